What follows belongs to an exercise in optimizing a design on an open flow for small area; a production flow would make more cautious choices.
In this exercise RTL edits were held to simulation tests only and were not proved equivalent to the original.
The runs stand in the order in which they began. Some may have run side by side, so a run need not build on the results above it, and the first need not be the original design.
The series may have gaps, and a smaller design here may also do less where the tests do not look.
The clock port is modelled as an ideal driver, which makes a skipped or thinned clock tree look cheaper than it is; a real chip needs a root buffer or a tree.

==> design/flow/design.v <==
`timescale 1ns / 1ps
module ten_us_counter(    
    input logic clk,
    input logic rst,
    input logic counter_en,
    output logic timer_out
);
    localparam TRIG_CLOCK_CYCLES = 350;
    logic [15:0] counter; 
    always @(posedge clk) begin
        if (rst) begin
            counter <= 0;
        end
        else if (counter_en) begin
            if (counter != TRIG_CLOCK_CYCLES) begin
                counter <= counter + 1;
            end
        end
        else begin
            counter <= 0;
        end
    end
    assign timer_out = (counter == TRIG_CLOCK_CYCLES);
endmodule
`timescale 1ns / 1ps
module SensorController(
    input logic clk,
    input logic rst,
    input logic READ,
    output logic TRIGGER_OUT,
    input  logic ECHO_IN,
    output logic [31:0] DISTANCE,
    output logic        DISTANCE_VALID
);
localparam IDLE = 0,
           TRIGGER = 1,
           WAIT_ECHO = 2,
           MEASURE = 3,
           DONE = 4;
logic [4:0] state, state_next;
localparam SOUND_SPEED_DIV2 = 145;
localparam DONE_DELAY = 200;   
logic [9:0] done_counter;    
localparam int ECHO_TIMEOUT = 3000000;
logic [26:0] echo_wait_counter;  
always @(posedge clk) begin
    if (rst) begin
        state <= IDLE;
    end else begin
        state <= state_next;
    end
end
always_comb begin
    if (rst) begin
        state_next = IDLE;
    end else begin
        case (state)
            IDLE: begin
                if (READ) state_next = TRIGGER;
                else state_next = state;
            end
            TRIGGER: begin
                if (timer_out) state_next = WAIT_ECHO;
                else state_next = state;
            end
            WAIT_ECHO: begin
                if (ECHO_IN) begin
                    state_next = MEASURE;
                end else if (echo_wait_counter >= ECHO_TIMEOUT) begin
                    state_next = IDLE;  
                end else begin
                    state_next = state;
                end
            end
            MEASURE: begin
                if (~ECHO_IN) state_next = DONE;
                else state_next = state;
            end
            DONE: begin
                if (done_counter >= DONE_DELAY - 1 && READ) begin
                    state_next = TRIGGER;
                end else begin
                    state_next = state;
                end
            end
            default: state_next = IDLE;
        endcase
    end
end
always @(posedge clk) begin
    if (rst || state != DONE) begin
        done_counter <= 0;
    end else if (state == DONE) begin
        done_counter <= done_counter + 1;
    end
    if (rst || state != WAIT_ECHO) begin
        echo_wait_counter <= 0;  
    end else begin
        echo_wait_counter <= echo_wait_counter + 1;  
    end
end
    always_comb begin
        TRIGGER_OUT    = 0;
        counter_en     = 0;
        counter_rst    = 0;
        DISTANCE_VALID = 0;
        if (state == IDLE) begin
            counter_rst    = 1;
        end
        else if (state == TRIGGER) begin
            counter_en  = 1;
            TRIGGER_OUT = 1;
        end
        else if (state == WAIT_ECHO) begin
            counter_rst = 1;
        end
        else if (state == MEASURE) begin
            counter_rst    = 1;
        end
        else if (state == DONE) begin
            DISTANCE_VALID = 1;
        end
        else begin
            TRIGGER_OUT    = 0;
            counter_en     = 0;
            counter_rst    = 0;
            DISTANCE_VALID = 0;
        end
    end
    logic counter_en;
    logic counter_rst;
    logic timer_out;
    ten_us_counter trig_counter(
        .clk ( clk ),
        .rst ( counter_rst ),
        .counter_en ( counter_en ),
        .timer_out  ( timer_out )
    );
    logic [31:0] echo_count;
    always @(posedge clk) begin
        if (rst || TRIGGER_OUT) begin
            echo_count <= 0;
        end
        else if (ECHO_IN) begin
            echo_count <= echo_count + 1;
        end
    end
    assign DISTANCE = (((echo_count << 4) + (echo_count)) << 1) << 1;
endmodule
`timescale 1ns / 1ps
module PWMGenerator(
    input  logic clk,           
    input  logic rst,
    input  logic [31:0] duty_cycle,  
    output logic pwm_out         
);
    localparam PERIOD = 256;    
    logic [7:0] counter;         
    logic pwm;
    assign pwm_out = pwm;
    always @(posedge clk) begin
        if (rst) begin
            counter <= 8'd0;   
            pwm <= 1'b0;   
        end
        else begin
            if (counter < PERIOD - 1)
                counter <= counter + 1'b1;   
            else
                counter <= 8'd0;   
            if (counter < (duty_cycle << 8) / 100)  
                pwm <= 1'b1;   
            else
                pwm <= 1'b0;   
        end
    end
endmodule
`timescale 1ns / 1ps
module PWMController(
    input logic clk,
    input logic rst,
    input logic [31:0] DISTANCE,
    input logic        DISTANCE_VALID,
    output logic        PWM,
    output logic [31:0] DutyCycle
);
logic [31:0] dist_reg_out;
always @(posedge clk) begin
    if (rst) begin
        dist_reg_out <= 1999999;
    end
    else if (DISTANCE_VALID) begin
        dist_reg_out <= DISTANCE;
    end
end
localparam THRESH = 1999999;  
logic [31:0] error;
assign error = (dist_reg_out > THRESH) ? 0 : THRESH - dist_reg_out;
logic [31:0] error_pipeline_reg_out;
always @(posedge clk) begin
    error_pipeline_reg_out <= error;
end
localparam Kp = 1;
logic [31:0] control_sig;
assign control_sig = Kp * error_pipeline_reg_out;
localparam int INDEX_INCREMENT = 85714;   
always_comb begin
    if      (rst)                    DutyCycle = 0; 
    else if (control_sig <= 85713)   DutyCycle = 0;
    else if (control_sig <= 171427)  DutyCycle = 5;
    else if (control_sig <= 257141)  DutyCycle = 10;
    else if (control_sig <= 342855)  DutyCycle = 15;
    else if (control_sig <= 428569)  DutyCycle = 20;
    else if (control_sig <= 514283)  DutyCycle = 25;
    else if (control_sig <= 599997)  DutyCycle = 30;
    else if (control_sig <= 685711)  DutyCycle = 35;
    else if (control_sig <= 771425)  DutyCycle = 40;
    else if (control_sig <= 857139)  DutyCycle = 45;
    else if (control_sig <= 942853)  DutyCycle = 50;
    else if (control_sig <= 1028567) DutyCycle = 55;
    else if (control_sig <= 1114281) DutyCycle = 60;
    else if (control_sig <= 1199995) DutyCycle = 65;
    else if (control_sig <= 1285709) DutyCycle = 70;
    else if (control_sig <= 1371423) DutyCycle = 75;
    else if (control_sig <= 1457137) DutyCycle = 80;
    else if (control_sig <= 1542851) DutyCycle = 85;
    else if (control_sig <= 1628565) DutyCycle = 90;
    else if (control_sig <= 1714279) DutyCycle = 95;
    else                             DutyCycle = 100;   
end
PWMGenerator pwm_gen(
    .clk (clk),
    .rst (rst),
    .duty_cycle (DutyCycle),
    .pwm_out    (PWM)
);
endmodule
`timescale 1ns / 1ps
module Controller_top(
    input logic clk,
    input logic rst,  
    output logic TRIGGER,
    input  logic ECHO,
    output logic PWM_out
);
    logic [31:0] DISTANCE;
    logic        DISTANCE_VALID;
    logic TRIGGER_OUT;
    assign TRIGGER = (rst) ? 0 : TRIGGER_OUT;
    logic        ECHO_sync;    
    logic        ECHO_sync_2;  
    always_ff @(posedge clk) begin
        if (rst) begin
            ECHO_sync   <= 0;
            ECHO_sync_2 <= 0;
        end else begin
            ECHO_sync   <= ECHO;         
            ECHO_sync_2 <= ECHO_sync;    
        end
    end
    SensorController sensor_ctrl (
        .clk            ( clk ),
        .rst            ( rst ),
        .READ           ( 1 ),  
        .TRIGGER_OUT    ( TRIGGER_OUT ),
        .ECHO_IN        ( ECHO_sync_2 ),
        .DISTANCE       ( DISTANCE ),
        .DISTANCE_VALID ( DISTANCE_VALID )
    );
    logic [31:0] DutyCycle_out;  
    PWMController pwm_ctrl(
        .clk            ( clk ),
        .rst            ( rst ),
        .DISTANCE       ( DISTANCE ),
        .DISTANCE_VALID ( DISTANCE_VALID ),
        .PWM            ( PWM_out ),
        .DutyCycle      ( DutyCycle_out )
);
endmodule
==> design/flow/run.sh <==
#!/bin/bash
# synth_recipe.tcl (not shown) runs the flow's synth.tcl, then flattens the netlist and writes it again
# the make line also repeats each setting of config.mk as NAME=value (left out here)
make -C /OpenROAD-flow-scripts/flow DESIGN_CONFIG=/design/flow/config.mk WORK_HOME=/design/flow/orfs CLKGATE_MAP_FILE= SYNTH_SCRIPT=/design/flow/synth_recipe.tcl finish
==> design/flow/config.mk <==
export PLATFORM = sky130hd
export DESIGN_NAME = Controller_top
export DESIGN_NICKNAME = Controller_top
export VERILOG_FILES = /design/flow/design.v
export SDC_FILE = /design/flow/constraint.sdc
export NUM_CORES = 4
export LEC_CHECK = 0
export CAP_MARGIN = 20
export CORE_MARGIN = 2
export CORE_UTILIZATION = 40
export SLEW_MARGIN = 20
==> design/flow/constraint.sdc <==
create_clock -name core_clock -period 12.0 [get_ports {clk}]
set_input_delay 2.4000 -clock core_clock [delete_from_list [all_inputs] [get_ports {clk}]]
set_output_delay 2.4000 -clock core_clock [all_outputs]
set_load 0.01 [all_outputs]
==> results.toml, run 1 <==
[status]
status = "finished clean"

[layout]
drive_gt1_share_pct = 9.58
final_cells = 1818
antennaDiodeCount = 0
area_growth_pct = 10.1
fillers = 2799
layout.nets = 1481

[synthesis]
syn-instance-count = 1426
synth.ff_latch_count = 159
async_flop_share_pct = 0
avgSynthCellArea_sq_um = 7.81
yosys_warnings = 6
synth_ff_type = "dfxtp_1"
ys_seq_area_share_pct = 28.6
synth-edff-count = 0
netlist_area_sq_um = 11100
synth_cell_types = 110

[worst_setup_path]
arrival_ns = 11.79
required_ns = 12.36
crit_top_cell = "ha_1"
worstSetupStartpointType = "primary input"
critPathKind = "in -> reg"
critPathMaxStageDelay_ns = 0.61
worstPathMaxFanout = 12
cp-end-kind = "flip-flop"
crit_path_top_delay_cell = "or4b_1"

[floorplan]
fp.dieH_um = 171
rows = 61
core_sq_um = 27600
start_util_pct = 40.3
die_w_um = 171
dieArea_sq_um = 29200
pin_count = 5

[global_routing]
grtUsageTotal_pct = 19.2
gr-total-overflow = 0
grt_max_degree = 45
met1_usage_pct = 26.0
met2_usage_pct = 30.9
grt_pass1_vias = 9736
grt_pass1_wl_mm = 46.8
antenna_found_initial = 0
grtUsageMet3_pct = 2.73
top_usage_layer = "met2"

[route]
ant_nets = 0
num_vias = 10200
drc = 0
vias_per_cell = 5.62
wl_mm = 27.0
wire_per_inst_um = 14.9
drt_first_pass_iters = 5
drt_first_iter_violations = 849

[timing]
fmaxAchievable_mhz = 87.5
worst_pin_slew_ns = 0.831
maxSlewViolCount = 0
min_period_over_period_pct = 95.3
hold_violations = 0
fin_worst_skew_ns = 0.00763
fin_ws_ns = 0.569
relSlewSlack_pct = 44.5
finalSetupViolCount = 0
post-route-min-period_ns = 11.43

[clocking]
hold_buffers = 0
cts-root-buf = "clkbuf_16"
cts_tree = "built"
insertion_delay_ns = 0.43
cts_made_buffers = 17
clk_pin_slew_ns = 0.07
h-tree-depth = 4
cts.sinks = 159
clock_path_buffers = 2

[flow_run]
max-cap-violations = 0

[placed_design]
place_congestion = 0.998
portBuffers = 4
dp_hpwl_mm = 20.2
placedCellCount = 1778
preCtsSetupSlack_ns = -0.0768

[worst_hold_path]
hold_path_class = "reg -> reg"
==> final cells by class <==
cell class / instances / area (sq um) / share of cell area (%)
inverters: 59 / 241 / 1.97
multi-input cells: 1149 / 7450 / 60.7
flip-flops and latches: 159 / 3180 / 25.9
well taps: 378 / 473 / 3.85
clock inverters: 15 / 174 / 1.42
clock buffers: 17 / 425 / 3.47
repair buffers: 41 / 325 / 2.65
==> logic make-up after synthesis <==
kind of cell	share of synthesized area [%]
other	0.0337
and+or+nand+nor	29.6
AOI/OAI and AO/OA	20.8
muxes	1.66
xor gates and xnor gates	8.41
DFF	28.6
adders and majority gates	5.90
buffers and inverters	4.97
==> cells in the mapped netlist (17+ instances only) <==
cell	number	area share [%]
nor2_1	190	6.4
buf_2	18	0.81
clkbuf_1	33	1.1
nor4_1	22	1.2
a21o_1	20	1.3
o21ai_0	61	2.7
xor2_1	58	4.6
inv_1	53	1.8
nand4_1	28	1.6
and3_1	35	2.0
or3_1	20	1.1
o211ai_1	22	1.5
ha_1	50	5.6
dfxtp_1	159	29
a21oi_1	82	3.7
nand3_1	62	2.8
nor3_1	33	1.5
nand2b_1	17	0.95
nand2_1	125	4.2
xnor2_1	49	3.9
==> per-stage QoR <==
stage	hold WS [ns]	TNS, ns	util, %	instance area [sq um]
final	0.408	0	44.4	12300
after global routing	0.427	-0.0448	44.4	12300
after CTS	0.413	0	44.1	12200
after detailed placement	0.409	-0.0768	41.9	11600
after global placement	0.403	0	41.9	11600
after floorplan	0.392	0	-	11200
==> worst max-delay path, delay by kind of cell <==
| kind | cells | cell delay [ns] |
|---|---|---|
| adder cells (fa/ha/maj) | 8 | 2.10 |
| buffers and inverters | 5 | 1.09 |
| multiplexers | 2 | 0.33 |
| AO/OA/AOI/OAI | 16 | 2.94 |
| AND/OR/NAND/NOR | 15 | 2.80 |
| XOR/XNOR | 1 | 0.12 |
==> placed cells by master (no fill, tap or decap), types with 9 or more instances in the layout <==
cell,synthesis,routed
a21o_1,20,20
xor2_1,58,58
clkbuf_16,0,17
o211ai_1,22,22
nor2b_1,13,13
and2_1,13,13
ha_1,50,50
nand3_1,62,62
or3_1,20,20
inv_1,53,53
dfxtp_1,159,159
xnor2_1,49,49
nor2_1,190,190
a211oi_1,13,13
buf_4,3,36
a31oi_1,10,9
nand2_1,125,125
a21oi_1,82,82
o21ai_0,61,61
nor3_1,33,32
and3_1,35,35
o31ai_1,12,11
nand4_1,28,28
nor4_1,22,22
nand2b_1,17,17
mux2i_1,9,9
==> path summary, 6_finish.rpt <==
check | start | to | slack, ns | cells past startpoint
hold reg to reg | pwm_ctrl.dist_reg_out[1] | pwm_ctrl.error_pipeline_reg_out[1] | 0.41 | 1
hold / removal | pwm_ctrl.dist_reg_out[1] | pwm_ctrl.error_pipeline_reg_out[1] | 0.41 | 1
setup reg to reg | pwm_ctrl.error_pipeline_reg_out[14] | pwm_ctrl.pwm_gen.pwm | 0.71 | 50
setup / recovery | rst | pwm_ctrl.pwm_gen.pwm | 0.57 | 47
==> sequential cells by signal (all words and copies together) (netlist names) <==
| register | cells |
|---|---|
| pwm_ctrl.pwm_gen.counter | 8 |
| ECHO_sync | 1 |
| pwm_ctrl.error_pipeline_reg_out | 31 |
| sensor_ctrl.echo_count | 30 |
| sensor_ctrl.echo_wait_counter | 27 |
| sensor_ctrl.done_counter | 10 |
| sensor_ctrl.trig_counter.counter | 16 |
| pwm_ctrl.dist_reg_out | 31 |
| sensor_ctrl.state | 3 |
| pwm_ctrl.pwm_gen.pwm | 1 |
| ECHO_sync_2 | 1 |
==> timing repair <==
item	CTS	global route
setup endpoints to repair	0	1
resized for setup	0	6
setup buffers	0	7
==> per-layer routing <==
layer	vias to the layer above	routed length (um)
met5	-	0
met4	0	726
met3	65	1420
met2	311	11900
met1	4656	13000
li1	5184	-
Power of run 1 is not shown: the default activity estimate is doubtful for this run.
==> run 2: changes to the inputs <==
==> design/flow/design.v (replaced) <==
`timescale 1ns / 1ps
`timescale 1ns / 1ps
`timescale 1ns / 1ps
`timescale 1ns / 1ps
`timescale 1ns / 1ps
module Controller_top(
    input  logic clk,
    input  logic rst,
    output logic TRIGGER,
    input  logic ECHO,
    output logic PWM_out
);
    logic s1, e;
    always_ff @(posedge clk) begin
        s1 <= ECHO;
        e  <= s1;
    end
    localparam logic [2:0] IDLE = 3'd0, TRIG = 3'd1, WAIT = 3'd2, MEAS = 3'd3, DONE = 3'd4;
    logic [2:0]  st;
    logic [23:0] R;
    wire zl = ~|R[10:0];
    wire zm = ~|R[15:11];
    wire zh = ~|R[21:16];
    wire zt = ~|R[23:22];
    wire [15:0] dec_lo = R[15:0] - 16'd1;
    wire        hi_cin = (st == WAIT) ? (zl & zm) : 1'b1;
    wire [7:0]  dec_hi = R[23:16] - {7'd0, hi_cin};
    wire [15:0] echo_nx = !zl ? dec_lo :
                          {zm ? 5'd0 : dec_lo[15:11], R[11] ? 11'd1259 : 11'd1260};
    always_ff @(posedge clk) begin
        if (rst) st <= IDLE;
        else case (st)
            IDLE: st <= TRIG;
            TRIG: if (zl) st <= WAIT;
            WAIT: if (e) st <= MEAS; else if (zl & zm & zh) st <= IDLE;
            MEAS: if (!e) st <= DONE;
            DONE: if (zh & zt) st <= TRIG;
            default: st <= IDLE;
        endcase
    end
    always_ff @(posedge clk) begin
        case (st)
            IDLE: R <= 24'd350;
            TRIG: R <= zl ? 24'd3000000 : {dec_hi, dec_lo};
            WAIT: R <= e ? {R[23:16], 5'd23, 11'd419} : {dec_hi, dec_lo};
            MEAS: R <= {8'd199, e ? echo_nx : R[15:0]};
            DONE: R <= (zh & zt) ? 24'd350 : {dec_hi, e ? echo_nx : R[15:0]};
            default: R <= 24'd350;
        endcase
    end
    logic [4:0] D;
    always_ff @(posedge clk) begin
        if (rst) D <= 5'd0;
        else if (st == DONE) D <= R[15:11];
    end
    logic [7:0] cnt;
    wire  [7:0] cnt_n = rst ? 8'd0 : cnt + 8'd1;
    logic [8:0] thr;
    always_comb begin
        case (D)
            5'd0:  thr = 9'd0;   5'd1:  thr = 9'd12;  5'd2:  thr = 9'd25;
            5'd3:  thr = 9'd38;  5'd4:  thr = 9'd51;  5'd5:  thr = 9'd64;
            5'd6:  thr = 9'd76;  5'd7:  thr = 9'd89;  5'd8:  thr = 9'd102;
            5'd9:  thr = 9'd115; 5'd10: thr = 9'd128; 5'd11: thr = 9'd140;
            5'd12: thr = 9'd153; 5'd13: thr = 9'd166; 5'd14: thr = 9'd179;
            5'd15: thr = 9'd192; 5'd16: thr = 9'd204; 5'd17: thr = 9'd217;
            5'd18: thr = 9'd230; 5'd19: thr = 9'd243;
            default: thr = 9'd256;
        endcase
    end
    logic x, pwm;
    always_ff @(posedge clk) begin
        cnt <= cnt_n;
        x   <= ({1'b0, cnt_n} < thr);
        pwm <= !rst & x;
    end
    assign PWM_out = pwm;
    assign TRIGGER = !rst & (st == TRIG);
endmodule
==> results.toml, run 2 <==
[timing]
finalSetupViolCount = 0
fin_worst_skew_ns = 0.00613
fmaxAchievable_mhz = 164
hold_violations = 0
holdWs_ns = 0.339
relSlewSlack_pct = 47.0
post-route-min-period_ns = 6.09
setup_tns_ns = 0
rsz0062_at_grt = "false"
min_period_over_period_pct = 50.7
worst_pin_slew_ns = 0.786
maxSlewViolCount = 0

[synthesis]
synth_common_cells = "dfxtp_1, nor2_1, nand2_1, o21ai_0, a21oi_1"
synth-edff-count = 8
ys_seq_area_share_pct = 36.7
synth_ff_type = "dfxtp_1"
async_flop_share_pct = 0
yosysMostFrequentCell = "dfxtp_1"
avgSynthCellArea_sq_um = 8.27
yosysTopAreaCell = "dfxtp_1"
synth.ff_latch_count = 51
netlist_area_sq_um = 3000
synth_cell_types = 53
yosys_warnings = 1
syn-instance-count = 363
synth_top_area_share_pct = 28.7
synthTopCellsByArea = "dfxtp_1, edfxtp_1, ha_1, nor2_1, o21ai_0"

[clocking]
hold_buffers = 0
clock_path_buffers = 2
cts_made_buffers = 5
clk_pin_slew_ns = 0.09
cts-root-buf = "clkbuf_8"
insertion_delay_ns = 0.30
h-tree-depth = 2
post_cts_buffers = 0
cts_tree = "built"
cts.sinks = 51
post_cts_resized = 0

[placed_design]
dp_hpwl_mm = 4.66
place_congestion = 0.794
portBuffers = 4

[route]
drt_first_iter_violations = 205
wl_mm = 6.49
wire_per_inst_um = 14.1
ant_nets = 0
drt_first_pass_iters = 5
drc = 0
num_vias = 2543
vias_per_cell = 5.52

[layout]
largest_reg_flops = 24
final_common_cell = "dfxtp_1"
mostFrequentLayoutCells = "dfxtp_1, nor2_1, nand2_1, o21ai_0, a21oi_1"
area_growth_pct = 7.84
regMostFlops = "R"
fillers = 753
layout.nets = 380
antennaDiodeCount = 0
final_util_pct = 44.6
drive_gt1_share_pct = 5.52
multi_input_area_sq_um = 1770
regArea_sq_um = 1100

[floorplan]
rows = 31
dieArea_sq_um = 8210
pin_count = 5
core_sq_um = 7250
die_w_um = 90.6
fp.dieH_um = 90.6
start_util_pct = 41.4

[global_routing]
grt_pass1_vias = 2427
grtUsageTotal_pct = 16.6
antenna_found_initial = 0
grt_max_degree = 29
grt_pass1_wl_mm = 11.5
gr-total-overflow = 0

[worst_setup_path]
required_ns = 9.60
worstPathMaxFanout = 21
arrival_ns = 3.69
cp-end-kind = "output port"
critPathKind = "in -> out"
worstSetupStartpointType = "primary input"

[status]
status = "finished clean"

[worst_hold_path]
hold_path_class = "reg -> reg"

[flow_run]
max-cap-violations = 0
[run 2: worst paths after layout]
check            end  from  cells after the start  slack (ns)
max          TRIGGER   rst                      4        5.91
min                e    s1                      0        0.34
max reg2reg    R[23]  R[6]                      5        9.42
min reg2reg        e    s1                      0        0.34
[run 2: layout make-up]
cell class,instances,share of cell area [%]
inverter,17,1.97
sequential,51,34.0
clock buffer,6,2.24
timing repair buffer,8,2.17
clock inverter,2,1.12
multi-input combinational,278,54.6
tap,99,3.83
[run 2: cell families after synthesis]
group                    count (synthesis)  share of synthesized area (%)
AO/OA/AOI/OAI                           94                           19.9
AND/OR/NAND/NOR                        139                           23.4
XOR/XNOR                                19                           5.55
flip-flops                              51                           36.7
multiplexers                            10                           3.38
adder cells (fa/ha/maj)                 16                           6.67
buffers and inverters                   34                           4.38
[run 2: metrics by stage]
stage | setup slack, ns | cell area [sq um] | instances
2_1_floorplan | 6.54 | 3000 | 363
3_3_place_gp | 5.94 | 3130 | 453
3_5_place_dp | 5.90 | 3130 | 453
4_1_cts | 5.90 | 3240 | 461
5_1_grt | 5.86 | 3240 | 461
6_report | 5.91 | 3240 | 461
[run 2: critical path: stages]
cell and delay, ns:
clkdlybuf4s50_1 0.39, buf_4 0.20, nor2_1 0.13, clkdlybuf4s50_1 0.56
[run 2: per-layer routing]
layer	vias to the layer above	track usage [%]	part of all wire (%)
met4	0	3.59	0.69
met3	4	2.67	3.7
met5	-	0	0
met2	49	26.6	45
met1	1187	23.5	51
li1	1303	-	-
Power of run 2 is not shown: the default activity estimate is doubtful for this run.
==> run 3: changes to the inputs <==
==> design/flow/design.v (replaced) <==
`timescale 1ns / 1ps
`timescale 1ns / 1ps
`timescale 1ns / 1ps
`timescale 1ns / 1ps
`timescale 1ns / 1ps
module Controller_top(
    input  logic clk,
    input  logic rst,
    output logic TRIGGER,
    input  logic ECHO,
    output logic PWM_out
);
    logic s1, e;
    always_ff @(posedge clk) begin
        s1 <= ECHO;
        e  <= s1;
    end
    localparam logic [2:0] IDLE = 3'b000, TRIG = 3'b001, WAIT = 3'b011,
                           MEAS = 3'b010, DONE = 3'b110;
    logic [2:0]  st;
    logic [21:0] T;
    logic [10:0] r;
    logic [4:0]  q;
    logic [4:0]  D;
    logic [3:0]  p;
    logic [4:0]  g;
    wire t_done = ~T[1] & T[2] & ~T[9];    
    wire t_trig = ~T[3] & T[4] & ~T[8] & ~T[16];    
    wire t_wait = T[0] & ~T[1] & ~T[2] & ~T[3] & ~T[4] & ~T[5] & ~T[6] & T[7] & ~T[8] & ~T[9] & ~T[10] & ~T[11] & ~T[12] & ~T[13] & T[14] & ~T[15] & T[16] & T[17] & ~T[18] & ~T[21];    
    wire r_end = ~r[0] & ~r[1] & ~r[2] & r[5] & ~r[6] & r[7] & ~r[8] & r[9] & r[10];    
    wire p_end = ~p[0] & ~p[2] & p[3];    
    always_ff @(posedge clk) begin
        if (rst) st <= IDLE;
        else case (st)
            IDLE: st <= TRIG;
            TRIG: if (t_trig) st <= WAIT;
            WAIT: if (e) st <= MEAS; else if (t_wait) st <= IDLE;
            MEAS: if (!e) st <= DONE;
            DONE: if (t_done) st <= TRIG;
            default: st <= IDLE;
        endcase
    end
    wire [21:0] T_sh = {T[20:0], ~(T[21] ^ T[20])};
    always_ff @(posedge clk) begin
        if (st == IDLE) T <= 22'h3ffbfb;
        else if (st == MEAS) T <= 22'd0;
        else T <= T_sh;
    end
    wire counting = (st == MEAS) || (st == DONE);
    always_ff @(posedge clk) begin
        if (!counting) begin
            r <= 11'h376;
            q <= 5'd23;
        end else if (e) begin
            if (r_end) begin
                r <= {10'd0, q[0]};
                if (q != 5'd0) q <= q - 5'd1;
            end else begin
                r <= {r[9:0], ~(r[10] ^ r[8])};
            end
        end
    end
    always_ff @(posedge clk) begin
        if (rst) D <= 5'd0;
        else if (st == DONE) D <= q;
    end
    wire last5 = (g == 5'd4) || (g == 5'd9) || (g == 5'd14) || (g == 5'd19);
    logic [3:0] p_n;
    logic [4:0] g_n;
    always_comb begin
        if (rst) begin
            p_n = 4'd1; g_n = 5'd0;
        end else if (p_end) begin
            p_n = {3'd0, last5};
            g_n = (g == 5'd19) ? 5'd0 : g + 5'd1;
        end else begin
            p_n = {p[2:0], ~(p[3] ^ p[2])};
            g_n = g;
        end
    end
    logic x, pwm;
    always_ff @(posedge clk) begin
        p   <= p_n;
        g   <= g_n;
        x   <= (g_n < D);
        pwm <= !rst & x;
    end
    assign PWM_out = pwm;
    assign TRIGGER = !rst & (st == TRIG);
endmodule
==> results.toml, run 3 <==
[timing]
fin_worst_skew_ns = 0.00746
post-route-min-period_ns = 6.07
min_period_over_period_pct = 50.6
finalSetupViolCount = 0
rsz0062_at_grt = "false"
holdWs_ns = 0.329
relSlewSlack_pct = 46.0
maxSlewViolCount = 0
fmaxAchievable_mhz = 165
worst_pin_slew_ns = 0.809
setup_tns_ns = 0
hold_violations = 0

[layout]
largest_reg_flops = 22
mostFrequentLayoutCells = "dfxtp_1, nand2_1, o21ai_0, nor2_1, a21oi_1"
layout.nets = 287
antennaDiodeCount = 0
drive_gt1_share_pct = 7.14
fillers = 595
area_growth_pct = 12.1
final_common_cell = "dfxtp_1"
final_cells = 355
regMostFlops = "T"

[clocking]
cts-root-buf = "clkbuf_8"
cts.sinks = 59
clk_pin_slew_ns = 0.07
post_cts_buffers = 0
clock_path_buffers = 2
cts_tree = "built"
h-tree-depth = 3
insertion_delay_ns = 0.34
hold_buffers = 0
post_cts_resized = 0
cts_made_buffers = 9

[synthesis]
async_flop_share_pct = 0
syn-instance-count = 274
synth.ff_latch_count = 59
synth-edff-count = 0
netlist_area_sq_um = 2450
yosysMostFrequentCell = "dfxtp_1"
ys_seq_area_share_pct = 48.1
synth_common_cells = "dfxtp_1, nand2_1, o21ai_0, nor2_1, a21oi_1"
yosys_warnings = 1
avgSynthCellArea_sq_um = 8.95
yosysTopAreaCell = "dfxtp_1"
synthTopCellsByArea = "dfxtp_1, o21ai_0, nand2_1, ha_1, mux2i_1"
synth_ff_type = "dfxtp_1"
synth_top_area_share_pct = 48.1
synth_cell_types = 44

[global_routing]
grt_max_degree = 29
grt_pass1_vias = 1737
grt_pass1_wl_mm = 7.75
antenna_found_initial = 0
grtUsageTotal_pct = 15.1
gr-total-overflow = 0

[worst_setup_path]
worstSetupStartpointType = "primary input"
critPathKind = "in -> out"
worstPathMaxFanout = 21
cp-end-kind = "output port"
arrival_ns = 3.67
required_ns = 9.60

[flow_run]
max-cap-violations = 0

[route]
wl_met1_mm = 2.12
met2_length_mm = 1.99
wire_per_inst_um = 12.3
wl_mm = 4.36
drt_first_pass_iters = 4
wl_met3_um = 177
routed.top_layer = "met4"
ant_nets = 0
drt_first_iter_violations = 76
drc = 0
vias_per_cell = 5.10
num_vias = 1810

[floorplan]
die_w_um = 82.3
fp.dieH_um = 82.3
core_sq_um = 5920
start_util_pct = 41.4
dieArea_sq_um = 6780
rows = 28
pin_count = 5

[worst_hold_path]
hold_path_class = "reg -> reg"

[placed_design]
dp_hpwl_mm = 2.78
place_congestion = 0.808
portBuffers = 4
placedCellCount = 339

[status]
status = "finished clean"
==> run 3: path summary, 6_finish.rpt <==
check,startpoint,to,slack [ns],depth (start not counted)
max,rst,TRIGGER,5.93,4
min,s1,e,0.33,0
max reg2reg,p[3],x,9.65,8
min reg2reg,s1,e,0.33,0
==> run 3: cell type report <==
cell class	instances	area [sq um]	area share, %
Tap cell	75	93.8	3.41
Clock inverter	6	90.1	3.28
Sequential cell	59	1180	42.9
Inverter	11	41.3	1.50
Timing Repair Buffer	5	47.5	1.73
Multi-Input combinational cell	189	1170	42.5
Clock buffer	10	128	4.64
==> run 3: metrics by stage <==
stage	worst slack, ns	cell area (sq um)	util (%)
after floorplan	6.53	2450	-
after global placement	5.92	2530	42.7
after detailed placement	5.93	2530	42.7
after CTS	5.92	2750	46.4
after global routing	5.85	2750	46.4
final	5.93	2750	46.4
==> run 3: cell families (layout without fill, tap and decap cells) <==
group           after synthesis  in the layout  share of synthesized area [%]
fa+ha+maj                     9              9                           4.59
mux                          10             10                           4.08
compound gates               57             57                           13.4
simple gates                108            108                           23.7
xor+xnor                      5              5                           1.79
buf+inv                      26             32                           4.33
flops                        59             59                           48.1
==> run 3: routing by layer <==
layer / global-route usage, % / up-vias
li1: - / 950
met1: 17.4 / 829
met2: 24.4 / 24
met3: 5.98 / 7
met4: 7.00 / 0
met5: 0 / -
==> run 3: critical path: stages <==
cell             delay [ns]
clkdlybuf4s50_1        0.40
buf_4                  0.21
nor2_1                 0.12
clkdlybuf4s50_1        0.54
Power of run 3 is not shown: the default activity estimate is doubtful for this run.
==> run 4: changes to the inputs <==
--- a/design/flow/design.v
+++ b/design/flow/design.v
@@ -20,13 +20,12 @@
     logic [2:0]  st;
     logic [21:0] T;
-    logic [10:0] r;
-    logic [4:0]  q;
+    logic [1:0]  X;
     logic [4:0]  D;
     logic [3:0]  p;
     logic [4:0]  g;
-    wire t_done = ~T[1] & T[2] & ~T[9];    
     wire t_trig = ~T[3] & T[4] & ~T[8] & ~T[16];    
     wire t_wait = T[0] & ~T[1] & ~T[2] & ~T[3] & ~T[4] & ~T[5] & ~T[6] & T[7] & ~T[8] & ~T[9] & ~T[10] & ~T[11] & ~T[12] & ~T[13] & T[14] & ~T[15] & T[16] & T[17] & ~T[18] & ~T[21];    
-    wire r_end = ~r[0] & ~r[1] & ~r[2] & r[5] & ~r[6] & r[7] & ~r[8] & r[9] & r[10];    
+    wire r_end = ~T[0] & ~T[1] & ~T[2] & T[5] & ~T[6] & T[7] & ~T[8] & T[9] & T[10];    
+    wire dt_end = T[16] & ~T[17] & T[18] & ~T[19] & ~T[21] & ~X[0] & ~X[1];    
     wire p_end = ~p[0] & ~p[2] & p[3];    
     always_ff @(posedge clk) begin
@@ -37,27 +36,32 @@
             WAIT: if (e) st <= MEAS; else if (t_wait) st <= IDLE;
             MEAS: if (!e) st <= DONE;
-            DONE: if (t_done) st <= TRIG;
+            DONE: if (dt_end) st <= TRIG;
             default: st <= IDLE;
         endcase
     end
-    wire [21:0] T_sh = {T[20:0], ~(T[21] ^ T[20])};
+    wire [21:0] T_sh  = {T[20:0], ~(T[21] ^ T[20])};
+    wire [4:0]  q     = T[15:11];
+    wire [15:0] echo_n = r_end ? {q - {4'd0, q != 5'd0}, 10'd0, q[0]}
+                               : {q, T[9:0], ~(T[10] ^ T[8])};
+    wire [7:0]  dt_sh = {X[0], T[21:16], ~(X[1] ^ T[21] ^ T[20] ^ T[19])};
     always_ff @(posedge clk) begin
-        if (st == IDLE) T <= 22'h3ffbfb;
-        else if (st == MEAS) T <= 22'd0;
-        else T <= T_sh;
-    end
-    wire counting = (st == MEAS) || (st == DONE);
-    always_ff @(posedge clk) begin
-        if (!counting) begin
-            r <= 11'h376;
-            q <= 5'd23;
-        end else if (e) begin
-            if (r_end) begin
-                r <= {10'd0, q[0]};
-                if (q != 5'd0) q <= q - 5'd1;
-            end else begin
-                r <= {r[9:0], ~(r[10] ^ r[8])};
+        case (st)
+            IDLE: T <= 22'h3ffbfb;
+            TRIG: T <= T_sh;
+            WAIT: T <= e ? {T_sh[21:16], 5'd23, 11'h376} : T_sh;
+            MEAS: begin
+                T[21:16] <= 6'd0;
+                X <= 2'd0;
+                if (e) T[15:0] <= echo_n;
             end
-        end
+            DONE: begin
+                if (dt_end) T <= 22'h3ffbfb;
+                else begin
+                    {X, T[21:16]} <= dt_sh;
+                    if (e) T[15:0] <= echo_n;
+                end
+            end
+            default: T <= 22'h3ffbfb;
+        endcase
     end
     always_ff @(posedge clk) begin
==> results.toml, run 4 <==
[status]
status = "finished clean"

[worst_setup_path]
cp-end-kind = "output port"
crit_top_cell = "clkdlybuf4s50_1"
worstPathCellList = "clkdlybuf4s50_1, buf_4, nor3_1, clkdlybuf4s50_1"
crit_path_top_delay_cell = "clkdlybuf4s50_1"
arrival_ns = 3.76
critPathMaxStageDelay_ns = 0.57
critPathKind = "in -> out"
worstPathMaxFanout = 16
required_ns = 9.60
r2r_slack_ns = 9.79
worstSetupStartpointType = "primary input"

[clocking]
post_cts_buffers = 0
cts_made_buffers = 5
cts.sinks = 45
cts-root-buf = "clkbuf_8"
post_cts_resized = 0
clk_pin_slew_ns = 0.08
clock_path_buffers = 2
hold_buffers = 0
cts_tree = "built"
insertion_delay_ns = 0.30
h-tree-depth = 2

[timing]
maxSlewViolCount = 0
post-route-min-period_ns = 6.16
hold_violations = 0
fmaxAchievable_mhz = 162
relSlewSlack_pct = 47.8
worst_pin_slew_ns = 0.779
fin_worst_skew_ns = 0.00731
rsz0062_at_grt = "false"
finalSetupViolCount = 0
setup_tns_ns = 0
min_period_over_period_pct = 51.3

[synthesis]
avgSynthCellArea_sq_um = 8.98
ys_seq_area_share_pct = 43.5
yosys_warnings = 1
yosysTopAreaCell = "dfxtp_1"
synth-edff-count = 2
yosysMostFrequentCell = "dfxtp_1"
synth_ff_type = "dfxtp_1"
syn-instance-count = 236
synth.ff_latch_count = 45
synthTopCellsByArea = "dfxtp_1, ha_1, nand2_1, a21oi_1, xnor2_1"
netlist_area_sq_um = 2120
synth_top_area_share_pct = 40.6
synth_cell_types = 44
async_flop_share_pct = 0
synth_common_cells = "dfxtp_1, nand2_1, a21oi_1, inv_1, nor2_1"

[global_routing]
antenna_found_initial = 0
grt_max_degree = 18
grtUsageTotal_pct = 16.3
gr-total-overflow = 0
grt_pass1_vias = 1648
grt_pass1_wl_mm = 7.69

[route]
ant_nets = 0
drc = 0
num_vias = 1695
wl_mm = 4.51
drt_first_iter_violations = 100
drt_first_pass_iters = 4
wire_per_inst_um = 14.5
vias_per_cell = 5.47

[flow_run]
max-cap-violations = 0

[layout]
mostFrequentLayoutCells = "dfxtp_1, nand2_1, a21oi_1, inv_1, nor2_1"
drive_gt1_share_pct = 5.83
layout.nets = 252
final_common_cell = "dfxtp_1"
area_growth_pct = 8.56
antennaDiodeCount = 0
largest_reg_flops = 22
regMostFlops = "T"

[floorplan]
dieArea_sq_um = 5890
start_util_pct = 41.5
fp.dieH_um = 76.8
core_sq_um = 5110
die_w_um = 76.8
pin_count = 5
rows = 26

[placed_design]
dp_hpwl_mm = 3.17
place_congestion = 0.791
portBuffers = 4

[worst_hold_path]
hold_path_class = "reg -> reg"
-- run 4: changes by cell type after synthesis, moves of 4 or more --
cell	previous run	this run
dfxtp_1	59	43
nor2_1	23	13
clkbuf_1	12	8
xnor2_1	3	7
nor2b_1	11	7
a21o_1	1	7
nand2b_1	6	2
a22oi_1	0	7
mux2i_1	10	0
o21ai_0	28	12
-- run 4: kinds of logic after synthesis --
logic type	synth area share (%)
xor+xnor	4.55
flops	43.5
simple gates	21.9
fa+ha+maj	5.91
compound gates	20.0
buf+inv	4.13
-- run 4: final timing paths --
path,start,end,cells past startpoint
max reg2reg,p[2],x,7
max,rst,TRIGGER,4
min,s1,e,0
min reg2reg,s1,e,0
-- run 4: per-layer routing --
metal	global-route usage [%]	vias up	part of all wire [%]
met5	0	-	0
met1	20.0	795	46
met2	26.9	34	48
li1	-	857	-
met4	8.36	0	2.1
met3	3.65	9	3.6
-- run 4: critical path, delay by kind of cell --
family,cells,cell delay [ns]
and+or+nand+nor,1,0.20
buffers and inverters,3,1.15
-- run 4: stage by stage --
stage | instances | worst slack (ns) | hold WS (ns) | utilization (%) | cell area (sq um)
final | 310 | 5.84 | 0.344 | 45.0 | 2300
after global routing | 310 | 5.78 | 0.366 | 45.0 | 2300
after CTS | 310 | 5.83 | 0.348 | 45.0 | 2300
after detailed placement | 302 | 5.83 | 0.312 | 43.4 | 2220
after global placement | 302 | 5.84 | 0.317 | 43.4 | 2220
after floorplan | 236 | 6.71 | 0.310 | - | 2120
-- run 4: cell type report --
type	count	area (sq um)
fill	522	2810
timing repair buffer	5	47.5
clock inverter	3	12.5
clock buffer	5	68.8
multi-input combinational	168	1110
sequential	45	921
inverter	14	52.6
tap	70	87.6
Power of run 4 is not shown: the default activity estimate is doubtful for this run.
==> run 5: changes to the inputs <==
--- a/design/flow/design.v
+++ b/design/flow/design.v
@@ -16,7 +16,6 @@
         e  <= s1;
     end
-    localparam logic [2:0] IDLE = 3'b000, TRIG = 3'b001, WAIT = 3'b011,
-                           MEAS = 3'b010, DONE = 3'b110;
-    logic [2:0]  st;
+    localparam logic [1:0] TRIG = 2'b00, WAIT = 2'b01, MEAS = 2'b11, DONE = 2'b10;
+    logic [1:0]  st;
     logic [21:0] T;
     logic [1:0]  X;
@@ -24,4 +23,5 @@
     logic [3:0]  p;
     logic [4:0]  g;
+    wire t_idle = T[0] & ~T[1] & T[2] & T[3] & T[5] & ~T[9] & T[21];    
     wire t_trig = ~T[3] & T[4] & ~T[8] & ~T[16];    
     wire t_wait = T[0] & ~T[1] & ~T[2] & ~T[3] & ~T[4] & ~T[5] & ~T[6] & T[7] & ~T[8] & ~T[9] & ~T[10] & ~T[11] & ~T[12] & ~T[13] & T[14] & ~T[15] & T[16] & T[17] & ~T[18] & ~T[21];    
@@ -30,12 +30,10 @@
     wire p_end = ~p[0] & ~p[2] & p[3];    
     always_ff @(posedge clk) begin
-        if (rst) st <= IDLE;
+        if (rst) st <= TRIG;
         else case (st)
-            IDLE: st <= TRIG;
             TRIG: if (t_trig) st <= WAIT;
-            WAIT: if (e) st <= MEAS; else if (t_wait) st <= IDLE;
+            WAIT: if (e) st <= MEAS; else if (t_wait) st <= TRIG;
             MEAS: if (!e) st <= DONE;
             DONE: if (dt_end) st <= TRIG;
-            default: st <= IDLE;
         endcase
     end
@@ -46,8 +44,9 @@
     wire [7:0]  dt_sh = {X[0], T[21:16], ~(X[1] ^ T[21] ^ T[20] ^ T[19])};
     always_ff @(posedge clk) begin
-        case (st)
-            IDLE: T <= 22'h3ffbfb;
+        X <= {X[0], T[21]};
+        if (rst) T <= 22'h3ffdfd;
+        else case (st)
             TRIG: T <= T_sh;
-            WAIT: T <= e ? {T_sh[21:16], 5'd23, 11'h376} : T_sh;
+            WAIT: T <= e ? {T_sh[21:16], 5'd23, 11'h376} : t_wait ? 22'h3ffdfd : T_sh;
             MEAS: begin
                 T[21:16] <= 6'd0;
@@ -62,5 +61,4 @@
                 end
             end
-            default: T <= 22'h3ffbfb;
         endcase
     end
@@ -91,4 +89,4 @@
     end
     assign PWM_out = pwm;
-    assign TRIGGER = !rst & (st == TRIG);
+    assign TRIGGER = !rst & (st == TRIG) & !t_idle;
 endmodule
==> design/flow/flow/run.sh (new file) <==
#!/bin/bash
# Layout flow: the standard flow (standard.sh) with these changes:
#  - synthesis maps the logic with an area-oriented ABC script
#    (flow/abc_area.script) and without Yosys's full/half-adder extraction;
#    the rest of the synthesis (registers, flattening, renaming) is the standard flow's own;
#  - clock tree synthesis with explicit buffer choice and no dummy load cells;
#  - port buffers are buf_1 cells.
# Each step's full output goes to its own log file here.
set -euo pipefail
rm -rf scripts_synth
cp -r "$FLOW_HOME/scripts" scripts_synth
cp flow/abc_area.script scripts_synth/abc_area.script
bash standard.sh SCRIPTS_DIR="$PWD/scripts_synth" ABC_AREA=1 ADDER_MAP_FILE= synth > synth.log 2>&1
bash standard.sh "CTS_ARGS=-sink_clustering_enable -repair_clock_nets -dont_use_dummy_load -buf_list sky130_fd_sc_hd__clkbuf_8 -root_buf sky130_fd_sc_hd__clkbuf_8 -sink_clustering_size 50 -sink_clustering_max_diameter 500" "BUFFER_PORTS_ARGS=-buffer_cell sky130_fd_sc_hd__buf_1"  > layout.log 2>&1
==> design/flow/flow/abc_area.script (new file) <==
strash
&get -n
&fraig -x
&put
scorr
dc2
strash
&get -n
&dch -f
&nf -R 1000 -a
&put
strash
&get -n
&synch2
&nf -R 1000 -a
&put
strash
&get -n
&synch2
&nf -R 1000 -a
&put
strash
&get -n
&dc2
&dch -f
&nf -R 1000 -a
&put
strash
&get -n
&synch2
&nf -R 1000 -a
&put
topo
==> design/flow/standard.sh (new file) <==
#!/bin/bash
# synth_recipe.tcl (not shown) runs the flow's synth.tcl, then flattens the netlist and writes it again
# the make line also repeats each setting of config.mk as NAME=value (left out here)
make -C /OpenROAD-flow-scripts/flow DESIGN_CONFIG=/design/flow/config.mk WORK_HOME=/design/flow/orfs CLKGATE_MAP_FILE= SYNTH_SCRIPT=/design/flow/synth_recipe.tcl "${@:-finish}"
removed: design/flow/run.sh
==> results.toml, run 5 <==
[layout]
regArea_sq_um = 881
multi_input_area_sq_um = 917
mostFrequentLayoutCells = "dfxtp_1, nor2_1, nand2_1, a21oi_1, o21ai_0"
fillers = 461
antennaDiodeCount = 0
regMostFlops = "T"
area_growth_pct = 8.54
largest_reg_flops = 22
drive_gt1_share_pct = 2.64
final_common_cell = "dfxtp_1"
layout.nets = 232

[worst_setup_path]
r2r_slack_ns = 9.55
crit_path_top_delay_cell = "nor4_1"
worstRegToRegCells = 4
critPathCapture = "TRIGGER"
cp-end-kind = "output port"
required_ns = 9.60
worstSetupStartpointType = "primary input"
critPathBufInv = 3
r2r_start = "st[1]"
crit_top_cell = "buf_1"
startpoint = "rst"
worstPathCellList = "buf_1, buf_4, nor4_1, buf_1"
cp.depth = 4
critPathMaxStageDelay_ns = 0.24
arrival_ns = 3.10
crit_family = "buffers and inverters"
worstPathMaxFanout = 26
r2r_end = "T[3]"
critPathKind = "in -> out"

[floorplan]
die_w_um = 71.7
dieArea_sq_um = 5140
core_sq_um = 4380
rows = 24
start_util_pct = 41.8
fp.dieH_um = 71.7
pin_count = 5

[global_routing]
grt_pass1_wl_mm = 6.72
grt_pass1_vias = 1462
grt_max_degree = 27
antenna_found_initial = 0
gr-total-overflow = 0
grtUsageTotal_pct = 16.7

[route]
drt_first_pass_iters = 4
drt_first_iter_violations = 59
ant_nets = 0
drc = 0
vias_per_cell = 5.52
wire_per_inst_um = 14.1
wl_mm = 3.94
num_vias = 1539

[synthesis]
synth_cell_types = 38
netlist_area_sq_um = 1830
synth_ff_type = "dfxtp_1"
ys_seq_area_share_pct = 48.1
async_flop_share_pct = 0
syn-instance-count = 217
synth.ff_latch_count = 44
synth_top_area_share_pct = 48.1
synth-edff-count = 0
yosysMostFrequentCell = "dfxtp_1"
yosysTopAreaCell = "dfxtp_1"
synthTopCellsByArea = "dfxtp_1, nor2_1, nand2_1, a21oi_1, a221o_1"
yosys_warnings = 1
avgSynthCellArea_sq_um = 8.44
synth_common_cells = "dfxtp_1, nor2_1, nand2_1, a21oi_1, o21ai_0"

[timing]
worst_pin_slew_ns = 0.730
hold_violations = 0
fmaxAchievable_mhz = 182
maxSlewViolCount = 0
finalSetupViolCount = 0
min_period_over_period_pct = 45.8
relSlewSlack_pct = 51.2
holdWs_ns = 0.331
setup_tns_ns = 0
rsz0062_at_grt = "false"
fin_worst_skew_ns = 0.0167
post-route-min-period_ns = 5.50

[worst_hold_path]
hold_path_class = "reg -> reg"

[clocking]
cts_tree = "built"
cts_made_buffers = 5
insertion_delay_ns = 0.29
cts.sinks = 44
clock_path_buffers = 2
post_cts_resized = 0
h-tree-depth = 2
hold_buffers = 0
cts-root-buf = "clkbuf_8"
post_cts_buffers = 0
clk_pin_slew_ns = 0.08

[placed_design]
place_congestion = 0.873
dp_hpwl_mm = 2.74
portBuffers = 4

[flow_run]
max-cap-violations = 0

[status]
status = "finished clean"
-- run 5: worst register-to-register path, stage by stage, from the launching register on --
cell and delay [ns]:
dfxtp_1 0.72, clkinv_1 0.48, nor2_1 0.69, nor2_1 0.12, a221o_1 0.32
-- run 5: how the worst min path moves through the flow --
stage	startpoint	endpoint	depth (start not counted)
2_1_floorplan	s1	e	0
3_3_place_gp	s1	e	0
3_5_place_dp	s1	e	0
4_1_cts	s1	e	0
5_1_grt	s1	e	0
6_report	s1	e	0
-- run 5: logic make-up (layout without fill, tap and decap cells) --
logic type	Yosys count	count (layout)	share of synthesized area [%]
compound gates	46	46	16.0
xor+xnor	7	7	3.35
fa+ha+maj	2	2	1.09
buf+inv	9	19	1.84
flops	44	44	48.1
mux	2	2	1.09
simple gates	107	107	28.6
-- run 5: stage by stage --
stage          setup WS (ns)  std cells  utilization (%)  instance area [sq um]
2_1_floorplan           6.79        217                -                   1830
3_3_place_gp            6.51        274             43.8                   1920
3_5_place_dp            6.49        274             43.8                   1920
4_1_cts                 6.49        279             45.3                   1990
5_1_grt                 6.39        279             45.3                   1990
6_report                6.50        279             45.3                   1990
-- run 5: area by class of cell --
cell class,instances,share of cell area (%)
Clock buffer,5,3.46
Inverter,9,1.70
Multi-Input combinational cell,164,46.1
Sequential cell,44,44.3
Tap cell,52,3.27
Timing Repair Buffer,5,1.13
-- run 5: routing by layer --
metal / wire length, um / part of all wire, % / track usage [%] / vias up
met5: 0 / 0 / 0 / -
met4: 67 / 1.7 / 7.34 / 0
met3: 157 / 4.0 / 4.22 / 6
met2: 1820 / 46 / 27.2 / 27
met1: 1900 / 48 / 21.1 / 718
li1: - / - / - / 788
Power of run 5 is not shown: the default activity estimate is doubtful for this run.
==> run 6: changes to the inputs <==
--- a/design/flow/flow/run.sh
+++ b/design/flow/flow/run.sh
@@ -12,3 +12,3 @@
 cp flow/abc_area.script scripts_synth/abc_area.script
 bash standard.sh SCRIPTS_DIR="$PWD/scripts_synth" ABC_AREA=1 ADDER_MAP_FILE= synth > synth.log 2>&1
-bash standard.sh "CTS_ARGS=-sink_clustering_enable -repair_clock_nets -dont_use_dummy_load -buf_list sky130_fd_sc_hd__clkbuf_8 -root_buf sky130_fd_sc_hd__clkbuf_8 -sink_clustering_size 50 -sink_clustering_max_diameter 500" "BUFFER_PORTS_ARGS=-buffer_cell sky130_fd_sc_hd__buf_1"  > layout.log 2>&1
+bash standard.sh "CTS_ARGS=-sink_clustering_enable -repair_clock_nets -dont_use_dummy_load -buf_list sky130_fd_sc_hd__clkbuf_8 -root_buf sky130_fd_sc_hd__clkbuf_8" "BUFFER_PORTS_ARGS=-buffer_cell sky130_fd_sc_hd__buf_1"  > layout.log 2>&1
--- a/design/flow/flow/abc_area.script
+++ b/design/flow/flow/abc_area.script
@@ -17,4 +17,10 @@
 strash
 &get -n
+&dc2
+&dch -f
+&nf -R 1000 -a
+&put
+strash
+&get -n
 &synch2
 &nf -R 1000 -a
@@ -31,3 +37,20 @@
 &nf -R 1000 -a
 &put
+strash
+&get -n
+&dc2
+&dch -f
+&nf -R 1000 -a
+&put
+strash
+&get -n
+&synch2
+&nf -R 1000 -a
+&put
+strash
+&get -n
+&dc2
+&dch -f
+&nf -R 1000 -a
+&put
 topo
==> results.toml, run 6 <==
[status]
status = "finished clean"

[route]
drc = 0
drt_first_iter_violations = 126
wl_met3_um = 126
num_vias = 1515
wl_mm = 3.88
ant_nets = 0
routed.top_layer = "met4"
vias_per_cell = 5.45
wire_per_inst_um = 14.0
drt_first_pass_iters = 4
met2_length_mm = 1.73
wl_met1_mm = 1.98

[synthesis]
synth_top_area_share_pct = 48.4
synth.ff_latch_count = 44
yosysMostFrequentCell = "dfxtp_1"
synth-edff-count = 0
synth_ff_type = "dfxtp_1"
ys_seq_area_share_pct = 48.4
synthTopCellsByArea = "dfxtp_1, nand2_1, nor2b_1, o21ai_0, a21oi_1"
avgSynthCellArea_sq_um = 8.43
syn-instance-count = 216
yosysTopAreaCell = "dfxtp_1"
async_flop_share_pct = 0
synth_common_cells = "dfxtp_1, nand2_1, nor2_1, o21ai_0, a21oi_1"
netlist_area_sq_um = 1820
yosys_warnings = 1
synth_cell_types = 35

[layout]
fillers = 450
mostFrequentLayoutCells = "dfxtp_1, nand2_1, nor2_1, o21ai_0, a21oi_1"
final_common_cell = "dfxtp_1"
layout.nets = 231
multi_input_area_sq_um = 903
antennaDiodeCount = 0
regMostFlops = "T"
final_util_pct = 45.1
regArea_sq_um = 881
drive_gt1_share_pct = 2.65
final_cells = 278
area_growth_pct = 8.59
largest_reg_flops = 22

[floorplan]
die_w_um = 71.5
core_sq_um = 4380
dieArea_sq_um = 5110
start_util_pct = 41.6
rows = 24
fp.dieH_um = 71.5
pin_count = 5

[worst_setup_path]
r2r_start = "T[2]"
worstPathMaxFanout = 25
critPathBufInv = 3
critPathMaxStageDelay_ns = 0.28
crit_path_top_delay_cell = "a2111oi_0"
worstSetupStartpointType = "primary input"
worstPathCellList = "buf_1, buf_4, a2111oi_0, buf_1"
required_ns = 9.60
crit_family = "buffers and inverters"
cp-end-kind = "output port"
arrival_ns = 3.17
critPathKind = "in -> out"
startpoint = "rst"
crit_top_cell = "buf_1"

[clocking]
clk_pin_slew_ns = 0.08
post_cts_resized = 0
hold_buffers = 0
cts.sinks = 44
post_cts_buffers = 0
cts_made_buffers = 5
cts_tree = "built"
cts-root-buf = "clkbuf_8"
h-tree-depth = 2
clock_path_buffers = 2
insertion_delay_ns = 0.30

[global_routing]
grt_pass1_vias = 1371
grt_pass1_wl_mm = 6.64
antenna_found_initial = 0
grtUsageTotal_pct = 16.8
grt_max_degree = 26
gr-total-overflow = 0

[timing]
post-route-min-period_ns = 5.57
hold_violations = 0
min_period_over_period_pct = 46.4
fin_worst_skew_ns = 0.0180
finalSetupViolCount = 0
rsz0062_at_grt = "false"
worst_pin_slew_ns = 0.694
relSlewSlack_pct = 53.7
fin_ws_ns = 6.43
setup_tns_ns = 0
maxSlewViolCount = 0
fmaxAchievable_mhz = 180

[flow_run]
max-cap-violations = 0

[placed_design]
place_congestion = 0.893
portBuffers = 4
placedCellCount = 273
preCtsSetupSlack_ns = 6.44
dp_hpwl_mm = 2.74

[worst_hold_path]
hold_start = "s1"
hold_path_class = "reg -> reg"
## run 6: changes by cell type after synthesis, moves of 5 or more
cell | before | now
a221o_1 | 6 | 1
a22oi_1 | 1 | 7
nand2_1 | 26 | 35
nor2_1 | 33 | 19
nor2b_1 | 8 | 14
o21ai_0 | 11 | 16
## run 6: worst register-to-register path: stages (launching register included)
cell	delay, ns
dfxtp_1	0.34
nor2_1	0.11
nand2_1	0.08
nor4_1	0.57
nand2_1	0.23
or4_1	0.47
a21oi_1	0.17
a21oi_1	0.05
or2_0	0.21
## run 6: cell families after synthesis
kind of cell              count (synthesis)  synth area share, %
DFF                                      44                 48.4
buffers and inverters                    10                 2.06
and+or+nand+nor                          99                 27.3
AOI/OAI and AO/OA                        56                 18.8
xor gates and xnor gates                  6                 2.89
muxes                                     1                0.618
## run 6: final timing paths
check | slack [ns] | end | depth (start not counted)
min | 0.33 | e | 0
max reg2reg | 9.68 | T[15] | 8
min reg2reg | 0.33 | e | 0
max | 6.43 | TRIGGER | 4
## run 6: stage by stage
step / instance area, sq um / hold WS, ns
after detailed placement: 1910 / 0.312
final: 1980 / 0.330
after floorplan: 1820 / 0.310
after CTS: 1980 / 0.331
after global routing: 1980 / 0.355
after global placement: 1910 / 0.312
## run 6: layer usage
metal	GRT usage, %	vias up
met4	5.66	0
met2	25.4	22
met1	23.0	695
met5	0	-
met3	5.06	4
li1	-	794
## run 6: cell type report
type | instances | share of cell area (%)
timing repair buffer | 5 | 1.14
clock buffer | 5 | 3.48
multi-input combinational | 162 | 45.7
inverter | 10 | 1.90
sequential | 44 | 44.5
tap | 52 | 3.29
Power of run 6 is not shown: the default activity estimate is doubtful for this run.
==> run 7: changes to the inputs <==
--- a/design/flow/design.v
+++ b/design/flow/design.v
@@ -23,7 +23,7 @@
     logic [3:0]  p;
     logic [4:0]  g;
-    wire t_idle = T[0] & ~T[1] & T[2] & T[3] & T[5] & ~T[9] & T[21];    
-    wire t_trig = ~T[3] & T[4] & ~T[8] & ~T[16];    
-    wire t_wait = T[0] & ~T[1] & ~T[2] & ~T[3] & ~T[4] & ~T[5] & ~T[6] & T[7] & ~T[8] & ~T[9] & ~T[10] & ~T[11] & ~T[12] & ~T[13] & T[14] & ~T[15] & T[16] & T[17] & ~T[18] & ~T[21];    
+    wire t_idle = ~T[4] & ~T[6] & ~T[8] & ~T[16] & ~T[19] & ~T[20];    
+    wire t_trig = T[0] & ~T[1] & ~T[4] & T[5] & T[7] & T[10] & ~T[21];    
+    wire t_wait = T[0] & T[1] & ~T[2] & T[4] & ~T[6] & ~T[8] & T[9] & ~T[10] & ~T[11] & T[13] & ~T[14] & T[15] & T[16] & T[17] & T[18] & T[19] & T[20] & X[0] & ~X[1];    
     wire r_end = ~T[0] & ~T[1] & ~T[2] & T[5] & ~T[6] & T[7] & ~T[8] & T[9] & T[10];    
     wire dt_end = T[16] & ~T[17] & T[18] & ~T[19] & ~T[21] & ~X[0] & ~X[1];    
@@ -38,28 +38,21 @@
         endcase
     end
-    wire [21:0] T_sh  = {T[20:0], ~(T[21] ^ T[20])};
-    wire [4:0]  q     = T[15:11];
-    wire [15:0] echo_n = r_end ? {q - {4'd0, q != 5'd0}, 10'd0, q[0]}
-                               : {q, T[9:0], ~(T[10] ^ T[8])};
-    wire [7:0]  dt_sh = {X[0], T[21:16], ~(X[1] ^ T[21] ^ T[20] ^ T[19])};
+    wire        counting = st[1];
+    wire [4:0]  q        = T[15:11];
+    wire        adv      = e | !counting;
+    wire        q_stop   = counting & (q == 5'd0);
+    wire [15:0] rq_n     = r_end ? {q_stop ? q : q - 5'd1, 10'd0, q[0]}
+                                 : {q, T[9:0], ~(T[10] ^ T[8])};
+    wire [7:0]  u_n      = {X[0], T[21:16], ~(X[1] ^ T[21] ^ T[20] ^ T[19])};
     always_ff @(posedge clk) begin
-        X <= {X[0], T[21]};
-        if (rst) T <= 22'h3ffdfd;
-        else case (st)
-            TRIG: T <= T_sh;
-            WAIT: T <= e ? {T_sh[21:16], 5'd23, 11'h376} : t_wait ? 22'h3ffdfd : T_sh;
-            MEAS: begin
-                T[21:16] <= 6'd0;
-                X <= 2'd0;
-                if (e) T[15:0] <= echo_n;
-            end
-            DONE: begin
-                if (dt_end) T <= 22'h3ffbfb;
-                else begin
-                    {X, T[21:16]} <= dt_sh;
-                    if (e) T[15:0] <= echo_n;
-                end
-            end
-        endcase
+        if (rst || (st == WAIT && !e && t_wait))
+            {X, T} <= 24'h000000;
+        else if (st == DONE && dt_end)
+            {X, T} <= 24'h010001;
+        else begin
+            {X, T[21:16]} <= (st == MEAS) ? 8'd0 : u_n;
+            if (st == WAIT && e) T[15:0] <= {5'd23, 11'h376};
+            else if (adv)        T[15:0] <= rq_n;
+        end
     end
     always_ff @(posedge clk) begin
==> design/flow/flow/run.sh (replaced) <==
#!/bin/bash
# Layout flow: the standard flow (standard.sh) with these changes:
#  - synthesis maps the logic with an area-oriented ABC script
#    (flow/abc_area.script) and without Yosys's full/half-adder extraction;
#    the rest of the synthesis (registers, flattening, renaming) is the standard flow's own;
#  - clock tree: after TritonCTS (no dummy loads), flow/post_cts.tcl rebuilds it
#    as 2 sky130_fd_sc_hd__clkbuf_16 buffers driven by the clock port, one per register cluster;
#  - port buffers are buf_1 cells.
# Each step's full output goes to its own log file here.
set -euo pipefail
rm -rf scripts_synth
cp -r "$FLOW_HOME/scripts" scripts_synth
cp flow/abc_area.script scripts_synth/abc_area.script
bash standard.sh SCRIPTS_DIR="$PWD/scripts_synth" ABC_AREA=1 ADDER_MAP_FILE= synth > synth.log 2>&1
export CLK_TREE_K=2 CLK_TREE_CELL=sky130_fd_sc_hd__clkbuf_16
bash standard.sh "CTS_ARGS=-sink_clustering_enable -repair_clock_nets -dont_use_dummy_load -buf_list sky130_fd_sc_hd__clkbuf_8 -root_buf sky130_fd_sc_hd__clkbuf_8" \
  "POST_CTS_TCL=$PWD/flow/post_cts.tcl" "BUFFER_PORTS_ARGS=-buffer_cell sky130_fd_sc_hd__buf_1"  > layout.log 2>&1
==> design/flow/flow/post_cts.tcl (new file) <==
# Clock tree rebuilt after TritonCTS: the clock port drives CLK_TREE_K buffers
# (CLK_TREE_CELL) directly, each feeding one cluster of registers (k-means on
# register positions), so every register sees the clock through exactly one
# buffer of the same type. TritonCTS's own buffers are removed first.
set ct_k    $::env(CLK_TREE_K)
set ct_cell $::env(CLK_TREE_CELL)
set block [ord::get_db_block]
set clk_net [[$block findBTerm clk] getNet]

# 1. remove TritonCTS's buffers: move their loads back onto their input net
set again 1
while {$again} {
  set again 0
  foreach inst [$block getInsts] {
    set mname [[$inst getMaster] getName]
    if {[string match "sky130_fd_sc_hd__clkbuf_*" $mname] && [string match "clkbuf_*" [$inst getName]]} {
      set out [[$inst findITerm X] getNet]
      set in  [[$inst findITerm A] getNet]
      set iname [$inst getName]
      foreach it [$out getITerms] {
        if {[[$it getInst] getName] ne $iname} {
          $it disconnect
          $it connect $in
        }
      }
      odb::dbInst_destroy $inst
      odb::dbNet_destroy $out
      set again 1
      break
    }
  }
}

# 2. cluster the register clock pins
set pts {}
foreach it [$clk_net getITerms] {
  set inst [$it getInst]
  set bb [$inst getBBox]
  set x [expr {([$bb xMin] + [$bb xMax]) / 2.0}]
  set y [expr {([$bb yMin] + [$bb yMax]) / 2.0}]
  lappend pts [list "[$inst getName]/[[$it getMTerm] getName]" $x $y]
}
puts "post_cts: [llength $pts] clock sinks, $ct_k clusters of $ct_cell"
set pts [lsort -real -index 1 $pts]
set n [llength $pts]
set cent {}
for {set k 0} {$k < $ct_k} {incr k} {
  set p [lindex $pts [expr {int(($k + 0.5) * $n / $ct_k)}]]
  lappend cent [list [lindex $p 1] [lindex $p 2]]
}
for {set iter 0} {$iter < 50} {incr iter} {
  set groups {}
  for {set k 0} {$k < $ct_k} {incr k} { lappend groups {} }
  foreach p $pts {
    set best 0; set bd 1e30
    for {set k 0} {$k < $ct_k} {incr k} {
      set c [lindex $cent $k]
      set d [expr {abs([lindex $p 1] - [lindex $c 0]) + abs([lindex $p 2] - [lindex $c 1])}]
      if {$d < $bd} { set bd $d; set best $k }
    }
    lset groups $best [concat [lindex $groups $best] [list $p]]
  }
  set cent {}
  foreach g $groups {
    set sx 0; set sy 0
    foreach p $g { set sx [expr {$sx + [lindex $p 1]}]; set sy [expr {$sy + [lindex $p 2]}] }
    set m [llength $g]
    if {$m == 0} { lappend cent {0 0} } else { lappend cent [list [expr {$sx / $m}] [expr {$sy / $m}]] }
  }
}

# 3. one buffer per cluster, at its centroid
set dbu [$block getDbUnitsPerMicron]
for {set k 0} {$k < $ct_k} {incr k} {
  set g [lindex $groups $k]
  if {[llength $g] == 0} { continue }
  set pins {}
  foreach p $g { lappend pins [get_pins [lindex $p 0]] }
  set c [lindex $cent $k]
  puts "post_cts: cluster $k: [llength $g] sinks at [expr {[lindex $c 0] / $dbu}] [expr {[lindex $c 1] / $dbu}]"
  insert_buffer -buffer_cell $ct_cell -net [get_nets [$clk_net getName]] -load_pins $pins \
    -location [list [expr {[lindex $c 0] / $dbu}] [expr {[lindex $c 1] / $dbu}]] \
    -buffer_name clkbuf_leaf_$k -net_name clknet_leaf_$k
}
foreach net [$block getNets] {
  if {[string match "clknet_leaf_*" [$net getName]]} { $net setSigType CLOCK }
}
detailed_placement
check_placement -verbose
estimate_parasitics -placement
report_clock_skew
==> results.toml, run 7 <==
[status]
status = "finished clean"

[placed_design]
portBuffers = 4
preCtsSetupSlack_ns = 6.26
place_congestion = 0.808
post_dp_cell_area_sq_um = 1820
dp_hpwl_mm = 2.51

[timing]
finalSetupViolCount = 0
rsz0062_at_grt = "false"
fin_ws_ns = 6.29
relSlewSlack_pct = 50.3
maxSlewViolCount = 0
fin_worst_skew_ns = 0.0257
hold_violations = 0
worst_pin_slew_ns = 0.746
fmaxAchievable_mhz = 175
setup_tns_ns = 0
min_period_over_period_pct = 47.6
post-route-min-period_ns = 5.71

[layout]
area_growth_pct = 7.34
final_common_cell = "dfxtp_1"
layout.nets = 206
fillers = 421
drive_gt1_share_pct = 0.995
regArea_sq_um = 881
largest_reg_flops = 22
mostFrequentLayoutCells = "dfxtp_1, nor2_1, nand2_1, a21oi_1, and2_0"
regMostFlops = "T"
multi_input_area_sq_um = 835
antennaDiodeCount = 0
design_area_sq_um = 1870

[worst_setup_path]
critPathMaxStageDelay_ns = 0.40
crit_family = "buffers and inverters"
arrival_ns = 3.31
cp-end-kind = "output port"
worstPathMaxFanout = 18
crit_path_top_delay_cell = "a2111oi_0"
critPathBufInv = 2
crit_top_cell = "buf_1"
required_ns = 9.60
critPathKind = "in -> out"
worstPathCellList = "buf_1, a2111oi_0, buf_1"
worstSetupStartpointType = "primary input"

[floorplan]
pin_count = 5
core_sq_um = 4090
dieArea_sq_um = 4890
rows = 23
die_w_um = 69.9
fp.dieH_um = 69.9
start_util_pct = 42.5

[global_routing]
antenna_found_initial = 0
grt_pass1_wl_mm = 5.97
gr-total-overflow = 0
grt_max_degree = 28
grt_pass1_vias = 1336
grtUsageTotal_pct = 17.3

[worst_hold_path]
hold_path_class = "reg -> reg"

[clocking]
insertion_delay_ns = 0.16
clk_pin_slew_ns = 0.10
cts.sinks = 44

[synthesis]
synth.ff_latch_count = 44
synth_common_cells = "dfxtp_1, nor2_1, nand2_1, a21oi_1, and2_0"
yosysMostFrequentCell = "dfxtp_1"
syn-instance-count = 195
synth-edff-count = 0
netlist_area_sq_um = 1740
synth_top_area_share_pct = 50.7
ys_seq_area_share_pct = 50.7
avgSynthCellArea_sq_um = 8.91
synth_cell_types = 34
synth_ff_type = "dfxtp_1"
yosys_warnings = 1
async_flop_share_pct = 0
yosysTopAreaCell = "dfxtp_1"
synthTopCellsByArea = "dfxtp_1, nor2_1, a21oi_1, nand2_1, and2_0"

[route]
wire_per_inst_um = 13.8
num_vias = 1439
drt_first_iter_violations = 155
wl_mm = 3.47
drt_first_pass_iters = 7
drc = 0
ant_nets = 0
vias_per_cell = 5.73

[flow_run]
max-cap-violations = 0
## run 7: final cells by class, without the clock buffers
class                   count  share of cell area (%)
repair buffers              4                   0.805
inverters                   6                    1.21
flip-flops and latches     44                    47.2
multi-input cells         145                    44.7
well taps                  50                    3.35
## run 7: kinds of logic after synthesis
logic type      Yosys count  synth area share [%]
simple gates             94                  27.1
flops                    44                  50.7
compound gates           38                  13.9
xor+xnor                  6                  3.02
buf+inv                   6                  1.30
mux                       4                  2.30
fa+ha+maj                 3                  1.73
## run 7: final timing paths
kind	from	endpoint	slack [ns]	depth (start not counted)
max	rst	TRIGGER	6.29	3
min	s1	e	0.35	0
max reg2reg	p[3]	x	9.36	7
min reg2reg	s1	e	0.35	0
## run 7: through the flow
step / utilization, % / std cells / hold WS, ns
final: 45.7 / 251 / 0.350
after global routing: 45.7 / 251 / 0.356
after detailed placement: 44.4 / 249 / 0.315
after global placement: 44.4 / 249 / 0.314
after floorplan: - / 195 / 0.310
## run 7: per-layer routing
metal | GRT usage, % | wire, um
met4 | 4.70 | 48
met2 | 28.0 | 1640
met3 | 2.02 | 274
met5 | 0 | 0
met1 | 24.4 | 1510
Power of run 7 is not shown: the default activity estimate is doubtful for this run.
==> run 8: changes to the inputs <==
--- a/design/flow/design.v
+++ b/design/flow/design.v
@@ -23,9 +23,9 @@
     logic [3:0]  p;
     logic [4:0]  g;
-    wire t_idle = ~T[4] & ~T[6] & ~T[8] & ~T[16] & ~T[19] & ~T[20];    
-    wire t_trig = T[0] & ~T[1] & ~T[4] & T[5] & T[7] & T[10] & ~T[21];    
-    wire t_wait = T[0] & T[1] & ~T[2] & T[4] & ~T[6] & ~T[8] & T[9] & ~T[10] & ~T[11] & T[13] & ~T[14] & T[15] & T[16] & T[17] & T[18] & T[19] & T[20] & X[0] & ~X[1];    
+    wire t_idle = ~T[0] & ~T[1] & ~T[5] & ~T[7] & ~T[9] & ~T[16] & ~T[21];    
+    wire t_trig = ~T[3] & ~T[4] & T[7] & T[10] & T[21] & X[1];    
+    wire t_wait = T[0] & T[1] & ~T[2] & T[4] & ~T[6] & T[7] & ~T[8] & T[9] & ~T[10] & ~T[11] & ~T[12] & ~T[14] & T[15] & ~T[17] & ~T[18] & ~T[19] & T[20] & T[21] & X[0] & X[1];    
     wire r_end = ~T[0] & ~T[1] & ~T[2] & T[5] & ~T[6] & T[7] & ~T[8] & T[9] & T[10];    
-    wire dt_end = T[16] & ~T[17] & T[18] & ~T[19] & ~T[21] & ~X[0] & ~X[1];    
+    wire dt_end = T[16] & T[17] & ~T[18] & ~T[19] & T[20] & ~T[21] & X[0] & X[1];    
     wire p_end = ~p[0] & ~p[2] & p[3];    
     always_ff @(posedge clk) begin
@@ -44,5 +44,5 @@
     wire [15:0] rq_n     = r_end ? {q_stop ? q : q - 5'd1, 10'd0, q[0]}
                                  : {q, T[9:0], ~(T[10] ^ T[8])};
-    wire [7:0]  u_n      = {X[0], T[21:16], ~(X[1] ^ T[21] ^ T[20] ^ T[19])};
+    wire [7:0]  u_n      = {X[0], T[21:16], ~(X[1] ^ T[20])};
     always_ff @(posedge clk) begin
         if (rst || (st == WAIT && !e && t_wait))
@@ -61,22 +61,16 @@
     end
     wire last5 = (g == 5'd4) || (g == 5'd9) || (g == 5'd14) || (g == 5'd19);
-    logic [3:0] p_n;
-    logic [4:0] g_n;
-    always_comb begin
-        if (rst) begin
-            p_n = 4'd1; g_n = 5'd0;
-        end else if (p_end) begin
-            p_n = {3'd0, last5};
-            g_n = (g == 5'd19) ? 5'd0 : g + 5'd1;
-        end else begin
-            p_n = {p[2:0], ~(p[3] ^ p[2])};
-            g_n = g;
-        end
-    end
     logic x, pwm;
     always_ff @(posedge clk) begin
-        p   <= p_n;
-        g   <= g_n;
-        x   <= (g_n < D);
+        if (rst) begin
+            p <= 4'h3;    
+            g <= 5'd0;
+        end else if (p_end) begin
+            p <= {3'd0, last5};
+            g <= (g == 5'd19) ? 5'd0 : g + 5'd1;
+        end else begin
+            p <= {p[2:0], ~(p[3] ^ p[2])};
+        end
+        x   <= rst ? (D != 5'd0) : (g < D);
         pwm <= !rst & x;
     end
==> design/flow/flow/run.sh (replaced) <==
#!/bin/bash
# Layout flow: the standard flow (standard.sh) with these changes:
#  - synthesis: the standard flow's own synthesis script, but the logic is mapped with
#    area-oriented ABC scripts (flow/abc_*.script, each tried in turn; the
#    smallest netlist is kept) and without Yosys's full/half-adder extraction.
#    Registers, flattening and renaming are untouched;
#  - clock tree: after TritonCTS (no dummy loads), flow/post_cts.tcl rebuilds it
#    as 2 sky130_fd_sc_hd__clkbuf_16 buffers driven by the clock port, one per register cluster;
#  - port buffers are buf_1 cells.
# Each step's full output goes to its own log file here.
set -euo pipefail
rm -rf scripts_synth
cp -r "$FLOW_HOME/scripts" scripts_synth
best=""; best_area=""
for s in flow/abc_*.script; do
  name=$(basename "$s" .script)
  cp "$s" scripts_synth/abc_area.script
  rm -rf orfs
  if bash standard.sh SCRIPTS_DIR="$PWD/scripts_synth" ABC_AREA=1 ADDER_MAP_FILE= synth > "synth_$name.log" 2>&1; then
    area=$(grep "Chip area" orfs/reports/*/Controller_top/base/synth_stat.txt | awk '{print $NF}')
    echo "$name $area" >> synth_areas.log
    if [ -z "$best" ] || awk "BEGIN {exit !($area < $best_area)}"; then
      rm -rf orfs_best; mv orfs orfs_best; best=$name; best_area=$area
    fi
  fi
done
echo "chosen $best $best_area" >> synth_areas.log
rm -rf orfs; mv orfs_best orfs
export CLK_TREE_K=2 CLK_TREE_CELL=sky130_fd_sc_hd__clkbuf_16
bash standard.sh "CTS_ARGS=-sink_clustering_enable -repair_clock_nets -dont_use_dummy_load -buf_list sky130_fd_sc_hd__clkbuf_8 -root_buf sky130_fd_sc_hd__clkbuf_8" \
  "POST_CTS_TCL=$PWD/flow/post_cts.tcl" "BUFFER_PORTS_ARGS=-buffer_cell sky130_fd_sc_hd__buf_1"  > layout.log 2>&1
==> design/flow/flow/abc_g_a4.script (new file) <==
strash
&get -n
&fraig -x
&put
scorr
dc2
strash
&get -n
&dch -f
&nf -R 1000 -a
&put
strash
&get -n
&synch2
&nf -R 1000 -a
&put
strash
&get -n
&synch2
&nf -R 1000 -a
&put
strash
&get -n
&synch2
&nf -R 1000 -a
&put
strash
&get -n
&synch2
&nf -R 1000 -a
&put
topo
==> design/flow/flow/abc_g_c2.script (new file) <==
strash
&get -n
&fraig -x
&put
scorr
dc2
strash
&get -n
&dch -f
&nf -R 1000 -a
&put
strash
&get -n
&synch2
&nf -R 1000 -a
&put
strash
&get -n
&dc2
&dch -f
&nf -R 1000 -a
&put
strash
&get -n
&synch2
&nf -R 1000 -a
&put
strash
&get -n
&dc2
&dch -f
&nf -R 1000 -a
&put
topo
==> design/flow/flow/abc_g_c4.script (new file) <==
strash
&get -n
&fraig -x
&put
scorr
dc2
strash
&get -n
&dch -f
&nf -R 1000 -a
&put
strash
&get -n
&synch2
&nf -R 1000 -a
&put
strash
&get -n
&dc2
&dch -f
&nf -R 1000 -a
&put
strash
&get -n
&synch2
&nf -R 1000 -a
&put
strash
&get -n
&dc2
&dch -f
&nf -R 1000 -a
&put
strash
&get -n
&synch2
&nf -R 1000 -a
&put
strash
&get -n
&dc2
&dch -f
&nf -R 1000 -a
&put
strash
&get -n
&synch2
&nf -R 1000 -a
&put
strash
&get -n
&dc2
&dch -f
&nf -R 1000 -a
&put
topo
==> design/flow/flow/abc_g_c6.script (new file) <==
strash
&get -n
&fraig -x
&put
scorr
dc2
strash
&get -n
&dch -f
&nf -R 1000 -a
&put
strash
&get -n
&synch2
&nf -R 1000 -a
&put
strash
&get -n
&dc2
&dch -f
&nf -R 1000 -a
&put
strash
&get -n
&synch2
&nf -R 1000 -a
&put
strash
&get -n
&dc2
&dch -f
&nf -R 1000 -a
&put
strash
&get -n
&synch2
&nf -R 1000 -a
&put
strash
&get -n
&dc2
&dch -f
&nf -R 1000 -a
&put
strash
&get -n
&synch2
&nf -R 1000 -a
&put
strash
&get -n
&dc2
&dch -f
&nf -R 1000 -a
&put
strash
&get -n
&synch2
&nf -R 1000 -a
&put
strash
&get -n
&dc2
&dch -f
&nf -R 1000 -a
&put
strash
&get -n
&synch2
&nf -R 1000 -a
&put
strash
&get -n
&dc2
&dch -f
&nf -R 1000 -a
&put
topo
==> design/flow/flow/abc_s10.script (new file) <==
strash
&get -n
&fraig -x
&put
scorr
dc2
strash
&get -n
&dch -f
&nf -R 1000 -a
&put
strash
&get -n
&synch2
&nf -R 1000 -a
&put
strash
&get -n
&synch2
&nf -R 1000 -a
&put
topo
==> design/flow/flow/abc_s13.script (new file) <==
strash
&get -n
&fraig -x
&put
scorr
dc2
strash
&get -n
&dch -f
&nf -R 1000 -a
&put
strash
&get -n
&synch2
&nf -R 1000 -a
&put
strash
&get -n
&synch2
&nf -R 1000 -a
&put
strash
&get -n
&dc2
&dch -f
&nf -R 1000 -a
&put
strash
&get -n
&synch2
&nf -R 1000 -a
&put
topo
removed: design/flow/flow/abc_area.script
==> results.toml, run 8 <==
[global_routing]
grtUsageTotal_pct = 17.5
antenna_found_initial = 0
grt_pass1_vias = 1386
grt_max_degree = 24
grt_pass1_wl_mm = 6.07
gr-total-overflow = 0

[synthesis]
synth-edff-count = 0
async_flop_share_pct = 0
avgSynthCellArea_sq_um = 8.82
synth_top_area_share_pct = 51.5
yosysMostFrequentCell = "dfxtp_1"
synth_ff_type = "dfxtp_1"
synth_cell_types = 33
netlist_area_sq_um = 1710
yosys_warnings = 1
synthTopCellsByArea = "dfxtp_1, nand2_1, a21oi_1, nor2_1, nand3_1"
ys_seq_area_share_pct = 51.5
synth.ff_latch_count = 44
synth_common_cells = "dfxtp_1, nand2_1, a21oi_1, nor2_1, nand3_1"
yosysTopAreaCell = "dfxtp_1"
syn-instance-count = 194

[worst_hold_path]
hold_start = "s1"
min_path_cells = 0
worstHoldEndpoint = "e"
hold_path_class = "reg -> reg"

[route]
ant_nets = 0
drt_first_pass_iters = 8
vias_per_cell = 5.82
drc = 0
drt_first_iter_violations = 104
num_vias = 1460
wl_mm = 3.52
wire_per_inst_um = 14.0

[floorplan]
pin_count = 5
rows = 23
dieArea_sq_um = 4810
core_sq_um = 4060
fp.dieH_um = 69.4
start_util_pct = 42.2
die_w_um = 69.4

[layout]
antennaDiodeCount = 0
regMostFlops = "T"
layout.nets = 206
largest_reg_flops = 22
area_growth_pct = 7.90
fillers = 417
drive_gt1_share_pct = 1.49
final_common_cell = "dfxtp_1"
mostFrequentLayoutCells = "dfxtp_1, nand2_1, a21oi_1, nor2_1, nand3_1"

[worst_setup_path]
r2r_start = "T[2]"
critPathBufInv = 3
critPathMaxStageDelay_ns = 0.30
worstSetupStartpointType = "primary input"
worstPathMaxFanout = 21
cp-end-kind = "output port"
critPathKind = "in -> out"
crit_family = "buffers and inverters"
required_ns = 9.60
worstRegToRegCells = 8
crit_path_top_delay_cell = "nor4_1"
r2r_slack_ns = 9.74
arrival_ns = 3.16
worstPathCellList = "buf_1, buf_4, nor4_1, buf_1"
r2r_end = "T[18]"
crit_top_cell = "buf_1"

[timing]
worst_pin_slew_ns = 0.690
min_period_over_period_pct = 46.3
finalSetupViolCount = 0
fmaxAchievable_mhz = 180
hold_violations = 0
post-route-min-period_ns = 5.56
fin_worst_skew_ns = 0.00778
maxSlewViolCount = 0
setup_tns_ns = 0
rsz0062_at_grt = "false"
relSlewSlack_pct = 54.0

[clocking]
clk_pin_slew_ns = 0.09
insertion_delay_ns = 0.15
cts.sinks = 44

[placed_design]
dp_hpwl_mm = 2.37
portBuffers = 4
place_congestion = 0.804

[status]
status = "finished clean"

[flow_run]
max-cap-violations = 0
-- run 8: cell count changes after synthesis, moves of 4 or more --
cell and delta:
a31oi_1 +4, nor2_1 -13, a221oi_1 -4, nand2_1 +12, mux2i_1 -4, a21oi_1 +7
-- run 8: cell type report, without the clock buffers --
type,instances,area [sq um],share of cell area (%)
Timing Repair Buffer,5,22.5,1.22
Sequential cell,44,881,47.7
Inverter,5,18.8,1.02
Tap cell,50,62.6,3.39
Multi-Input combinational cell,145,811,43.9
-- run 8: cell families (layout without fill, tap and decap cells) --
group,after synthesis,in the layout,share of synthesized area [%]
and+or+nand+nor,94,94,27.7
DFF,44,44,51.5
AOI/OAI and AO/OA,41,41,14.3
xor gates and xnor gates,7,7,3.58
buffers and inverters,5,12,1.10
adders and majority gates,3,3,1.76
-- run 8: how the worst max path moves through the flow --
stage                     start       to  slack (ns)  cells past startpoint
after detailed placement    rst  TRIGGER        6.45                      4
after global placement      rst  TRIGGER        6.46                      4
after global routing        rst  TRIGGER        6.36                      4
after floorplan             rst  TRIGGER        6.79                      1
final                       rst  TRIGGER        6.44                      4
-- run 8: worst register-to-register path, delay by kind of cell (launching register included) --
family	cells	cell delay [ns]
simple gates	7	1.64
flops	1	0.34
compound gates	1	0.19
-- run 8: metal layers --
metal	up-vias	GRT usage, %	wire length, um
li1	714	-	-
met2	47	29.0	1670
met1	687	24.2	1620
met3	12	2.62	182
met5	-	0	0
met4	0	3.92	56
-- run 8: through the flow --
step	utilization (%)	hold WS, ns	setup slack [ns]	cell area, sq um	std cells
2_1_floorplan	-	0.310	6.79	1710	194
3_3_place_gp	44.2	0.313	6.46	1800	249
3_5_place_dp	44.2	0.316	6.45	1800	249
5_1_grt	45.5	0.348	6.36	1850	251
6_report	45.5	0.334	6.44	1850	251
Power of run 8 is not shown: the default activity estimate is doubtful for this run.
==> run 9: changes to the inputs <==
==> design/flow/flow/abc_h1.script (new file) <==
strash
&get -n
&fraig -x
&put
scorr
dc2
strash
&get -n
&dch -f
&nf -R 1000 -a -F 4 -A 4
&put
strash
&get -n
&synch2
&nf -R 1000 -a -F 4 -A 4
&put
strash
&get -n
&dc2
&dch -f
&nf -R 1000 -a -F 4 -A 4
&put
strash
&get -n
&synch2
&nf -R 1000 -a -F 4 -A 4
&put
strash
&get -n
&dc2
&dch -f
&nf -R 1000 -a -F 4 -A 4
&put
strash
&get -n
&synch2
&nf -R 1000 -a -F 4 -A 4
&put
strash
&get -n
&dc2
&dch -f
&nf -R 1000 -a -F 4 -A 4
&put
strash
&get -n
&synch2
&nf -R 1000 -a -F 4 -A 4
&put
strash
&get -n
&dc2
&dch -f
&nf -R 1000 -a -F 4 -A 4
&put
topo
==> design/flow/flow/abc_h3.script (new file) <==
strash
&get -n
&fraig -x
&put
scorr
dc2
strash
&get -n
&dch -f
&nf -R 1000 -a -F 8 -A 8 -C 16
&put
strash
&get -n
&synch2
&nf -R 1000 -a -F 8 -A 8 -C 16
&put
strash
&get -n
&dc2
&dch -f
&nf -R 1000 -a -F 8 -A 8 -C 16
&put
strash
&get -n
&synch2
&nf -R 1000 -a -F 8 -A 8 -C 16
&put
strash
&get -n
&dc2
&dch -f
&nf -R 1000 -a -F 8 -A 8 -C 16
&put
strash
&get -n
&synch2
&nf -R 1000 -a -F 8 -A 8 -C 16
&put
strash
&get -n
&dc2
&dch -f
&nf -R 1000 -a -F 8 -A 8 -C 16
&put
topo
==> design/flow/flow/abc_h5.script (new file) <==
strash
&get -n
&fraig -x
&put
scorr
dc2
strash
&get -n
&dch -f
&nf -R 1000 -a -F 4 -A 4
&put
strash
&get -n
&synch2
&nf -R 1000 -a -F 4 -A 4
&put
strash
&get -n
&dc2
&dch -f
&nf -R 1000 -a -F 4 -A 4
&put
strash
&get -n
&synch2
&nf -R 1000 -a -F 4 -A 4
&put
strash
&get -n
&dc2
&dch -f
&nf -R 1000 -a -F 4 -A 4
&put
topo
==> design/flow/flow/abc_h6.script (new file) <==
strash
&get -n
&fraig -x
&put
scorr
dc2
strash
&get -n
&dch -f
&nf -R 1000 -a -F 8 -A 8 -C 16
&put
strash
&get -n
&synch2
&nf -R 1000 -a -F 8 -A 8 -C 16
&put
strash
&get -n
&dc2
&dch -f
&nf -R 1000 -a -F 8 -A 8 -C 16
&put
strash
&get -n
&synch2
&nf -R 1000 -a -F 8 -A 8 -C 16
&put
strash
&get -n
&dc2
&dch -f
&nf -R 1000 -a -F 8 -A 8 -C 16
&put
strash
&get -n
&synch2
&nf -R 1000 -a -F 8 -A 8 -C 16
&put
strash
&get -n
&dc2
&dch -f
&nf -R 1000 -a -F 8 -A 8 -C 16
&put
strash
&get -n
&synch2
&nf -R 1000 -a -F 8 -A 8 -C 16
&put
strash
&get -n
&dc2
&dch -f
&nf -R 1000 -a -F 8 -A 8 -C 16
&put
strash
&get -n
&synch2
&nf -R 1000 -a -F 8 -A 8 -C 16
&put
strash
&get -n
&dc2
&dch -f
&nf -R 1000 -a -F 8 -A 8 -C 16
&put
topo
==> design/flow/flow/abc_h8.script (new file) <==
strash
&get -n
&fraig -x
&put
scorr
dc2
strash
&get -n
&dch -f
&nf -R 1000 -a -F 16 -A 16 -C 16
&put
strash
&get -n
&synch2
&nf -R 1000 -a -F 16 -A 16 -C 16
&put
strash
&get -n
&dc2
&dch -f
&nf -R 1000 -a -F 16 -A 16 -C 16
&put
strash
&get -n
&synch2
&nf -R 1000 -a -F 16 -A 16 -C 16
&put
strash
&get -n
&dc2
&dch -f
&nf -R 1000 -a -F 16 -A 16 -C 16
&put
strash
&get -n
&synch2
&nf -R 1000 -a -F 16 -A 16 -C 16
&put
strash
&get -n
&dc2
&dch -f
&nf -R 1000 -a -F 16 -A 16 -C 16
&put
topo
removed: design/flow/flow/abc_g_a4.script
removed: design/flow/flow/abc_g_c6.script
removed: design/flow/flow/abc_s13.script
==> results.toml, run 9 <==
[worst_setup_path]
worstSetupStartpointType = "primary input"
critPathMaxStageDelay_ns = 0.42
worstRegToRegCells = 5
required_ns = 9.60
cp-end-kind = "output port"
crit_top_cell = "buf_1"
crit_path_top_delay_cell = "a2111oi_0"
critPathBufInv = 2
worstPathCellList = "buf_1, a2111oi_0, buf_1"
r2r_start = "T[9]"
r2r_slack_ns = 9.82
worstPathMaxFanout = 21
arrival_ns = 3.37
r2r_end = "T[15]"
critPathKind = "in -> out"
crit_family = "buffers and inverters"

[timing]
fmaxAchievable_mhz = 173
hold_violations = 0
maxSlewViolCount = 0
relSlewSlack_pct = 45.0
post-route-min-period_ns = 5.77
fin_worst_skew_ns = 0.00966
rsz0062_at_grt = "false"
worst_pin_slew_ns = 0.825
min_period_over_period_pct = 48.0
finalSetupViolCount = 0
setup_tns_ns = 0

[floorplan]
die_w_um = 69.1
pin_count = 5
rows = 23
core_sq_um = 4030
start_util_pct = 42.0
fp.dieH_um = 69.1
dieArea_sq_um = 4770

[synthesis]
netlist_area_sq_um = 1690
synthTopCellsByArea = "dfxtp_1, a21oi_1, nand2_1, and3_1, nor3_1"
avgSynthCellArea_sq_um = 8.69
synth_compound_area_share_pct = 17.1
synth_top_family_by_area = "simple AND/OR/NAND/NOR gates"
synth_cell_types = 30
yosysMostFrequentCell = "dfxtp_1"
synth-edff-count = 0
async_flop_share_pct = 0
ys_seq_area_share_pct = 52.0
yosys.area_share.xor_xnor_pct = 2.07
yosys_warnings = 1
synth.ff_latch_count = 44
synth_common_cells = "dfxtp_1, nand2_1, a21oi_1, nor2_1"
synth_top_area_share_pct = 52.0
yosys.area_share.simple_pct = 27.2
synth_fa_ha_area_share_pct = 0.591
synthMuxAreaShare_pct = 0
yosysTopAreaCell = "dfxtp_1"
syn-instance-count = 195
synth_ff_type = "dfxtp_1"

[flow_run]
max-cap-violations = 0

[global_routing]
grtUsageTotal_pct = 17.9
grt_pass1_wl_mm = 6.08
grt_pass1_vias = 1325
gr-total-overflow = 0
antenna_found_initial = 0
grt_max_degree = 24

[layout]
layout.nets = 206
regMostFlops = "T"
mostFrequentLayoutCells = "dfxtp_1, nand2_1, a21oi_1, nor2_1"
largest_reg_flops = 22
final_common_cell = "dfxtp_1"
area_growth_pct = 7.53
antennaDiodeCount = 0
drive_gt1_share_pct = 0.995

[route]
vias_per_cell = 5.76
wire_per_inst_um = 13.8
drt_first_pass_iters = 6
drc = 0
wl_mm = 3.46
ant_nets = 0
num_vias = 1447
drt_first_iter_violations = 180

[status]
status = "finished clean"

[clocking]
insertion_delay_ns = 0.15
clk_pin_slew_ns = 0.08
cts.sinks = 44

[worst_hold_path]
worstHoldEndpoint = "e"
min_path_cells = 0
hold_path_class = "reg -> reg"
hold_start = "s1"

[placed_design]
portBuffers = 4
dp_hpwl_mm = 2.45
place_congestion = 0.874
-- run 9: through the flow --
step                      hold slack (ns)  std cells  instance area [sq um]  worst slack (ns)  util (%)
after floorplan                     0.310        195                   1690              6.61         -
after global placement              0.319        249                   1770              6.19      44.0
after detailed placement            0.315        249                   1770              6.24      44.0
after global routing                0.350        251                   1820              6.03      45.2
final                               0.331        251                   1820              6.23      45.2
-- run 9: worst max path at each step --
stage | slack, ns | end | start | cells after the start
after floorplan | 6.61 | TRIGGER | rst | 1
after global placement | 6.19 | TRIGGER | rst | 3
after detailed placement | 6.24 | TRIGGER | rst | 3
after global routing | 6.03 | TRIGGER | rst | 3
final | 6.23 | TRIGGER | rst | 3
-- run 9: logic make-up after synthesis --
group / count (synthesis)
simple gates: 91
compound gates: 50
flops: 44
fa+ha+maj: 1
xor+xnor: 4
buf+inv: 5
-- run 9: final cells by class, without the clock buffers --
cell class / instances / area, sq um
well taps: 50 / 62.6
fillers: 409 / 2210
inverters: 5 / 18.8
flip-flops and latches: 44 / 881
repair buffers: 4 / 15.0
multi-input cells: 146 / 795
-- run 9: metal layers --
metal,vias to the layer above,wire length [um],global-route usage [%]
li1,721,-,-
met3,2,207,2.63
met1,676,1530,26.8
met5,-,0,0
met2,48,1680,27.2
met4,0,38,3.92
Power of run 9 is not shown: the default activity estimate is doubtful for this run.
==> run 10: changes to the inputs <==
--- a/design/flow/flow/run.sh
+++ b/design/flow/flow/run.sh
@@ -6,5 +6,5 @@
 #    Registers, flattening and renaming are untouched;
 #  - clock tree: after TritonCTS (no dummy loads), flow/post_cts.tcl rebuilds it
-#    as 2 sky130_fd_sc_hd__clkbuf_16 buffers driven by the clock port, one per register cluster;
+#    as 2 sky130_fd_sc_hd__buf_12 buffers driven by the clock port, one per register cluster;
 #  - port buffers are buf_1 cells.
 # Each step's full output goes to its own log file here.
@@ -27,5 +27,5 @@
 echo "chosen $best $best_area" >> synth_areas.log
 rm -rf orfs; mv orfs_best orfs
-export CLK_TREE_K=2 CLK_TREE_CELL=sky130_fd_sc_hd__clkbuf_16
+export CLK_TREE_K=2 CLK_TREE_CELL=sky130_fd_sc_hd__buf_12
 bash standard.sh "CTS_ARGS=-sink_clustering_enable -repair_clock_nets -dont_use_dummy_load -buf_list sky130_fd_sc_hd__clkbuf_8 -root_buf sky130_fd_sc_hd__clkbuf_8" \
   "POST_CTS_TCL=$PWD/flow/post_cts.tcl" "BUFFER_PORTS_ARGS=-buffer_cell sky130_fd_sc_hd__buf_1"  > layout.log 2>&1
==> design/flow/flow/abc_r1.script (new file) <==
strash
&get -n
&fraig -x
&put
scorr
dc2
strash
&get -n
&dch -f
&nf -R 1000 -a -F 12 -A 12 -C 20
&put
strash
&get -n
&b
&dch -f
&nf -R 1000 -a -F 12 -A 12 -C 20
&put
strash
&get -n
&synch2
&nf -R 1000 -a -F 12 -A 12 -C 20
&put
strash
&get -n
&dc2
&dch -f
&nf -R 1000 -a -F 12 -A 12 -C 20
&put
strash
&get -n
&b
&dch -f
&nf -R 1000 -a -F 12 -A 12 -C 20
&put
strash
&get -n
&dc2
&dch -f
&nf -R 1000 -a -F 12 -A 12 -C 20
&put
strash
&get -n
&synch2
&nf -R 1000 -a -F 12 -A 12 -C 20
&put
strash
&get -n
&dc2
&dch -f
&nf -R 1000 -a -F 12 -A 12 -C 20
&put
topo
==> design/flow/flow/abc_r2.script (new file) <==
strash
&get -n
&fraig -x
&put
scorr
dc2
strash
&get -n
&dch -f
&nf -R 1000 -a -F 4 -A 4
&put
strash
&get -n
&syn2
&dch -f
&nf -R 1000 -a -F 4 -A 4
&put
strash
&get -n
&syn2
&dch -f
&nf -R 1000 -a -F 4 -A 4
&put
strash
&get -n
&dc2
&dch -f
&nf -R 1000 -a -F 4 -A 4
&put
strash
&get -n
&dc2
&dch -f
&nf -R 1000 -a -F 4 -A 4
&put
strash
&get -n
&syn2
&dch -f
&nf -R 1000 -a -F 4 -A 4
&put
strash
&get -n
&syn2
&dch -f
&nf -R 1000 -a -F 4 -A 4
&put
strash
&get -n
&b
&dch -f
&nf -R 1000 -a -F 4 -A 4
&put
topo
==> design/flow/flow/abc_r3.script (new file) <==
strash
&get -n
&fraig -x
&put
scorr
dc2
strash
&get -n
&dch -f
&nf -R 1000 -a -C 16
&put
strash
&get -n
&syn2
&dch -f
&nf -R 1000 -a -C 16
&put
strash
&get -n
&dc2
&dch -f
&nf -R 1000 -a -C 16
&put
strash
&get -n
&synch2
&nf -R 1000 -a -C 16
&put
strash
&get -n
&synch2
&nf -R 1000 -a -C 16
&put
strash
&get -n
&b
&dch -f
&nf -R 1000 -a -C 16
&put
strash
&get -n
&synch2
&nf -R 1000 -a -C 16
&put
topo
==> design/flow/flow/abc_r4.script (new file) <==
strash
&get -n
&fraig -x
&put
scorr
dc2
strash
&get -n
&dch -f
&nf -R 1000 -a -F 8 -A 8 -C 16
&put
strash
&get -n
&synch2
&nf -R 1000 -a -F 8 -A 8 -C 16
&put
strash
&get -n
&b
&dch -f
&nf -R 1000 -a -F 8 -A 8 -C 16
&put
strash
&get -n
&b
&dch -f
&nf -R 1000 -a -F 8 -A 8 -C 16
&put
strash
&get -n
&synch2
&nf -R 1000 -a -F 8 -A 8 -C 16
&put
strash
&get -n
&synch2
&nf -R 1000 -a -F 8 -A 8 -C 16
&put
strash
&get -n
&b
&dch -f
&nf -R 1000 -a -F 8 -A 8 -C 16
&put
strash
&get -n
&synch2
&nf -R 1000 -a -F 8 -A 8 -C 16
&put
topo
removed: design/flow/flow/abc_g_c2.script
removed: design/flow/flow/abc_g_c4.script
removed: design/flow/flow/abc_h1.script
removed: design/flow/flow/abc_h5.script
==> results.toml, run 10 <==
[status]
status = "finished clean"

[worst_setup_path]
worstSetupStartpointType = "primary input"
r2r_start = "T[2]"
cp-end-kind = "output port"
required_ns = 9.60
worstPathMaxFanout = 19
crit_top_cell = "buf_1"
crit_path_top_delay_cell = "a2111oi_0"
critPathKind = "in -> out"
startpoint = "rst"
worstRegToRegCells = 7
worstPathCellList = "buf_1, a2111oi_0, buf_1"
r2r_slack_ns = 9.28
r2r_end = "T[15]"
critPathMaxStageDelay_ns = 0.39
arrival_ns = 3.33

[layout]
drive_gt1_share_pct = 1.05
final_common_cell = "dfxtp_1"
mostFrequentLayoutCells = "dfxtp_1, nor2_1, nand2_1, a21oi_1, o21ai_0"
area_growth_pct = 7.05
final_util_pct = 44.7
fillers = 396
layout.nets = 196
regMostFlops = "T"
regArea_sq_um = 881
antennaDiodeCount = 0
largest_reg_flops = 22
multi_input_area_sq_um = 769

[route]
drc = 0
wire_per_inst_um = 14.2
num_vias = 1407
drt_first_iter_violations = 168
drt_first_pass_iters = 5
vias_per_cell = 5.84
ant_nets = 0
wl_mm = 3.43

[synthesis]
async_flop_share_pct = 0
synth_ff_type = "dfxtp_1"
yosysTopAreaCell = "dfxtp_1"
synth_cell_types = 33
yosys_warnings = 1
synth-edff-count = 0
synth.ff_latch_count = 44
synthTopCellsByArea = "dfxtp_1, a21oi_1, nor2_1, nand2_1, and2_0"
syn-instance-count = 185
ys_seq_area_share_pct = 52.8
synth_common_cells = "dfxtp_1, nor2_1, a21oi_1, nand2_1, o21ai_0"
netlist_area_sq_um = 1670
avgSynthCellArea_sq_um = 9.02
yosysMostFrequentCell = "dfxtp_1"
synth_top_area_share_pct = 52.8

[timing]
post-route-min-period_ns = 5.73
finalSetupViolCount = 0
rsz0062_at_grt = "false"
maxSlewViolCount = 0
fin_ws_ns = 6.27
fmaxAchievable_mhz = 175
setup_tns_ns = 0
hold_violations = 0
worst_pin_slew_ns = 0.822
relSlewSlack_pct = 45.2
fin_worst_skew_ns = 0.00584
min_period_over_period_pct = 47.8
holdWs_ns = 0.332

[placed_design]
place_congestion = 0.850
preCtsSetupSlack_ns = 6.28
dp_hpwl_mm = 2.41
portBuffers = 4

[worst_hold_path]
min_path_cells = 0
hold_start = "s1"
worstHoldEndpoint = "e"
hold_path_class = "reg -> reg"

[clocking]
insertion_delay_ns = 0.12
clk_pin_slew_ns = 0.08
cts.sinks = 44

[global_routing]
grt_pass1_vias = 1298
gr-total-overflow = 0
grt_max_degree = 23
grtUsageTotal_pct = 19.1
antenna_found_initial = 0
grt_pass1_wl_mm = 5.84

[floorplan]
rows = 23
fp.dieH_um = 68.6
pin_count = 5
core_sq_um = 4000
dieArea_sq_um = 4710
die_w_um = 68.6
start_util_pct = 41.7

[flow_run]
max-cap-violations = 0
-- run 10: area by class of cell, without the clock buffers --
class / instances / area share, %
multi-input combinational: 136 / 43.1
inverter: 5 / 1.05
sequential: 44 / 49.3
timing repair buffer: 4 / 0.840
tap: 50 / 3.50
-- run 10: how the worst max path moves through the flow --
stage	endpoint	cells past startpoint
floorplan	TRIGGER	1
global placement	TRIGGER	3
detailed placement	TRIGGER	3
global route	TRIGGER	3
finish	TRIGGER	3
-- run 10: routing by layer --
layer	up-vias	part of all wire, %	GRT usage, %
met5	-	0	0
met3	7	6.1	3.08
met4	0	1.4	3.75
met1	657	45	26.0
met2	56	48	31.9
li1	687	-	-
-- run 10: worst max-delay path: cells and delay by family --
| family | cells | cell delay (ns) |
|---|---|---|
| AO/OA/AOI/OAI | 1 | 0.39 |
| buffers and inverters | 2 | 0.54 |
-- run 10: stage by stage --
stage          area [sq um]  instances
6_report               1790        241
5_1_grt                1790        241
3_5_place_dp           1750        239
3_3_place_gp           1750        239
2_1_floorplan          1670        185
-- run 10: cell families after synthesis --
group                     synth area share (%)
and+or+nand+nor                           25.5
AOI/OAI and AO/OA                         18.5
DFF                                       52.8
buffers and inverters                     1.12
xor gates and xnor gates                  2.10
Power of run 10 is not shown: the default activity estimate is doubtful for this run.

static timing again, ports no longer ideal:
In the flow no input, the clock included, has a driving cell. The finished layouts below were timed again as built, in two steps.
Step 1, drivers: a clkbuf_16 drives clk and a buf_2 each remaining input, both assumed.
Step 2 moves the port delays by t, midway between the first and last clock arrival at a register: inputs arrive t later, outputs are due t later. That takes back most of the time a late clock gives input paths.
Three values: ideal ports, drivers, drivers and shift; two values: the first two.
run | t, ns | setup WS [ns] | latest minus earliest clock arrival (ns)
run 1 | 0.465 | 0.569 / 0.584 / 0.119 | 0.013 / 0.013
run 2 | 0.328 | 5.914 / 5.893 / 5.893 | 0.006 / 0.006
run 3 | 0.359 | 5.928 / 5.904 / 5.904 | 0.008 / 0.008
run 4 | 0.327 | 5.841 / 5.817 / 5.817 | 0.009 / 0.008
run 5 | 0.315 | 6.499 / 6.480 / 6.480 | 0.017 / 0.017
run 6 | 0.316 | 6.432 / 6.412 / 6.412 | 0.018 / 0.018
run 7 | 0.190 | 6.292 / 6.271 / 6.271 | 0.026 / 0.026
run 8 | 0.193 | 6.440 / 6.421 / 6.421 | 0.010 / 0.010
run 9 | 0.194 | 6.234 / 6.213 / 6.213 | 0.009 / 0.009
run 10 | 0.168 | 6.270 / 6.249 / 6.249 | 0.006 / 0.006
After both steps every run listed still meets setup and hold. For run 1, which loses most, drivers alone change the setup slack by +0.015 ns; drivers and shift together by -0.450 ns.
